Context: an optimization exercise on an open-source flow, tuned for a short achievable clock period and few clock cycles. The choices shown serve that exercise and are no tape-out recipe.
Only simulation tests tie the RTL to the original design; equivalence was not proved.
The runs stand in the order in which they began. Some may have run side by side, so a run need not build on the results above it, and the first need not be the original design.
Some runs may be left out. An edit can pass the tests and still lose a function that they never use.

==> design/flow/run.sh <==
#!/bin/bash
# synth_recipe.tcl (not shown) runs the flow's synth.tcl, then flattens the netlist and writes it again
# the make line also repeats each setting of config.mk as NAME=value (left out here)
make -C /OpenROAD-flow-scripts/flow DESIGN_CONFIG=/design/flow/config.mk WORK_HOME=/design/flow/orfs CLKGATE_MAP_FILE= SYNTH_SCRIPT=/design/flow/synth_recipe.tcl finish
==> design/flow/config.mk <==
export PLATFORM = sky130hd
export DESIGN_NAME = FemtoRV32
export DESIGN_NICKNAME = FemtoRV32
export VERILOG_FILES = /design/flow/design.v
export SDC_FILE = /design/flow/constraint.sdc
export NUM_CORES = 4
export LEC_CHECK = 0
export CAP_MARGIN = 20
export CORE_MARGIN = 2
export CORE_UTILIZATION = 45
export PLACE_DENSITY = 0.6
export SLEW_MARGIN = 20
==> design/flow/constraint.sdc <==
create_clock -name core_clock -period 16.0 [get_ports {clk}]
set_input_delay 3.2000 -clock core_clock [delete_from_list [all_inputs] [get_ports {clk}]]
set_output_delay 3.2000 -clock core_clock [all_outputs]
set_load 0.01 [all_outputs]
==> design/flow/design.v <==
module FemtoRV32(
	input clk,
	output reg [31:0] mem_addr,  
	output [31:0] mem_wdata,  
	output [3:0] mem_wmask,  
	input [31:0] mem_rdata,  
	output mem_rstrb,  
	input mem_rbusy,  
	input mem_wbusy,  
	input reset,  
	output reg trap,
	output reg [3:0] trap_cause
	);
	parameter RESET_ADDR = 32'h00000000;
	parameter NUM_PMP_ENTRIES = 4;  
	reg [31:0] pmpcfg    [0:0];   
	reg [31:0] pmpaddr   [3:0];   
	wire [7:0] pmpcfg_entry [3:0];   
	genvar i;
	integer j, k;   
	generate
		for(i = 0; i < 4; i = i + 1) begin : PMP_CFG_DECODE
			assign pmpcfg_entry[i] = pmpcfg[0][8*i +: 8];
		end
	endgenerate
	wire [31:0] pmp_addr = (state == FETCH_INSTR) ? PC : aluPlus;
	wire [31:0] pmp_waddr = {2'b00, pmp_addr[31:2]};
	reg [2:0] pmp_priv;
	reg [31:0] napot_mask;
	always @(*) begin
		pmp_priv = 3'b000;  
		napot_mask = 32'b0;
		for(j = 0; j < NUM_PMP_ENTRIES; j = j + 1) begin
			case(pmpcfg_entry[j][4:3])  
				2'b00: begin  
				end
				2'b01: begin  
					if(pmp_waddr >= (j == 0 ? 32'h0 : pmpaddr[j-1]) && 
					   pmp_waddr < pmpaddr[j]) begin
						pmp_priv = pmpcfg_entry[j][2:0];
					end
				end
				2'b10: begin  
					if(pmp_waddr == pmpaddr[j]) begin
						pmp_priv = pmpcfg_entry[j][2:0];
					end
				end
				2'b11: begin  
					napot_mask = pmpaddr[j] ^ (pmpaddr[j] + 32'd1);
					if(((pmp_waddr ^ pmpaddr[j]) & ~napot_mask) == 32'b0) begin
						pmp_priv = pmpcfg_entry[j][2:0];
					end
				end
				default: begin
				end
			endcase
		end
	end
	wire pmp_access_fault = 
		reset && !trap && (   
			(state == FETCH_INSTR && !pmp_priv[2]) ||  
			(state == LOAD && !pmp_priv[0]) ||         
			(state == STORE && !pmp_priv[1])           
		);
	localparam CSR_PMPCFG0  = 12'h3A0;
	localparam CSR_PMPADDR0 = 12'h3B0;
	wire [11:0] csr_addr = instr[31:20];
	wire csr_write = (state == EXECUTE) && isSYSTEM && (funct3Is[1] || funct3Is[2] || funct3Is[3]);
	wire [31:0] csr_wdata = funct3Is[1] ? rs1 :            
				funct3Is[2] ? (rs1 | csr_rdata) :   
				funct3Is[3] ? (~rs1 & csr_rdata) :  
				32'b0;
	wire [31:0] csr_rdata = 
		(csr_addr == CSR_PMPCFG0) ? pmpcfg[0] :
		(csr_addr >= CSR_PMPADDR0 && 
		 csr_addr < CSR_PMPADDR0 + NUM_PMP_ENTRIES) ? 
			pmpaddr[csr_addr[1:0]] :   
		32'b0;
	always @(posedge clk) begin
		if (!reset) begin
			pmpcfg[0] <= {24'b0, 8'b00011111};   
			pmpaddr[0] <= 32'hFFFFFFFF;   
			for(k = 1; k < NUM_PMP_ENTRIES; k = k + 1)
				pmpaddr[k] <= 32'b0;
			for(k = 1; k < NUM_PMP_ENTRIES/4; k = k + 1)
				pmpcfg[k] <= 32'b0;
		end else if (csr_write) begin
			if(csr_addr == CSR_PMPCFG0)
				pmpcfg[0] <= csr_wdata;
			else if(csr_addr >= CSR_PMPADDR0 && 
				csr_addr < CSR_PMPADDR0 + NUM_PMP_ENTRIES)
				pmpaddr[csr_addr[1:0]] <= csr_wdata;   
		end
	end
	wire [4:0] rdId = instr[11:7];
	(* onehot *)
	wire [7:0] funct3Is = 8'b00000001 << instr[14:12];
	wire [31:0] Uimm = {	instr[31],	instr[30:12], {12{1'b0}}};
	wire [31:0] Iimm = {{21{instr[31]}},	instr[30:20]};
	/*verilator lint_off UNUSED*/  
	wire [31:0] Simm = {{21{instr[31]}}, instr[30:25], instr[11:7]};
	wire [31:0] Bimm = {{20{instr[31]}}, instr[7], instr[30:25], instr[11:8], 1'b0};
	wire [31:0] Jimm = {{12{instr[31]}}, instr[19:12], instr[20], instr[30:21], 1'b0};
	/*verilator lint_on UNUSED*/
	wire isLoad    = (instr[6:2] == 5'b00000);  
	wire isALUimm  = (instr[6:2] == 5'b00100);  
	wire isStore   = (instr[6:2] == 5'b01000);  
	wire isALUreg  = (instr[6:2] == 5'b01100);  
	wire isSYSTEM  = (instr[6:2] == 5'b11100);  
	wire isJAL     = (instr[6:2] == 5'b11011);  
	wire isJALR    = (instr[6:2] == 5'b11001);  
	wire isLUI     = (instr[6:2] == 5'b01101);  
	wire isAUIPC   = (instr[6:2] == 5'b00101);  
	wire isBranch  = (instr[6:2] == 5'b11000);  
	wire isALU = isALUimm | isALUreg;
	reg [31:0] rs1;
	reg [31:0] rs2;
	(* no_rw_check *)
	reg [31:0] registerFile [31:0];
	always @(posedge clk) begin
	    if (writeBack)
		if (rdId != 0)
		    registerFile[rdId] <= writeBackData;
	end
	wire [31:0] aluIn1 = rs1;
	wire [31:0] aluIn2 = isALUreg | isBranch ? rs2 : isStore ? Simm : Iimm;
	reg  [31:0] aluReg;      
	reg  [4:0]  aluShamt;    
	wire aluBusy = |aluShamt;  
	wire aluWr;                
	wire [31:0] aluPlus = aluIn1 + aluIn2;
	wire [32:0] aluMinus = {1'b1, ~aluIn2} + {1'b0, aluIn1} + 33'b1;
	wire        LT  = (aluIn1[31] ^ aluIn2[31]) ? aluIn1[31] : aluMinus[32];
	wire        LTU = aluMinus[32];
	wire        EQ  = (aluMinus[31:0] == 0);
	wire [31:0] aluOut =
	    (funct3Is[0] ? (instr[30] & instr[5] ? aluMinus[31:0] : aluPlus) : 32'b0) |
	    (funct3Is[2] ? {31'b0, LT}  : 32'b0) |
	    (funct3Is[3] ? {31'b0, LTU} : 32'b0) |
	    (funct3Is[4] ? aluIn1 ^ aluIn2 : 32'b0) |
	    (funct3Is[6] ? aluIn1 | aluIn2 : 32'b0) |
	    (funct3Is[7] ? aluIn1 & aluIn2 : 32'b0) |
	    (funct3IsShift ? aluReg : 32'b0);
	wire funct3IsShift = funct3Is[1] | funct3Is[5];
	assign aluWr = (state == EXECUTE) && isALU && funct3IsShift;
	always @(posedge clk) begin
		if (aluWr) begin
			aluReg   <= aluIn1;
			aluShamt <= aluIn2[4:0];
		end else if (aluShamt != 0) begin
			aluShamt <= aluShamt - 1;
			case (1'b1)
				funct3Is[1]: aluReg <= {aluReg[30:0], 1'b0};                     
				funct3Is[5]: aluReg <= {(instr[30] & aluReg[31]), aluReg[31:1]};  
				default: aluReg <= aluReg;   
			endcase
		end
	end
	reg [31:0] PC;
	reg [31:0] instr;
	reg [2:0] state;
	localparam FETCH_INSTR = 0;
	localparam WAIT_INSTR = 1;
	localparam DECODE     = 2;
	localparam EXECUTE    = 3;
	localparam WAIT_ALU   = 4;
	localparam LOAD       = 5;
	localparam WAIT_LOAD  = 6;
	localparam STORE      = 7;
	wire [31:0] nextPC = (isJAL || (isBranch && takeBranch)) ? PC + (isJAL ? Jimm : Bimm) :
			     isJALR ? {aluPlus[31:1], 1'b0} :
			     PC + 4;
	wire takeBranch = isBranch && (
		(funct3Is[0] &&  EQ)  ||  
		(funct3Is[1] && !EQ)  ||  
		(funct3Is[4] &&  LT)  ||  
		(funct3Is[5] && !LT)  ||  
		(funct3Is[6] &&  LTU) ||  
		(funct3Is[7] && !LTU)     
	);
	always @(posedge clk) begin
		if (!reset) begin
			PC    <= RESET_ADDR;
			state <= FETCH_INSTR;
			trap <= 0;
			trap_cause <= 4'b0;
		end else if (!trap) begin
			case (state)
				FETCH_INSTR: begin
					mem_addr <= PC;
					if (!mem_rbusy) begin
						state <= WAIT_INSTR;
					end
				end
				WAIT_INSTR: begin
					if (!mem_rbusy) begin
						instr <= mem_rdata;
						state <= DECODE;
					end
				end
				DECODE: begin
					rs1 <= (instr[19:15] == 5'd0) ? 32'b0 : registerFile[instr[19:15]];
					rs2 <= (instr[24:20] == 5'd0) ? 32'b0 : registerFile[instr[24:20]];
					state <= EXECUTE;
				end
				EXECUTE: begin
					if (isALU && funct3IsShift) begin
						state <= WAIT_ALU;
					end else if (isLoad) begin
						state <= LOAD;
					end else if (isStore) begin
						mem_addr <= aluPlus;
						state <= STORE;
					end else begin
						PC <= nextPC;
						state <= FETCH_INSTR;
					end
				end
				WAIT_ALU: begin
					if (!aluBusy) begin
						PC <= nextPC;
						state <= FETCH_INSTR;
					end
				end
				LOAD: begin
					mem_addr <= aluPlus;
					if (!mem_rbusy) begin
						state <= WAIT_LOAD;
					end
				end
				WAIT_LOAD: begin
					if (!mem_rbusy) begin
						PC <= nextPC;
						state <= FETCH_INSTR;
					end
				end
				STORE: begin
					if (!mem_wbusy) begin
						PC <= nextPC;
						state <= FETCH_INSTR;
					end
				end
				default: begin
					state <= FETCH_INSTR;
				end
			endcase
			if (pmp_access_fault) begin
				trap <= 1;
				trap_cause <= (state == FETCH_INSTR) ? 4'h1 :   
							 (state == LOAD)         ? 4'h5 :   
							 (state == STORE)        ? 4'h7 :   
													4'h0;
				state <= FETCH_INSTR;   
			end
		end
	end
	assign mem_rstrb = ((state == WAIT_INSTR) || (state == WAIT_LOAD)) && reset && !trap;
	wire [31:0] loadWord = mem_rdata >> (8 * mem_addr[1:0]);  
	wire [31:0] loadData =
		funct3Is[0] ? {{24{loadWord[7]}},  loadWord[7:0]} :   
		funct3Is[1] ? {{16{loadWord[15]}}, loadWord[15:0]} :  
		funct3Is[2] ? mem_rdata :                              
		funct3Is[4] ? {24'b0, loadWord[7:0]} :                
		funct3Is[5] ? {16'b0, loadWord[15:0]} :               
		32'b0;
	assign mem_wmask =
		(state == STORE && reset && !trap && !pmp_access_fault) ?
		(funct3Is[0] ? (4'b0001 << aluPlus[1:0]) :   
		 funct3Is[1] ? (4'b0011 << aluPlus[1:0]) :   
		 funct3Is[2] ? 4'b1111 :                      
		 4'b0000) : 4'b0000;
	wire [31:0] storeData = 
		funct3Is[0] ? {4{rs2[7:0]}} :    
		funct3Is[1] ? {2{rs2[15:0]}} :   
		rs2;                             
	assign mem_wdata = storeData << (8 * aluPlus[1:0]);
	wire [31:0] writeBackData =
		isLoad ? loadData :
		isJAL || isJALR ? PC + 4 :
		isLUI ? Uimm :
		isAUIPC ? PC + Uimm :
		isSYSTEM ? csr_rdata :
		aluOut;
	wire writeBack = (state == EXECUTE && !isStore && !isLoad && !isBranch) ||
			(state == WAIT_ALU && !aluBusy) ||
			(state == WAIT_LOAD && !mem_rbusy);
endmodule
==> run summary, run 1 <==
Critical Path Max Stage Delay=0.87 ns; maximum root-to-sink buffer count=3; Rows=154; nets=6548; CTS clock-pin slew for the worst setup and hold paths=0.06 ns; Detailed Route Iter0 Violations=8532; Max Cap Viol=0; routed length on met1=117800 um; # resized after CTS=0; DR WL met3=33570 um; top_reg_cell synth=edfxtp_1; count of cell types in the netlist=99; mapped cell area=80030 um^2; H-tree depth reported by CTS=4; Synth top area share=49.34%; final period utilization=90.52%; Fmax=69.04 MHz; # hold bufs at CTS=0; Crit Path Class=reg2out; reg2reg end=state[0]; gr ovfl total=0; Initial Utilization=45.34%; WL/cell=36.88 um; Hold Path Class=reg2reg; Yosys Warn Count=2; CORE AREA=176500 um^2; CP Data Required Time=12.80 ns; CP Data Arrival Time=11.28 ns; Met2 Routed Length=145500 um; Final setup viols=0; sequential-to-total area share from yosys stat=51.14%; die area=181200 um^2; number of synthesized register bits=1387; Port Buffer Count=108; DR vias/cell=6.789; DR top layer=met5; clk sinks=1387; Final Hold Fails=0; synthesized instance count=6129; gpl congestion=1.063; setup bufs post-CTS=0; Slew @ Worst Pin=1.285 ns; setup_tns=0 ns; later-pin clock latency in the skew report=0.83 ns; Synth area leader=edfxtp_1; Worst Hold Depth=2; Post-synth ARST share=0%; unrepaired setup endpoints after global routing=no; worst-path fanout max=38; Worst Reg-to-Reg Cells=32; fin crit period=14.48 ns; GRT Resource Usage Total=35.18%; first-pass GRT wire length=443400 um; HP Start=trap_cause[0]; DP HPWL=215500 um; Critical-path top delay cell=or4_1; hold slack=0.4750 ns; vias post-DR=59104; Root Buffer=clkbuf_16; fin. max-slew vios=0; initial antenna violation count=14; total CTS buffers=153; Post-route DRC=0; Mapped Avg Cell Area=13.06 um^2; DRT Pass-1 Iters=6; Worst Hold End=trap_cause[0]; Area Overhead vs Synth=12.24%; share of post-route cells with drive strength above 1=19.80%; startpoint types=flop; EDFF count, synth=1315; Die Y=425.7 um; Synth area leaders=edfxtp_1 (49%), mux4_2 (19%), ha_1 (4.3%); Die W=425.7 um; largest net degree at the start of global routing=125; worst r2r src=instr[6]; Routed Antenna Nets=0; status=finished clean; Reg2Reg Setup Slack=5.75 ns; Top Ports=110; slew margin rel.=13.72%; Setup Skew=0.05665 ns; CP endpoint kind=primary output; total wire length=321100 um; CTS tree=done; vias in the first global route=57090
==> cell type report <==
class | count | area, um^2
diodes | 12 | 30.03
clock buffers | 192 | 4048
clock inverters | 86 | 910.9
fillers | 15132 | 86680
inverters | 289 | 1085
multi-input cells | 4070 | 37070
flip-flops and latches | 1387 | 40930
well taps | 2340 | 2928
repair buffers | 330 | 2823
==> per-stage QoR <==
step,setup WS (ns),cells,cell area [um^2],util [%]
after floorplan,4.973,6161,80150,-
after global placement,2.729,8414,84790,48.04
after detailed placement,2.528,8415,84820,48.06
after CTS,1.620,8693,89780,50.87
after global routing,1.021,8694,89790,50.87
final,1.516,8706,89820,50.89
==> metal layers <==
layer  up-vias  GRT usage [%]
met1     30190          45.30
met4        15          22.36
met3       801          7.973
met5         -              0
met2      3763          53.96
li1      24335              -
==> worst max-delay path: cells and delay by family, from the launching register on <==
kind	cells	cell delay, ns
simple gates	13	4.16
compound gates	12	3.27
buf+inv	4	1.26
fa+ha+maj	2	0.72
xor+xnor	1	0.53
flops	1	0.49
==> cell usage after synthesis, drive strengths merged, types with 49 or more instances <==
library cell and n:
a211oi 66, a21o 100, a21oi 332, a31oi 88
buf 101, clkbuf 314, dfxtp 72, edfxtp 1315
ha 277, inv 282, mux2i 85, mux4 672
nand2 513, nand2b 62, nand3 82, nand4 52
nor2 504, nor2b 49, nor3 87, o211ai 66
o21ai 298, xnor2 98
==> registers in the layout, summed over array words and instances, names as in the netlist, named ones only <==
register	cells
pmpcfg	32
trap	1
aluReg	32
state	3
PC	31
rs2	32
aluShamt	5
mem_addr	32
instr	30
rs1	32
registerFile	1024
trap_cause	3
pmpaddr	128
==> worst max-delay path by stage <==
| stage | from | cells after the start | endpoint |
|---|---|---|---|
| final | instr[6] | 32 | mem_wmask[0] |
| after global routing | instr[6] | 33 | mem_wmask[0] |
| after CTS | instr[6] | 32 | mem_wmask[0] |
| after detailed placement | instr[3] | 27 | mem_wmask[0] |
| after global placement | instr[3] | 27 | mem_wmask[0] |
| after floorplan | instr[5] | 31 | mem_wmask[0] |
==> logic make-up after synthesis <==
group	after synthesis	share of synthesized area, %
buf+inv	704	3.360
flops	1387	51.14
xor+xnor	133	1.456
simple gates	1552	8.888
mux	773	20.20
compound gates	1298	10.51
fa+ha+maj	281	4.431
other cells	1	0.004686
==> layout by cell type, fill, tap and decap left out, types with 19 or more instances in the layout <==
cell type,n
edfxtp_1,1315
mux4_2,672
nand2_1,508
nor2_1,475
a21oi_1,319
o21ai_0,289
inv_1,281
ha_1,277
buf_4,214
clkbuf_16,155
clkdlybuf4s50_1,107
a21o_1,98
xnor2_1,98
mux2i_1,85
nand3_1,82
a31oi_1,81
nor3_1,75
dfxtp_1,71
o211ai_1,66
a211oi_1,62
nand2b_1,61
nand4_1,52
nor2b_1,48
nor4_1,40
and3_1,38
a22o_1,36
clkinv_1,35
xor2_1,35
clkbuf_1,34
conb_1,33
a22oi_1,31
o22ai_1,28
nor2_4,26
clkinv_2,24
o21a_1,23
a221oi_1,23
or2_2,21
o21bai_1,20
or3_1,19
Testbench counts, summed over its fixed seeds: cycles 248,748.
Power of run 1 is not shown: the default activity estimate is doubtful for this run.
==> inputs of run 2 (changes only) <==
==> design/flow/design.v (replaced) <==
module FemtoRV32(
	input clk,
	output reg [31:0] mem_addr,   
	output [31:0] mem_wdata,      
	output [3:0] mem_wmask,       
	input [31:0] mem_rdata,       
	output mem_rstrb,             
	input mem_rbusy,              
	input mem_wbusy,              
	input reset,                  
	output reg trap,
	output reg [3:0] trap_cause
	);
	parameter RESET_ADDR = 32'h00000000;
	reg [31:0] pmpcfg;
	reg [31:0] pmpaddr [3:0];
	reg [31:0] registerFile [31:0];    
	reg [31:0] fpc;         
	reg        mem_cycle;   
	reg        m_load;      
	reg [4:0]  m_rd;        
	reg [4:0]  m_ld;        
	reg        rstrb_r;
	reg [3:0]  wmask_r;
	reg [31:0] wdata_r;
	reg        e_valid;
	reg [31:0] e_pc;
	reg [31:0] e_pc4;       
	reg [31:0] e_pcimm;     
	reg        e_pred;      
	reg [31:0] e_imm;       
	reg [31:0] e_rs1v;
	reg [31:0] e_rs2v;
	reg [31:0] e_op2;       
	reg [4:0]  e_rs1;
	reg [4:0]  e_rs2;
	reg [4:0]  e_rd;
	reg [7:0]  e_f3;        
	reg [2:0]  e_fn3;       
	reg        e_i30;       
	reg        e_sub;       
	reg [4:0]  e_csrSel;    
	reg [4:0]  e_resSel;    
	reg e_isLoad, e_isStore, e_isALUreg, e_isSYSTEM, e_isJALR, e_isBranch, e_writesRd;
	reg        w_en;
	reg [4:0]  w_rd;
	reg [31:0] w_data;
	wire [31:0] agu = e_rs1v + e_imm;           
	wire [31:0] pa_x = {2'b00, e_pc[31:2]};
	wire [31:0] pa_d = {2'b00, agu[31:2]};
	wire [3:0] match_x, match_d;
	genvar i;
	generate
		for (i = 0; i < 4; i = i + 1) begin : PMP
			wire [1:0]  A    = pmpcfg[8*i+3 +: 2];
			wire [31:0] addr = pmpaddr[i];
			wire [31:0] lo   = (i == 0) ? 32'b0 : pmpaddr[(i == 0) ? 0 : i-1];
			wire [31:0] mask = addr ^ (addr + 32'd1);
			wire tor_x  = (pa_x >= lo) && (pa_x < addr);
			wire tor_d  = (pa_d >= lo) && (pa_d < addr);
			wire na4_x  = (pa_x == addr);
			wire na4_d  = (pa_d == addr);
			wire nap_x  = (((pa_x ^ addr) & ~mask) == 32'b0);
			wire nap_d  = (((pa_d ^ addr) & ~mask) == 32'b0);
			assign match_x[i] = (A == 2'd1) ? tor_x : (A == 2'd2) ? na4_x : (A == 2'd3) ? nap_x : 1'b0;
			assign match_d[i] = (A == 2'd1) ? tor_d : (A == 2'd2) ? na4_d : (A == 2'd3) ? nap_d : 1'b0;
		end
	endgenerate
	wire [2:0] perm_x = match_x[3] ? pmpcfg[26:24] : match_x[2] ? pmpcfg[18:16] :
	                    match_x[1] ? pmpcfg[10:8]  : match_x[0] ? pmpcfg[2:0]   : 3'b000;
	wire [2:0] perm_d = match_d[3] ? pmpcfg[26:24] : match_d[2] ? pmpcfg[18:16] :
	                    match_d[1] ? pmpcfg[10:8]  : match_d[0] ? pmpcfg[2:0]   : 3'b000;
	wire run    = !trap;
	wire e_exec = run && !mem_cycle && e_valid;
	wire xfault = !perm_x[2];
	wire lfault = e_isLoad  && !perm_d[0];
	wire sfault = e_isStore && !perm_d[1];
	wire fault  = e_exec && (xfault || lfault || sfault);
	wire [31:0] aluIn1 = e_rs1v;
	wire [31:0] aluIn2 = e_op2;
	wire [31:0] aluPlus = aluIn1 + aluIn2;
	wire [32:0] aluMinus = {1'b0, aluIn1} - {1'b0, aluIn2};
	wire LT  = (aluIn1[31] ^ aluIn2[31]) ? aluIn1[31] : aluMinus[32];
	wire LTU = aluMinus[32];
	wire [4:0]  shamt = aluIn2[4:0];
	wire [31:0] sll = aluIn1 << shamt;
	wire [63:0] srx64 = {{32{e_i30 & aluIn1[31]}}, aluIn1} >> shamt;
	wire [31:0] srx = srx64[31:0];
	wire [31:0] aluOut =
		(e_f3[0] ? (e_sub ? aluMinus[31:0] : aluPlus) : 32'b0) |
		(e_f3[1] ? sll : 32'b0) |
		(e_f3[2] ? {31'b0, LT}  : 32'b0) |
		(e_f3[3] ? {31'b0, LTU} : 32'b0) |
		(e_f3[4] ? aluIn1 ^ aluIn2 : 32'b0) |
		(e_f3[5] ? srx : 32'b0) |
		(e_f3[6] ? aluIn1 | aluIn2 : 32'b0) |
		(e_f3[7] ? aluIn1 & aluIn2 : 32'b0);
	wire [32:0] bMinus = {1'b0, e_rs1v} - {1'b0, e_rs2v};
	wire bEQ  = (e_rs1v == e_rs2v);
	wire bLTU = bMinus[32];
	wire bLT  = (e_rs1v[31] ^ e_rs2v[31]) ? e_rs1v[31] : bMinus[32];
	wire takeBranch =
		(e_f3[0] &  bEQ)  | (e_f3[1] & !bEQ)  |
		(e_f3[4] &  bLT)  | (e_f3[5] & !bLT)  |
		(e_f3[6] &  bLTU) | (e_f3[7] & !bLTU);
	wire mispredict = e_isBranch && (takeBranch != e_pred);
	wire redirect   = e_exec && (mispredict || e_isJALR);
	wire [31:0] redirect_pc = e_isJALR ? {agu[31:1], 1'b0} : (e_pred ? e_pc4 : e_pcimm);
	wire [31:0] csr_rdata =
		(e_csrSel[0] ? pmpcfg     : 32'b0) |
		(e_csrSel[1] ? pmpaddr[0] : 32'b0) |
		(e_csrSel[2] ? pmpaddr[1] : 32'b0) |
		(e_csrSel[3] ? pmpaddr[2] : 32'b0) |
		(e_csrSel[4] ? pmpaddr[3] : 32'b0);
	wire csr_write = e_exec && !xfault && e_isSYSTEM && (e_f3[1] | e_f3[2] | e_f3[3]);
	wire [31:0] csr_wdata = e_f3[1] ? e_rs1v :
	                        e_f3[2] ? (e_rs1v | csr_rdata) :
	                        e_f3[3] ? (~e_rs1v & csr_rdata) : 32'b0;
	wire [31:0] e_auipc = e_pc + e_imm;
	wire [31:0] e_result =
		(e_resSel[0] ? aluOut    : 32'b0) |
		(e_resSel[1] ? e_imm     : 32'b0) |
		(e_resSel[2] ? e_auipc   : 32'b0) |
		(e_resSel[3] ? e_pc4     : 32'b0) |
		(e_resSel[4] ? csr_rdata : 32'b0);
	wire e_wr = e_valid && !mem_cycle && e_writesRd;
	wire ldst = e_exec && (e_isLoad || e_isStore);
	wire [3:0] st_mask = e_f3[0] ? (4'b0001 << agu[1:0]) :
	                     e_f3[1] ? (4'b0011 << agu[1:0]) :
	                     e_f3[2] ? 4'b1111 : 4'b0000;
	wire [31:0] st_data = (e_f3[0] ? {4{e_rs2v[7:0]}} : e_f3[1] ? {2{e_rs2v[15:0]}} : e_rs2v)
	                      << (8 * agu[1:0]);
	wire [31:0] loadWord = mem_rdata >> (8 * mem_addr[1:0]);
	wire [31:0] loadData =
		(m_ld[4] ? mem_rdata : 32'b0) |
		(m_ld[3] ? {{16{m_ld[1] & loadWord[15]}}, loadWord[15:0]} : 32'b0) |
		(m_ld[2] ? {{24{m_ld[1] & loadWord[7]}},  loadWord[7:0]}  : 32'b0);
	wire m_done = mem_cycle && (m_load ? !mem_rbusy : !mem_wbusy);
	wire m_wr   = mem_cycle && m_load && !mem_rbusy;
	always @(posedge clk) begin
		if (w_en)
			registerFile[w_rd] <= w_data;
	end
	wire [31:0] fi = mem_rdata;
	wire f_isLoad   = (fi[6:2] == 5'b00000);
	wire f_isALUimm = (fi[6:2] == 5'b00100);
	wire f_isStore  = (fi[6:2] == 5'b01000);
	wire f_isALUreg = (fi[6:2] == 5'b01100);
	wire f_isSYSTEM = (fi[6:2] == 5'b11100);
	wire f_isJAL    = (fi[6:2] == 5'b11011);
	wire f_isJALR   = (fi[6:2] == 5'b11001);
	wire f_isLUI    = (fi[6:2] == 5'b01101);
	wire f_isAUIPC  = (fi[6:2] == 5'b00101);
	wire f_isBranch = (fi[6:2] == 5'b11000);
	wire [31:0] f_Uimm = {fi[31:12], 12'b0};
	wire [31:0] f_Iimm = {{21{fi[31]}}, fi[30:20]};
	wire [31:0] f_Simm = {{21{fi[31]}}, fi[30:25], fi[11:7]};
	wire [31:0] f_Bimm = {{20{fi[31]}}, fi[7], fi[30:25], fi[11:8], 1'b0};
	wire [31:0] f_Jimm = {{12{fi[31]}}, fi[19:12], fi[20], fi[30:21], 1'b0};
	wire [31:0] f_bt  = fpc + f_Bimm;
	wire [31:0] f_jt  = fpc + f_Jimm;
	wire [31:0] f_pc4 = fpc + 32'd4;
	wire        f_predB = f_isBranch && fi[31];
	wire [31:0] f_next  = f_isJAL ? f_jt : f_predB ? f_bt : f_pc4;
	wire [31:0] f_imm = f_isStore ? f_Simm : (f_isLUI | f_isAUIPC) ? f_Uimm : f_Iimm;
	wire [4:0] f_rs1 = fi[19:15];
	wire [4:0] f_rs2 = fi[24:20];
	wire [31:0] sel1 = 32'b1 << f_rs1;
	wire [31:0] sel2 = 32'b1 << f_rs2;
	reg  [31:0] rf1, rf2;
	integer k;
	always @(*) begin
		rf1 = 32'b0;
		rf2 = 32'b0;
		for (k = 1; k < 32; k = k + 1) begin
			rf1 = rf1 | (registerFile[k] & {32{sel1[k]}});
			rf2 = rf2 | (registerFile[k] & {32{sel2[k]}});
		end
	end
	wire hitE1 = e_wr && (e_rd == f_rs1) && (f_rs1 != 5'd0);
	wire hitE2 = e_wr && (e_rd == f_rs2) && (f_rs2 != 5'd0);
	wire hitW1 = w_en && (w_rd == f_rs1);
	wire hitW2 = w_en && (w_rd == f_rs2);
	wire [31:0] f_rs1v = hitE1 ? e_result : hitW1 ? w_data : rf1;
	wire [31:0] f_rs2v = hitE2 ? e_result : hitW2 ? w_data : rf2;
	wire f_take = run && !mem_cycle && !mem_rbusy && !redirect;
	always @(posedge clk) begin
		if (!reset) begin
			trap       <= 1'b0;
			trap_cause <= 4'b0;
			mem_addr   <= RESET_ADDR;
			fpc        <= RESET_ADDR;
			mem_cycle  <= 1'b0;
			rstrb_r    <= 1'b1;
			wmask_r    <= 4'b0;
			e_valid    <= 1'b0;
			w_en       <= 1'b0;
		end else if (!trap) begin
			w_en <= 1'b0;
			if (mem_cycle) begin
				if (m_done) begin
					mem_cycle <= 1'b0;
					mem_addr  <= fpc;
					rstrb_r   <= 1'b1;
					wmask_r   <= 4'b0;
				end
				if (m_wr) begin
					w_en   <= (m_rd != 5'd0);
					w_rd   <= m_rd;
					w_data <= loadData;
					if (e_rs1 == m_rd && m_rd != 5'd0) e_rs1v <= loadData;
					if (e_rs2 == m_rd && m_rd != 5'd0) e_rs2v <= loadData;
					if (e_rs2 == m_rd && m_rd != 5'd0 && e_isALUreg) e_op2 <= loadData;
				end
			end else begin
				if (fault) begin
					trap       <= 1'b1;
					trap_cause <= xfault ? 4'h1 : lfault ? 4'h5 : 4'h7;
					rstrb_r    <= 1'b0;
				end
				w_en   <= e_exec && e_writesRd && !xfault && (e_rd != 5'd0);
				w_rd   <= e_rd;
				w_data <= e_result;
				if (redirect) begin
					fpc      <= redirect_pc;
					mem_addr <= redirect_pc;
				end else begin
					if (!mem_rbusy) fpc <= f_next;
					mem_addr <= ldst ? agu : (!mem_rbusy ? f_next : fpc);
				end
				if (ldst) begin
					mem_cycle <= 1'b1;
					m_load    <= e_isLoad;
					m_rd      <= e_rd;
					m_ld      <= {e_f3[2], e_f3[1] | e_f3[5], e_f3[0] | e_f3[4], !e_fn3[2], 1'b0};
					if (!fault) rstrb_r <= e_isLoad;
					wmask_r   <= (e_isStore && !fault) ? st_mask : 4'b0;
					wdata_r   <= st_data;
				end
				e_valid    <= f_take;
				e_pc       <= fpc;
				e_pc4      <= f_pc4;
				e_pcimm    <= f_bt;
				e_pred     <= f_predB;
				e_imm      <= f_imm;
				e_rs1v     <= f_rs1v;
				e_rs2v     <= f_rs2v;
				e_op2      <= f_isALUreg ? f_rs2v : f_imm;
				e_rs1      <= f_rs1;
				e_rs2      <= f_rs2;
				e_rd       <= fi[11:7];
				e_f3       <= 8'b00000001 << fi[14:12];
				e_fn3      <= fi[14:12];
				e_i30      <= fi[30];
				e_sub      <= fi[30] & f_isALUreg;
				e_csrSel   <= {fi[31:20] == 12'h3B3, fi[31:20] == 12'h3B2, fi[31:20] == 12'h3B1,
				               fi[31:20] == 12'h3B0, fi[31:20] == 12'h3A0};
				e_resSel   <= {f_isSYSTEM, f_isJAL | f_isJALR, f_isAUIPC, f_isLUI,
				               f_isALUreg | f_isALUimm};
				e_isLoad   <= f_isLoad;
				e_isStore  <= f_isStore;
				e_isALUreg <= f_isALUreg;
				e_isSYSTEM <= f_isSYSTEM;
				e_isJALR   <= f_isJALR;
				e_isBranch <= f_isBranch;
				e_writesRd <= f_isALUreg | f_isALUimm | f_isLUI | f_isAUIPC | f_isJAL | f_isJALR | f_isSYSTEM;
			end
		end
	end
	always @(posedge clk) begin
		if (!reset) begin
			pmpcfg     <= 32'h0000001F;
			pmpaddr[0] <= 32'hFFFFFFFF;
			pmpaddr[1] <= 32'b0;
			pmpaddr[2] <= 32'b0;
			pmpaddr[3] <= 32'b0;
		end else if (csr_write) begin
			if (e_csrSel[0]) pmpcfg     <= csr_wdata;
			if (e_csrSel[1]) pmpaddr[0] <= csr_wdata;
			if (e_csrSel[2]) pmpaddr[1] <= csr_wdata;
			if (e_csrSel[3]) pmpaddr[2] <= csr_wdata;
			if (e_csrSel[4]) pmpaddr[3] <= csr_wdata;
		end
	end
	assign mem_rstrb = rstrb_r;
	assign mem_wmask = reset ? wmask_r : 4'b0000;
	assign mem_wdata = wdata_r;
endmodule
==> run 2 against run 1 <==
Compared with the run above: highest routed layer unchanged; sequential share of layout area down 3.3 points; maximum frequency up 82%; design area up 18%; hold slack worse by 0.0070 ns; register-to-register slack better by 2.5 ns; clock-buffer cell count up 23; die area up 18%; critical endpoint is now mem_wmask[3]; sequential cell count up 184; via count up 52%; non-clock buffer count up 75; critical path depth down 29; first-iteration DRC count up 120%.
==> run summary, run 2 <==
initial antenna violation count=27; slew margin rel.=16.02%; Critical Path, Cell by Cell=buf_8 -> and2_1 -> clkdlybuf4s50_1; Rows=168; die area=214400 um^2; DP HPWL=320400 um; CP Data Arrival Time=4.75 ns; Reg with most FFs=registerFile; hold slack=0.4680 ns; first-pass GRT wire length=671000 um; share of post-route cells with drive strength above 1=9.600%; Fmax=125.8 MHz; Critical-path top delay cell=clkdlybuf4s50_1; most frequent cells in the layout=edfxtp_1 (1335), nand2_1 (822), a22oi_1 (665); most common cell after layout, fill and taps aside=edfxtp_1; count of cell types in the netlist=114; Port Buffer Count=108; nets=9635; worst-path fanout max=99; most frequent cell after synthesis=edfxtp_1; WL/cell=41.00 um; total CTS buffers=171; Root Buffer=clkbuf_16; CP Data Required Time=12.80 ns; Slew @ Worst Pin=1.260 ns; CTS tree=done; Synth top area share=42.28%; Mapped Avg Cell Area=10.39 um^2; vias in the first global route=83948; sequential-to-total area share from yosys stat=47.27%; number of synthesized register bits=1571; GRT Resource Usage Total=44.29%; CP endpoint kind=primary output; Synth area leaders=edfxtp_1 (42%), ha_1 (6.7%), a22oi_1 (5.3%); # hold bufs at CTS=0; startpoint types=input port; Die Y=463.0 um; clk sinks=1571; setup_tns=0 ns; reg2reg end=wmask_r[1]; Reg2Reg Setup Slack=8.22 ns; setup bufs post-CTS=0; maximum root-to-sink buffer count=3; list of most frequent post-synthesis cells=edfxtp_1 (1335), nand2_1 (823), a22oi_1 (665); Post-Synth Simple-Gate Area=12.78%; mapped cell area=94810 um^2; Area Overhead vs Synth=11.87%; EDFF count, synth=1335; DR vias/cell=7.470; Crit Path Class=in2out; Worst Hold Depth=2; fin. max-slew vios=0; Post-route DRC=0; status=finished clean; HP Start=pmpcfg[14]; main combinational cell family by area after synthesis=compound AO/OA/AOI/OAI gates; Top Ports=110; largest net degree at the start of global routing=139; CTS clock-pin slew for the worst setup and hold paths=0.06 ns; Final setup viols=0; Hold Path Class=reg2reg; # resized after CTS=0; Worst Reg-to-Reg Cells=21; final period utilization=49.68%; Synth area leader=edfxtp_1; unrepaired setup endpoints after global routing=no; Synth Area in Adders=6.857%; xor/xnor share of the synthesized area=1.580%; Setup Skew=0.07548 ns; total wire length=494000 um; top_reg_cell synth=edfxtp_1; Routed Antenna Nets=0; DRT Pass-1 Iters=12; max reg flops=992; Regs by FF count=registerFile x992, pmpaddr x128; synthesized instance count=9128; H-tree depth reported by CTS=4; Yosys Warn Count=2; fin crit period=7.949 ns; Initial Utilization=45.24%; Detailed Route Iter0 Violations=19044; Post-synth ARST share=0%; Critical path origin=reset; post-synthesis mux area share=4.905%; gr ovfl total=0; CORE AREA=209600 um^2; Max Cap Viol=0; gpl congestion=1.077; Synth Area in Compound Gates=22.41%; vias post-DR=89998; Die W=463.0 um; Worst Hold End=pmpcfg[14]; worst r2r src=e_rs1v[0]; Critical Path Max Stage Delay=0.62 ns; later-pin clock latency in the skew report=0.89 ns; Final Hold Fails=0
[run 2: area by class of cell]
type / count / area (um^2)
fillers: 18752 / 103500
clock inverters: 104 / 1410
multi-input cells: 6553 / 46870
clock buffers: 215 / 4536
diodes: 14 / 35.03
repair buffers: 405 / 3448
flip-flops and latches: 1571 / 44820
inverters: 381 / 1435
well taps: 2805 / 3510
[run 2: worst max-delay path: cells and delay by family]
family | cells | cell delay, ns
buf+inv | 2 | 1.09
simple gates | 1 | 0.41
[run 2: routing by layer]
| layer | vias to the layer above | global-route usage, % | wire length (um) |
|---|---|---|---|
| met5 | - | 0.1783 | 173 |
| met1 | 42946 | 51.18 | 162000 |
| li1 | 35938 | - | - |
| met3 | 2634 | 14.38 | 68050 |
| met4 | 20 | 39.91 | 56840 |
| met2 | 8460 | 65.48 | 206800 |
[run 2: worst max path at each step]
stage,slack [ns],end
2_1_floorplan,8.61,e_csrSel[0]
3_3_place_gp,7.90,mem_addr[22]
3_5_place_dp,8.07,mem_addr[22]
4_1_cts,8.09,mem_wmask[3]
5_1_grt,7.73,wmask_r[3]
6_report,8.05,mem_wmask[3]
[run 2: cells by family after synthesis]
group,count (synthesis)
other,1
DFF,1571
adders and majority gates,516
buffers and inverters,1004
and+or+nand+nor,2512
AOI/OAI and AO/OA,2973
xor gates and xnor gates,171
muxes,380
[run 2: metrics by stage]
stage                     setup WS [ns]  instances  cell area, um^2  util [%]
after detailed placement          8.067      11703            99870     47.65
final                             8.051      12048           106100     50.61
after floorplan                   8.607       9128            94810         -
after CTS                         8.090      12022           105800     50.49
after global placement            7.896      11703            99870     47.65
after global routing              7.729      12037           106000     50.60
Testbench counts for the RTL of run 2, summed over its fixed seeds: cycles 60,601.
Power of run 2 is not shown: the default activity estimate is doubtful for this run.
==> inputs of run 3 (changes only) <==
==> design/flow/flow/run.sh (new file) <==
#!/bin/bash
set -euo pipefail
MARGIN=${MARGIN:-9.4}
sed "s/CLKGATE_MAP_FILE= /CLKGATE_MAP_FILE= SETUP_SLACK_MARGIN=${MARGIN} /" standard.sh > standard_margin.sh
grep -q "SETUP_SLACK_MARGIN=${MARGIN}" standard_margin.sh
bash standard_margin.sh > standard_margin.log 2>&1
==> design/flow/standard.sh (new file) <==
#!/bin/bash
# synth_recipe.tcl (not shown) runs the flow's synth.tcl, then flattens the netlist and writes it again
# the make line also repeats each setting of config.mk as NAME=value (left out here)
make -C /OpenROAD-flow-scripts/flow DESIGN_CONFIG=/design/flow/config.mk WORK_HOME=/design/flow/orfs CLKGATE_MAP_FILE= SYNTH_SCRIPT=/design/flow/synth_recipe.tcl "${@:-finish}"
removed: design/flow/run.sh
==> run 3 against run 2 <==
Compared with the run above: clock skew is 0.011 ns higher; sequential share of layout area is 0.51 points lower; area after synthesis stayed put; sequential cell count stayed put; worst setup slack better by 1.1 ns; design area is 1.2% higher; maximum frequency is 17% higher; global-route usage is 0.99 points higher.
==> run summary, run 3 <==
status=finished clean; Critical Path Stages=3; Root Buffer=clkbuf_16; list of most frequent post-synthesis cells=edfxtp_1 (1335), nand2_1 (823), a22oi_1 (665); final period utilization=42.59%; main combinational cell family by area after synthesis=compound AO/OA/AOI/OAI gates; initial antenna violation count=35; setup_tns=0 ns; Critical Path Max Stage Delay=0.15 ns; Worst Hold Depth=2; Regs by FF count=registerFile x992, pmpaddr x128; fin. max-slew vios=0; Critical Path, Cell by Cell=buf_16 -> and2_4 -> buf_6; Rows=168; max reg flops=992; Crit path buffers/inverters=2; gr ovfl total=0; Final Hold Fails=0; CP Data Arrival Time=3.62 ns; WL/cell=41.77 um; nets=9695; Fmax=146.7 MHz; sequential-to-total area share from yosys stat=47.27%; vias post-DR=90516; most common cell after layout, fill and taps aside=edfxtp_1; Initial Utilization=45.24%; top_reg_cell synth=edfxtp_1; Hold Path Class=reg2reg; worst-path fanout max=6; CP endpoint kind=primary output; Post-Synth Simple-Gate Area=12.78%; DR vias/cell=7.469; total wire length=506200 um; unrepaired setup endpoints after global routing=yes; Mapped Avg Cell Area=10.39 um^2; xor/xnor share of the synthesized area=1.580%; Inst Count DP=11714; Post-route DRC=0; total CTS buffers=172; gpl congestion=1.060; Max Cap Viol=0; mapped cell area=94810 um^2; share of post-route cells with drive strength above 1=11.15%; CP Data Required Time=12.80 ns; Synth Area in Adders=6.857%; maximum root-to-sink buffer count=3; CP top delay family=buffers and inverters; Worst Reg-to-Reg Cells=21; most frequent cells in the layout=edfxtp_1 (1335), nand2_1 (822), a22oi_1 (665); Critical-path top delay cell=and2_4; startpoint types=input port; Setup Skew=0.08635 ns; Final setup viols=0; multi-input logic area=47280 um^2; Synth area leader=edfxtp_1; Fillers=18722; EDFF count, synth=1335; Die W=463.0 um; Die Y=463.0 um; most frequent cell after synthesis=edfxtp_1; Reg with most FFs=registerFile; vias in the first global route=83984; count of cell types in the netlist=114; first-pass GRT wire length=683500 um; hold slack=0.4733 ns; Synth area leaders=edfxtp_1 (42%), ha_1 (6.7%), a22oi_1 (5.3%); GRT Resource Usage Total=45.28%; number of synthesized register bits=1571; CTS clock-pin slew for the worst setup and hold paths=0.06 ns; Register Area=44820 um^2; CORE AREA=209600 um^2; Synth top area share=42.28%; DRT Pass-1 Iters=17; Yosys Warn Count=2; slew margin rel.=16.45%; Slew @ Worst Pin=1.218 ns; Synth Area in Compound Gates=22.41%; largest net degree at the start of global routing=170; Setup WS pre-CTS=8.283 ns; non-filler cells, final=12119; Detailed Route Iter0 Violations=19032; H-tree depth reported by CTS=4; Crit Path Class=in2out; DP HPWL=332000 um; Area Overhead vs Synth=13.23%; CTS tree=done; clk sinks=1571; Top Ports=110; Post-synth ARST share=0%; post-synthesis mux area share=4.905%; Routed Antenna Nets=0; later-pin clock latency in the skew report=0.92 ns; die area=214400 um^2; synthesized instance count=9128; fin crit period=6.815 ns; Port Buffer Count=108; setup ws final=9.185 ns
[run 3: kinds of logic after synthesis]
group | count (synthesis)
other | 1
AND/OR/NAND/NOR | 2512
multiplexers | 380
adder cells (fa/ha/maj) | 516
XOR/XNOR | 171
flip-flops | 1571
buffers and inverters | 1004
AO/OA/AOI/OAI | 2973
[run 3: path summary, 6_finish.rpt]
path              startpoint           end  slack, ns
setup / recovery       reset  mem_wmask[3]       9.18
hold / removal     pmpcfg[6]     pmpcfg[6]       0.47
setup reg to reg   e_rs1v[2]    wmask_r[3]       9.46
hold reg to reg    pmpcfg[6]     pmpcfg[6]       0.47
[run 3: final cells by class]
| class | instances | share of cell area [%] |
|---|---|---|
| Tap cell | 2805 | 3.269 |
| Inverter | 381 | 1.343 |
| Clock inverter | 122 | 1.647 |
| Antenna cell | 21 | 0.04895 |
| Sequential cell | 1571 | 41.75 |
| Clock buffer | 202 | 4.179 |
| Multi-Input combinational cell | 6553 | 44.04 |
| Timing Repair Buffer | 464 | 3.727 |
[run 3: stage by stage]
| step | util [%] | area [um^2] |
|---|---|---|
| final | 51.23 | 107400 |
| after global routing | 51.21 | 107300 |
| after CTS | 50.83 | 106500 |
| after detailed placement | 47.70 | 99970 |
| after global placement | 47.69 | 99950 |
| after floorplan | - | 94860 |
[run 3: tightest hold or removal path, cell delays in order, from the launching register on]
cell     delay, ns
dfxtp_1       0.31
nand2_1       0.06
mux2i_1       0.06
[run 3: repair_timing]
item                       4_1_cts  5_1_grt
setup endpoints to repair       28       58
gates resized for setup         52       85
hold buffers                     0        0
setup buffers                   14       35
pin swaps                        7       19
cloned                           2        0
[run 3: layer usage]
metal | GRT usage, % | share of wire, % | up-vias
li1 | - | - | 36010
met1 | 52.51 | 33 | 43225
met2 | 66.90 | 42 | 8627
met3 | 14.19 | 13 | 2632
met4 | 41.20 | 12 | 22
met5 | 0.4011 | 0.054 | -
Power of run 3 is not shown: the default activity estimate is doubtful for this run.
==> inputs of run 4 (changes only) <==
--- a/design/flow/design.v
+++ b/design/flow/design.v
@@ -43,6 +43,14 @@
 	reg [4:0]  e_resSel;    
+	reg [31:0] e_negimm;    
 	reg e_isLoad, e_isStore, e_isALUreg, e_isSYSTEM, e_isJALR, e_isBranch, e_writesRd;
-	reg        w_en;
-	reg [4:0]  w_rd;
-	reg [31:0] w_data;
+	reg e_isAUIPC, e_isADDI, e_useRs1, e_useRs2;
+	reg        wa_en;
+	reg [4:0]  wa_rd;
+	reg [31:0] wa_data;
+	reg        wb_en;
+	reg [4:0]  wb_rd;
+	reg [31:0] wb_data;
+	reg [31:0] ic_data [15:0];
+	reg [25:0] ic_tag  [15:0];
+	reg [15:0] ic_valid;
 	wire [31:0] agu = e_rs1v + e_imm;           
@@ -51,2 +59,3 @@
 	wire [3:0] match_x, match_d;
+	wire [3:0] lt_x, lt_d;
 	genvar i;
@@ -56,12 +65,11 @@
 			wire [31:0] addr = pmpaddr[i];
-			wire [31:0] lo   = (i == 0) ? 32'b0 : pmpaddr[(i == 0) ? 0 : i-1];
-			wire [31:0] mask = addr ^ (addr + 32'd1);
-			wire tor_x  = (pa_x >= lo) && (pa_x < addr);
-			wire tor_d  = (pa_d >= lo) && (pa_d < addr);
-			wire na4_x  = (pa_x == addr);
-			wire na4_d  = (pa_d == addr);
-			wire nap_x  = (((pa_x ^ addr) & ~mask) == 32'b0);
-			wire nap_d  = (((pa_d ^ addr) & ~mask) == 32'b0);
-			assign match_x[i] = (A == 2'd1) ? tor_x : (A == 2'd2) ? na4_x : (A == 2'd3) ? nap_x : 1'b0;
-			assign match_d[i] = (A == 2'd1) ? tor_d : (A == 2'd2) ? na4_d : (A == 2'd3) ? nap_d : 1'b0;
+			wire [31:0] cmpmask = (A == 2'd3) ? ~(addr ^ (addr + 32'd1)) : 32'hFFFFFFFF;
+			assign lt_x[i] = (pa_x < addr);
+			assign lt_d[i] = (pa_d < addr);
+			wire ge_x = (i == 0) ? 1'b1 : !lt_x[(i == 0) ? 0 : i-1];
+			wire ge_d = (i == 0) ? 1'b1 : !lt_d[(i == 0) ? 0 : i-1];
+			wire eq_x = (((pa_x ^ addr) & cmpmask) == 32'b0);
+			wire eq_d = (((pa_d ^ addr) & cmpmask) == 32'b0);
+			assign match_x[i] = (A == 2'd1) ? (ge_x && lt_x[i]) : A[1] && eq_x;
+			assign match_d[i] = (A == 2'd1) ? (ge_d && lt_d[i]) : A[1] && eq_d;
 		end
@@ -73,3 +81,7 @@
 	wire run    = !trap;
-	wire e_exec = run && !mem_cycle && e_valid;
+	wire m_hazard = m_load && (m_rd != 5'd0) &&
+	                ((e_useRs1 && e_rs1 == m_rd) || (e_useRs2 && e_rs2 == m_rd) ||
+	                 (e_writesRd && e_rd == m_rd));
+	wire conc_ok = !e_isLoad && !e_isStore && !m_hazard && perm_x[2];
+	wire e_exec = run && e_valid && (!mem_cycle || conc_ok || (m_done && !m_hazard));
 	wire xfault = !perm_x[2];
@@ -106,3 +118,3 @@
 	wire mispredict = e_isBranch && (takeBranch != e_pred);
-	wire redirect   = e_exec && (mispredict || e_isJALR);
+	wire redirect   = e_exec && (mispredict || (e_isJALR && !e_pred));
 	wire [31:0] redirect_pc = e_isJALR ? {agu[31:1], 1'b0} : (e_pred ? e_pc4 : e_pcimm);
@@ -125,3 +137,3 @@
 		(e_resSel[4] ? csr_rdata : 32'b0);
-	wire e_wr = e_valid && !mem_cycle && e_writesRd;
+	wire e_wr = e_valid && e_writesRd;
 	wire ldst = e_exec && (e_isLoad || e_isStore);
@@ -139,7 +151,23 @@
 	wire m_wr   = mem_cycle && m_load && !mem_rbusy;
+	integer r;
 	always @(posedge clk) begin
-		if (w_en)
-			registerFile[w_rd] <= w_data;
+		for (r = 1; r < 32; r = r + 1) begin
+			if (wa_en && wa_rd == r)
+				registerFile[r] <= wa_data;
+			else if (wb_en && wb_rd == r)
+				registerFile[r] <= wb_data;
+		end
 	end
-	wire [31:0] fi = mem_rdata;
+	wire [3:0] ic_idx = fpc[5:2];
+	wire st_cycle = mem_cycle && !m_load;
+	wire [15:0] ic_onehot = 16'b1 << ic_idx;
+	reg  [15:0] ic_match;
+	integer t;
+	always @(*)
+		for (t = 0; t < 16; t = t + 1)
+			ic_match[t] = ic_valid[t] && ic_onehot[t] && (ic_tag[t] == fpc[31:6]);
+	wire ic_hit = (|ic_match) && !(st_cycle && mem_addr[31:2] == fpc[31:2]);
+	wire f_port = !mem_cycle && !mem_rbusy;     
+	wire f_avail = ic_hit || f_port;
+	wire [31:0] fi = ic_hit ? ic_data[ic_idx] : mem_rdata;
 	wire f_isLoad   = (fi[6:2] == 5'b00000);
@@ -162,4 +190,2 @@
 	wire [31:0] f_pc4 = fpc + 32'd4;
-	wire        f_predB = f_isBranch && fi[31];
-	wire [31:0] f_next  = f_isJAL ? f_jt : f_predB ? f_bt : f_pc4;
 	wire [31:0] f_imm = f_isStore ? f_Simm : (f_isLUI | f_isAUIPC) ? f_Uimm : f_Iimm;
@@ -181,7 +207,22 @@
 	wire hitE2 = e_wr && (e_rd == f_rs2) && (f_rs2 != 5'd0);
-	wire hitW1 = w_en && (w_rd == f_rs1);
-	wire hitW2 = w_en && (w_rd == f_rs2);
-	wire [31:0] f_rs1v = hitE1 ? e_result : hitW1 ? w_data : rf1;
-	wire [31:0] f_rs2v = hitE2 ? e_result : hitW2 ? w_data : rf2;
-	wire f_take = run && !mem_cycle && !mem_rbusy && !redirect;
+	wire hitM1 = m_wr && (m_rd == f_rs1);
+	wire hitM2 = m_wr && (m_rd == f_rs2);
+	wire hitA1 = wa_en && (wa_rd == f_rs1);
+	wire hitA2 = wa_en && (wa_rd == f_rs2);
+	wire hitB1 = wb_en && (wb_rd == f_rs1);
+	wire hitB2 = wb_en && (wb_rd == f_rs2);
+	wire [31:0] f_v1 = hitM1 ? loadData : hitA1 ? wa_data : hitB1 ? wb_data : rf1;
+	wire [31:0] f_v2 = hitM2 ? loadData : hitA2 ? wa_data : hitB2 ? wb_data : rf2;
+	wire [31:0] f_rs1v = hitE1 ? e_result : f_v1;
+	wire [31:0] f_rs2v = hitE2 ? e_result : f_v2;
+	wire e_zero = (e_rs1v == e_negimm);
+	wire zE = e_isADDI && fi[14:13] == 2'b00 &&
+	          ((hitE1 && f_rs2 == 5'd0) || (hitE2 && f_rs1 == 5'd0));
+	wire f_predB = f_isBranch && (zE ? (e_zero ^ fi[12]) : fi[31]);
+	wire f_predJ = f_isJALR && hitE1 && e_isAUIPC;
+	wire [31:0] f_jrt = e_auipc + f_Iimm;
+	wire [31:0] f_next = f_isJAL ? f_jt : f_predJ ? {f_jrt[31:1], 1'b0} : f_predB ? f_bt : f_pc4;
+	wire e_free = !e_valid || e_exec;
+	wire f_take = run && f_avail && e_free && !redirect;
+	wire [31:0] next_fetch = redirect ? redirect_pc : f_take ? f_next : fpc;
 	always @(posedge clk) begin
@@ -196,45 +237,46 @@
 			e_valid    <= 1'b0;
-			w_en       <= 1'b0;
+			wa_en      <= 1'b0;
+			wb_en      <= 1'b0;
+			ic_valid   <= 16'b0;
 		end else if (!trap) begin
-			w_en <= 1'b0;
-			if (mem_cycle) begin
-				if (m_done) begin
-					mem_cycle <= 1'b0;
-					mem_addr  <= fpc;
-					rstrb_r   <= 1'b1;
-					wmask_r   <= 4'b0;
-				end
-				if (m_wr) begin
-					w_en   <= (m_rd != 5'd0);
-					w_rd   <= m_rd;
-					w_data <= loadData;
-					if (e_rs1 == m_rd && m_rd != 5'd0) e_rs1v <= loadData;
-					if (e_rs2 == m_rd && m_rd != 5'd0) e_rs2v <= loadData;
-					if (e_rs2 == m_rd && m_rd != 5'd0 && e_isALUreg) e_op2 <= loadData;
-				end
-			end else begin
-				if (fault) begin
-					trap       <= 1'b1;
-					trap_cause <= xfault ? 4'h1 : lfault ? 4'h5 : 4'h7;
-					rstrb_r    <= 1'b0;
-				end
-				w_en   <= e_exec && e_writesRd && !xfault && (e_rd != 5'd0);
-				w_rd   <= e_rd;
-				w_data <= e_result;
-				if (redirect) begin
-					fpc      <= redirect_pc;
-					mem_addr <= redirect_pc;
-				end else begin
-					if (!mem_rbusy) fpc <= f_next;
-					mem_addr <= ldst ? agu : (!mem_rbusy ? f_next : fpc);
-				end
-				if (ldst) begin
-					mem_cycle <= 1'b1;
-					m_load    <= e_isLoad;
-					m_rd      <= e_rd;
-					m_ld      <= {e_f3[2], e_f3[1] | e_f3[5], e_f3[0] | e_f3[4], !e_fn3[2], 1'b0};
-					if (!fault) rstrb_r <= e_isLoad;
-					wmask_r   <= (e_isStore && !fault) ? st_mask : 4'b0;
-					wdata_r   <= st_data;
-				end
+			wa_en   <= e_exec && e_writesRd && !xfault && (e_rd != 5'd0);
+			wa_rd   <= e_rd;
+			wa_data <= e_result;
+			wb_en   <= m_wr && (m_rd != 5'd0);
+			wb_rd   <= m_rd;
+			wb_data <= loadData;
+			if (f_port) begin
+				ic_data[ic_idx]  <= mem_rdata;
+				ic_tag[ic_idx]   <= fpc[31:6];
+				ic_valid[ic_idx] <= 1'b1;
+			end
+			if (st_cycle)
+				ic_valid[mem_addr[5:2]] <= 1'b0;
+			if (fault) begin
+				trap       <= 1'b1;
+				trap_cause <= xfault ? 4'h1 : lfault ? 4'h5 : 4'h7;
+			end
+			if (m_done) begin
+				mem_cycle <= 1'b0;
+				rstrb_r   <= 1'b1;
+				wmask_r   <= 4'b0;
+			end
+			if (ldst) begin
+				mem_cycle <= 1'b1;
+				m_load    <= e_isLoad;
+				m_rd      <= e_rd;
+				m_ld      <= {e_f3[2], e_f3[1] | e_f3[5], e_f3[0] | e_f3[4], !e_fn3[2], 1'b0};
+				rstrb_r   <= e_isLoad;
+				wmask_r   <= (perm_d[1] && !xfault && e_isStore) ? st_mask : 4'b0;
+				wdata_r   <= st_data;
+			end
+			if (mem_cycle && !m_done)
+				mem_addr <= mem_addr;
+			else if (ldst)
+				mem_addr <= agu;
+			else
+				mem_addr <= next_fetch;
+			if (redirect || f_take)
+				fpc <= next_fetch;
+			if (e_free) begin
 				e_valid    <= f_take;
@@ -243,3 +285,6 @@
 				e_pcimm    <= f_bt;
-				e_pred     <= f_predB;
+				e_pred     <= f_predB | f_predJ;
+				e_negimm   <= 32'b0 - f_Iimm;
+				e_isAUIPC  <= f_isAUIPC;
+				e_isADDI   <= f_isALUimm && fi[14:12] == 3'd0;
 				e_imm      <= f_imm;
@@ -266,2 +311,8 @@
 				e_writesRd <= f_isALUreg | f_isALUimm | f_isLUI | f_isAUIPC | f_isJAL | f_isJALR | f_isSYSTEM;
+				e_useRs1   <= !(f_isLUI | f_isAUIPC | f_isJAL);
+				e_useRs2   <= f_isALUreg | f_isBranch | f_isStore;
+			end else if (m_wr && m_rd != 5'd0) begin
+				if (e_rs1 == m_rd) e_rs1v <= loadData;
+				if (e_rs2 == m_rd) e_rs2v <= loadData;
+				if (e_rs2 == m_rd && e_isALUreg) e_op2 <= loadData;
 			end
@@ -284,3 +335,3 @@
 	end
-	assign mem_rstrb = rstrb_r;
+	assign mem_rstrb = rstrb_r && !trap;
 	assign mem_wmask = reset ? wmask_r : 4'b0000;
--- a/design/flow/flow/run.sh
+++ b/design/flow/flow/run.sh
@@ -2,3 +2,3 @@
 set -euo pipefail
-MARGIN=${MARGIN:-9.4}
+MARGIN=${MARGIN:-9.3}
 sed "s/CLKGATE_MAP_FILE= /CLKGATE_MAP_FILE= SETUP_SLACK_MARGIN=${MARGIN} /" standard.sh > standard_margin.sh
==> run 4 against run 3 <==
Compared with the run above: critical path type unchanged; die area rose by 54%; clock-buffer cell count is 149 higher; worst setup slack got worse by 0.17 ns; still clean; sequential cell count increased by 969.
==> run summary, run 4 <==
Fmax=143.2 MHz; max reg flops=992; gpl congestion=1.045; Slew @ Worst Pin=1.319 ns; Synth top area share=46.69%; Crit Path Class=in2out; Setup Skew=0.09989 ns; slew margin rel.=12.05%; Post-synth ARST share=0%; clk sinks=2540; fin. max-slew vios=0; initial antenna violation count=67; maximum root-to-sink buffer count=4; Die Y=575.2 um; share of post-route cells with drive strength above 1=23.14%; Hold Path Class=reg2reg; fin crit period=6.985 ns; total CTS buffers=291; setup_tns=0 ns; most common cell after layout, fill and taps aside=edfxtp_1; Mapped Avg Cell Area=11.69 um^2; later-pin clock latency in the skew report=0.99 ns; Synth area leader=edfxtp_1; DR vias/cell=7.363; Final Hold Fails=0; Top Ports=110; nets=13261; total wire length=745200 um; gr ovfl total=0; Inst Count DP=16496; most frequent cell after synthesis=edfxtp_1; DRT Pass-1 Iters=13; list of most frequent post-synthesis cells=edfxtp_1 (2283), mux2_2 (1019), nor2_1 (750); startpoint types=input port; Port Buffer Count=108; Final setup viols=0; most frequent cells in the layout=edfxtp_1 (2283), mux2_2 (1014), nor2_1 (707); vias in the first global route=118616; synthesized instance count=12565; CP Data Required Time=12.80 ns; final period utilization=43.65%; Synth area leaders=edfxtp_1 (47%), mux2_2 (7.8%), ha_1 (4.5%); H-tree depth reported by CTS=5; vias post-DR=127440; Initial Utilization=45.24%; Yosys Warn Count=3; CTS tree=done; CP endpoint kind=primary output; count of cell types in the netlist=116; WL/cell=43.05 um; CORE AREA=324500 um^2; EDFF count, synth=2283; Post-route DRC=0; mapped cell area=146800 um^2; number of synthesized register bits=2540; status=finished clean; Routed Antenna Nets=0; largest net degree at the start of global routing=100; top_reg_cell synth=edfxtp_1; CP Data Arrival Time=3.78 ns; non-filler cells, final=17309; die area=330900 um^2; Die W=575.2 um; Root Buffer=clkbuf_16; sequential-to-total area share from yosys stat=50.20%; Detailed Route Iter0 Violations=24137; worst-path fanout max=5; Max Cap Viol=0; DP HPWL=477100 um; unrepaired setup endpoints after global routing=yes; CTS clock-pin slew for the worst setup and hold paths=0.06 ns; Regs by FF count=registerFile x992, ic_data x480, ic_tag x416; first-pass GRT wire length=1000000 um; Rows=209; GRT Resource Usage Total=43.49%; Area Overhead vs Synth=15.86%; Reg with most FFs=registerFile
==> run 4: cell count changes after synthesis, moves of 76 or more <==
| cell | delta |
|---|---|
| a21oi_1 | +99 |
| a22oi_1 | -161 |
| buf_2 | +146 |
| clkbuf_1 | +187 |
| edfxtp_1 | +948 |
| mux2_2 | +962 |
| mux2i_1 | +110 |
| mux4_2 | +124 |
| nand2_1 | -130 |
| nor2_1 | +187 |
| nor4_1 | +122 |
| xnor2_1 | +76 |
| xor2_1 | +473 |
==> run 4: final cells by class <==
class / count / area, um^2
antenna: 65 / 162.7
clock buffer: 351 / 7664
clock inverter: 171 / 1987
fill: 27844 / 154400
inverter: 411 / 1612
multi-input combinational: 8612 / 71270
sequential: 2540 / 73780
tap: 4325 / 5411
timing repair buffer: 834 / 8235
==> run 4: routing by layer <==
metal / up-vias / track usage, % / share of wire (%)
li1: 49316 / - / -
met1: 62704 / 52.80 / 35
met2: 11748 / 61.85 / 41
met3: 3636 / 15.64 / 13
met4: 36 / 35.80 / 10
met5: - / 0.5452 / 0.082
==> run 4: per-stage QoR <==
stage	hold WS, ns	area, um^2	utilization, %	worst slack [ns]
after floorplan	0.4082	147200	-	8.679
after CTS	0.4458	167300	51.55	9.039
final	0.4498	170100	52.42	9.015
after detailed placement	0.4271	154600	47.64	6.670
after global routing	0.4591	170000	52.37	9.037
after global placement	0.4205	154400	47.59	6.781
==> run 4: worst max-delay path, cell delays in order <==
cell,delay (ns)
buf_16,0.13
buf_12,0.18
nand2_4,0.06
inv_2,0.04
buf_6,0.11
==> run 4: worst paths after layout <==
check | startpoint | to | slack (ns) | cells after the start
worst max register to register | e_rs1v[0] | wmask_r[3] | 9.17 | 28
worst max-delay path | reset | mem_wmask[2] | 9.02 | 5
worst min register to register | fpc[0] | e_pcimm[0] | 0.45 | 0
worst min-delay path | fpc[0] | e_pcimm[0] | 0.45 | 0
==> run 4: cell families after synthesis <==
kind of cell | synth area share [%]
AOI/OAI and AO/OA | 14.65
xor gates and xnor gates | 4.295
adders and majority gates | 4.590
buffers and inverters | 3.901
DFF | 50.20
muxes | 13.28
other | 0.002554
and+or+nand+nor | 9.080
==> run 4: timing repair <==
item / CTS / global route
hold buffers: 0 / 0
buffers inserted: 86 / 93
gates cloned: 14 / 2
pin swaps: 103 / 73
setup endpoints to repair: 595 / 518
resized for setup: 429 / 309
Testbench counts for the RTL of run 4, summed over its fixed seeds: cycles 55,213.
Power of run 4 is not shown: the default activity estimate is doubtful for this run.
==> inputs of run 5 (changes only) <==
--- a/design/flow/design.v
+++ b/design/flow/design.v
@@ -57,5 +57,6 @@
 	wire [31:0] pa_x = {2'b00, e_pc[31:2]};
-	wire [31:0] pa_d = {2'b00, agu[31:2]};
 	wire [3:0] match_x, match_d;
-	wire [3:0] lt_x, lt_d;
+	wire [3:0] lt_x;
+	wire [32:0] b_lo [3:0];    
+	wire [32:0] b_hi [3:0];
 	genvar i;
@@ -65,11 +66,58 @@
 			wire [31:0] addr = pmpaddr[i];
-			wire [31:0] cmpmask = (A == 2'd3) ? ~(addr ^ (addr + 32'd1)) : 32'hFFFFFFFF;
+			wire [31:0] prev = (i == 0) ? 32'b0 : pmpaddr[(i == 0) ? 0 : i-1];
+			wire [31:0] ones = addr ^ (addr + 32'd1);    
+			wire [31:0] cmpmask = (A == 2'd3) ? ~ones : 32'hFFFFFFFF;
 			assign lt_x[i] = (pa_x < addr);
-			assign lt_d[i] = (pa_d < addr);
 			wire ge_x = (i == 0) ? 1'b1 : !lt_x[(i == 0) ? 0 : i-1];
-			wire ge_d = (i == 0) ? 1'b1 : !lt_d[(i == 0) ? 0 : i-1];
 			wire eq_x = (((pa_x ^ addr) & cmpmask) == 32'b0);
-			wire eq_d = (((pa_d ^ addr) & cmpmask) == 32'b0);
 			assign match_x[i] = (A == 2'd1) ? (ge_x && lt_x[i]) : A[1] && eq_x;
-			assign match_d[i] = (A == 2'd1) ? (ge_d && lt_d[i]) : A[1] && eq_d;
+			assign b_lo[i] = (A == 2'd1) ? {1'b0, prev} : (A == 2'd2) ? {1'b0, addr} : {1'b0, addr & ~ones};
+			assign b_hi[i] = ((A == 2'd1 || A == 2'd2) ? {1'b0, addr} : {1'b0, addr | ones}) +
+			                 ((A == 2'd1) ? 33'd0 : 33'd1);
+		end
+	endgenerate
+	reg  [32:0] bl_r [3:0];
+	reg  [32:0] bh_r [3:0];
+	reg         pmp_chg;         
+	wire [32:0] bnd [7:0];       
+	generate
+		for (i = 0; i < 4; i = i + 1) begin : BND
+			assign bnd[2*i]   = bl_r[i];
+			assign bnd[2*i+1] = bh_r[i];
+		end
+	endgenerate
+	wire [11:0] f_dimm;
+	wire [35:0] yF [7:0];
+	wire [35:0] yE [7:0];
+	generate
+		for (i = 0; i < 8; i = i + 1) begin : YB
+			wire [34:0] X      = {bnd[i], 2'b00};
+			wire [23:0] xh     = {1'b0, X[34:12]};
+			wire [23:0] xh_inc = xh + 24'd1;
+			wire [23:0] xh_dec = xh - 24'd1;
+			wire [12:0] lo_f = {1'b0, X[11:0]} - {1'b0, f_dimm};
+			assign yF[i] = {(f_dimm[11] && !lo_f[12]) ? xh_inc : (!f_dimm[11] && lo_f[12]) ? xh_dec : xh,
+			                lo_f[11:0]};
+			wire [12:0] lo_e = {1'b0, X[11:0]} - {1'b0, e_imm[11:0]};
+			assign yE[i] = {(e_imm[11] && !lo_e[12]) ? xh_inc : (!e_imm[11] && lo_e[12]) ? xh_dec : xh,
+			                lo_e[11:0]};
+		end
+	endgenerate
+	reg  [35:0] e_Y [7:0];
+	reg  [31:0] e_K;             
+	reg         e_immPos, e_immNeg;
+	wire cw = (e_rs1v < e_K);
+	wire wP = e_immPos && !cw;   
+	wire wN = e_immNeg && cw;    
+	wire [7:0] lt_d;
+	generate
+		for (i = 0; i < 8; i = i + 1) begin : DBOUND
+			wire [3:0] yh = e_Y[i][35:32];
+			wire c = (e_rs1v < e_Y[i][31:0]);
+			assign lt_d[i] = wP ? (!yh[3] || (yh == 4'hF && c)) :
+			                 wN ? ((!yh[3] && yh[2:1] != 2'b00) || (yh == 4'h1 && c)) :
+			                      ((!yh[3] && yh != 4'h0) || (yh == 4'h0 && c));
+		end
+		for (i = 0; i < 4; i = i + 1) begin : DMATCH
+			assign match_d[i] = (pmpcfg[8*i+3 +: 2] != 2'd0) && !lt_d[2*i] && lt_d[2*i+1];
 		end
@@ -85,3 +133,5 @@
 	wire conc_ok = !e_isLoad && !e_isStore && !m_hazard && perm_x[2];
-	wire e_exec = run && e_valid && (!mem_cycle || conc_ok || (m_done && !m_hazard));
+	reg e_stale;
+	wire e_wait = e_stale && (e_isLoad || e_isStore);
+	wire e_exec = run && e_valid && !e_wait && (!mem_cycle || conc_ok || (m_done && !m_hazard));
 	wire xfault = !perm_x[2];
@@ -187,4 +237,14 @@
 	wire [31:0] f_Jimm = {{12{fi[31]}}, fi[19:12], fi[20], fi[30:21], 1'b0};
-	wire [31:0] f_bt  = fpc + f_Bimm;
-	wire [31:0] f_jt  = fpc + f_Jimm;
+	wire [13:0] bt_lo = {1'b0, fpc[12:0]} + {1'b0, f_Bimm[12:0]};
+	wire [18:0] fpc_b = fpc[31:13];
+	wire [18:0] fpc_b_inc = fpc_b + 19'd1;
+	wire [18:0] fpc_b_dec = fpc_b - 19'd1;
+	wire [31:0] f_bt = {(bt_lo[13] && !fi[31]) ? fpc_b_inc : (!bt_lo[13] && fi[31]) ? fpc_b_dec : fpc_b,
+	                    bt_lo[12:0]};
+	wire [21:0] jt_lo = {1'b0, fpc[20:0]} + {1'b0, f_Jimm[20:0]};
+	wire [10:0] fpc_j = fpc[31:21];
+	wire [10:0] fpc_j_inc = fpc_j + 11'd1;
+	wire [10:0] fpc_j_dec = fpc_j - 11'd1;
+	wire [31:0] f_jt = {(jt_lo[21] && !fi[31]) ? fpc_j_inc : (!jt_lo[21] && fi[31]) ? fpc_j_dec : fpc_j,
+	                    jt_lo[20:0]};
 	wire [31:0] f_pc4 = fpc + 32'd4;
@@ -220,5 +280,12 @@
 	          ((hitE1 && f_rs2 == 5'd0) || (hitE2 && f_rs1 == 5'd0));
-	wire f_predB = f_isBranch && (zE ? (e_zero ^ fi[12]) : fi[31]);
+	wire f_predB = f_isBranch && (zE ? (e_zero ^ fi[12]) : (fi[14:12] == 3'd1) ? 1'b1 :
+	                              (fi[14:12] == 3'd0) ? 1'b0 : fi[31]);
 	wire f_predJ = f_isJALR && hitE1 && e_isAUIPC;
-	wire [31:0] f_jrt = e_auipc + f_Iimm;
+	wire [12:0] jrt_lo = {1'b0, e_auipc[11:0]} + {1'b0, fi[31:20]};
+	wire [19:0] auipc_h = e_auipc[31:12];
+	wire [19:0] auipc_h_inc = auipc_h + 20'd1;
+	wire [19:0] auipc_h_dec = auipc_h - 20'd1;
+	wire [31:0] f_jrt = {(jrt_lo[12] && !fi[31]) ? auipc_h_inc : (!jrt_lo[12] && fi[31]) ? auipc_h_dec : auipc_h,
+	                     jrt_lo[11:0]};
+	assign f_dimm = f_isStore ? {fi[31:25], fi[11:7]} : fi[31:20];
 	wire [31:0] f_next = f_isJAL ? f_jt : f_predJ ? {f_jrt[31:1], 1'b0} : f_predB ? f_bt : f_pc4;
@@ -237,2 +304,3 @@
 			e_valid    <= 1'b0;
+			e_stale    <= 1'b0;
 			wa_en      <= 1'b0;
@@ -282,2 +350,8 @@
 				e_valid    <= f_take;
+				e_stale    <= pmp_wr || pmp_chg;
+				for (t = 0; t < 8; t = t + 1)
+					e_Y[t] <= yF[t];
+				e_K        <= 32'b0 - {{20{f_dimm[11]}}, f_dimm};
+				e_immPos   <= !f_dimm[11] && (f_dimm != 12'b0);
+				e_immNeg   <= f_dimm[11];
 				e_pc       <= fpc;
@@ -313,3 +387,9 @@
 				e_useRs2   <= f_isALUreg | f_isBranch | f_isStore;
-			end else if (m_wr && m_rd != 5'd0) begin
+			end else begin
+				if (e_stale && !pmp_chg) begin
+					e_stale <= 1'b0;
+					for (t = 0; t < 8; t = t + 1)
+						e_Y[t] <= yE[t];
+				end
+				if (m_wr && m_rd != 5'd0) begin
 				if (e_rs1 == m_rd) e_rs1v <= loadData;
@@ -317,2 +397,3 @@
 				if (e_rs2 == m_rd && e_isALUreg) e_op2 <= loadData;
+				end
 			end
@@ -320,2 +401,10 @@
 	end
+	wire pmp_wr = csr_write && (|e_csrSel) && (csr_wdata != csr_rdata);
+	always @(posedge clk) begin
+		for (t = 0; t < 4; t = t + 1) begin
+			bl_r[t] <= b_lo[t];
+			bh_r[t] <= b_hi[t];
+		end
+		pmp_chg <= !reset || pmp_wr;
+	end
 	always @(posedge clk) begin
--- a/design/flow/flow/run.sh
+++ b/design/flow/flow/run.sh
@@ -5,2 +5,2 @@
 grep -q "SETUP_SLACK_MARGIN=${MARGIN}" standard_margin.sh
-bash standard_margin.sh > standard_margin.log 2>&1
+bash standard_margin.sh "BUFFER_PORTS_ARGS=-buffer_cell sky130_fd_sc_hd__buf_4" finish > standard_margin.log 2>&1
--- a/design/flow/config.mk
+++ b/design/flow/config.mk
@@ -9,4 +9,4 @@
 export CORE_MARGIN = 2
-export CORE_UTILIZATION = 45
-export PLACE_DENSITY = 0.6
+export CORE_UTILIZATION = 40
+export PLACE_DENSITY = 0.5
 export SLEW_MARGIN = 20
==> run 5 against run 4 <==
Compared with the run above: still clean on timing, DRC and antenna; first-iteration DRC count rose by 28%; global-route usage decreased by 5.2 points; register-to-register slack worse by 0.10 ns; worst setup slack got worse by 0.021 ns; via count is 34% higher; hold slack got worse by 0.024 ns; core utilization down 5.3 points; design area rose by 34%; critical path type is now in2reg; critical endpoint is now e_Y[0][34]; largest cell class is now multi-input combinational cells.
==> run summary, run 5 <==
vias in the first global route=157254; startpoint types=input port; synthesized instance count=18137; Final Hold Fails=0; number of synthesized register bits=3090; Synth top area share=39.74%; Post-synth ARST share=0%; Crit Path Class=in2reg; GRT Resource Usage Total=38.28%; DR top layer=met5; Worst Reg-to-Reg Cells=31; vias post-DR=170999; Setup Skew=0.1648 ns; H-tree depth reported by CTS=5; CORE AREA=483100 um^2; routed length on met1=375700 um; total CTS buffers=368; share of post-route cells with drive strength above 1=21.39%; # hold bufs at CTS=0; Area Overhead vs Synth=17.30%; DP HPWL=628500 um; status=finished clean; Post-route DRC=0; CTS clock-pin slew for the worst setup and hold paths=0.06 ns; first-pass GRT wire length=1319000 um; most frequent cells in the layout=edfxtp_1 (2571), ha_1 (1050), mux2_2 (1040); Initial Utilization=40.21%; Port Buffer Count=108; Worst Hold Depth=0; CTS tree=done; Regs by FF count=registerFile x992, ic_data x480, ic_tag x416; later-pin clock latency in the skew report=1.10 ns; Critical path origin=mem_rdata[3]; final period utilization=43.78%; fin. max-slew vios=0; Fillers=44745; top_reg_cell synth=edfxtp_1; most frequent cell after synthesis=edfxtp_1; initial antenna violation count=103; nets=19516; Rows=255; Synth area leaders=edfxtp_1 (40%), ha_1 (7.1%), mux2_2 (6.0%); Reg2Reg Setup Slack=9.07 ns; Mapped Avg Cell Area=10.71 um^2; maximum root-to-sink buffer count=4; Detailed Route Iter0 Violations=30812; count of cell types in the netlist=109; Met2 Routed Length=404400 um; Hold Path Class=reg2reg; sequential-to-total area share from yosys stat=45.09%; max reg flops=992; slew margin rel.=9.372%; total wire length=987100 um; DRT Pass-1 Iters=11; Synth area leader=edfxtp_1; list of most frequent post-synthesis cells=edfxtp_1 (2571), ha_1 (1096), nor2_1 (1071); CP Data Arrival Time=7.80 ns; Reg with most FFs=registerFile; Root Buffer=clkbuf_16; Max Cap Viol=0; worst r2r src=mem_addr[8]; EDFF count, synth=2571; CP endpoint kind=flop; DR vias/cell=6.794; mapped cell area=194300 um^2; Routed Antenna Nets=0; worst-path fanout max=7; reg2reg end=e_Y[0][34]; Final setup viols=0; Top Ports=110; die area=491200 um^2; Die Y=700.9 um; gr ovfl total=0; setup_tns=0 ns; WL/cell=39.22 um; worst setup path end=e_Y[0][34]; most common cell after layout, fill and taps aside=edfxtp_1; Fmax=142.7 MHz; Yosys Warn Count=6; CP Data Required Time=16.79 ns; Die W=700.9 um; unrepaired setup endpoints after global routing=yes; DR WL met3=122300 um; fin crit period=7.005 ns; gpl congestion=1.037; clk sinks=3090; Slew @ Worst Pin=1.350 ns; largest net degree at the start of global routing=132
run 5: changes by cell type after synthesis, sizes merged, moves of 283 or more:
cell,previous run,this run
edfxtp,2283,2571
nor2,752,1072
ha,529,1096
o21ai,398,681
xnor2,190,504
clkbuf,721,1065
nand2,694,1024
inv,409,805
run 5: repair_timing:
item	in CTS	in global routing
gates cloned	50	27
hold endpoints to repair	0	0
endpoints found under the setup margin	1234	992
setup buffers	285	183
resized for setup	671	651
pin swaps	129	345
run 5: area by class of cell:
cell class / count / area, um^2 / area share, %
tap: 6425 / 8039 / 3.528
sequential: 3090 / 87730 / 38.51
antenna: 65 / 162.7 / 0.07139
clock buffer: 451 / 9714 / 4.264
clock inverter: 219 / 2711 / 1.190
multi-input combinational: 12826 / 103200 / 45.28
inverter: 814 / 3138 / 1.377
timing repair buffer: 1278 / 13170 / 5.780
run 5: worst min path at each step:
stage / startpoint / to / slack, ns
6_report: fpc[0] / e_pc[0] / 0.43
3_5_place_dp: fpc[0] / e_pc[0] / 0.41
2_1_floorplan: fpc[0] / e_pc[0] / 0.40
3_3_place_gp: fpc[0] / e_pc[0] / 0.41
4_1_cts: fpc[0] / e_pc[0] / 0.42
5_1_grt: fpc[0] / e_pc[0] / 0.46
run 5: cells by family after synthesis:
logic type	synth area share [%]
compound gates	15.01
xor+xnor	5.911
fa+ha+maj	7.143
buf+inv	4.613
flops	45.09
mux	11.24
other cells	0.001931
simple gates	10.99
run 5: per-layer routing:
| metal | GRT usage (%) | vias up |
|---|---|---|
| li1 | - | 69569 |
| met1 | 49.86 | 85146 |
| met2 | 54.49 | 12950 |
| met3 | 11.37 | 3288 |
| met4 | 26.27 | 46 |
| met5 | 0.3725 | - |
run 5: worst max-delay path, stage by stage:
cell and delay [ns]:
buf_16 0.12, nor2_4 0.12, nand2_2 0.07, or3_4 0.38
mux2i_4 0.18, buf_6 0.16, buf_6 0.10, o21ai_4 0.10
buf_12 0.17, buf_6 0.12, buf_8 0.11, ha_4 0.21
a21o_1 0.17, a21oi_2 0.17, o21ai_2 0.09, a21oi_2 0.16
o21bai_1 0.11, a21oi_2 0.20, o21bai_1 0.12, a21oi_2 0.25
o21bai_4 0.11, a21oi_4 0.21, nand2_4 0.13, buf_6 0.20
nor2_4 0.07, a21oi_2 0.03, or4_4 0.45, o31ai_2 0.24
run 5: per-stage QoR:
step | cell area [um^2] | hold WS, ns | setup WS, ns | util (%) | cells
final | 227800 | 0.4258 | 8.995 | 47.17 | 25168
after global routing | 227700 | 0.4607 | 8.893 | 47.15 | 25123
after CTS | 222800 | 0.4218 | 9.121 | 46.11 | 24875
after detailed placement | 203500 | 0.4064 | 6.041 | 42.14 | 23870
after global placement | 203400 | 0.4063 | 6.200 | 42.11 | 23860
after floorplan | 194500 | 0.4005 | 6.249 | - | 18137
Testbench counts for the RTL of run 5, summed over its fixed seeds: cycles 55,502.
Power of run 5 is not shown: the default activity estimate is doubtful for this run.

## what the ideal ports hide
Ports are ideal in the flow. The routed layouts listed here were re-timed in OpenROAD.
Step 1, drivers: a clkbuf_16 drives clk and a buf_2 each remaining input, both assumed.
Step 2 times the ports against the registers' clock, not the clock port: input delays grow and output delays shrink by t, the midpoint of the rising clock arrivals with the driver on.
Slacks: ideal ports / drivers / drivers and shift; pairs: ideal ports / drivers.
run	t, ns	slack for setup (ns)	worst setup path after step 2	worst register clock-pin slew, ns
run 1	0.891	1.516 / 1.425 / 2.316	register to output	0.06 / 0.06
run 2	0.956	8.051 / 7.999 / 7.817	input to register	0.08 / 0.08
run 3	0.971	9.185 / 9.017 / 8.305	input to register	0.08 / 0.08
run 4	1.056	9.015 / 8.871 / 8.144	input to register	0.07 / 0.07
run 5	1.149	8.995 / 8.682 / 7.892	input to register	0.09 / 0.09
After both steps setup and hold are still met in every run listed. For run 5, which loses most, drivers alone change the setup slack by -0.313 ns; drivers and shift together by -1.103 ns.
